This is an optimization exercise on Yosys and OpenROAD, whose aim is small area, not a production implementation.
Where RTL was checked, it was by simulation tests only, not by an equivalence proof against the original.
The runs stand in the order in which they began. Some may have run side by side, so a run need not build on the results above it, and the first need not be the original design.
Not every run is shown, and edits may drop behaviour that the tests do not exercise.
No functional check of the RTL was part of runs 3 to 5.

**config.mk**
```make
export PLATFORM = sky130hd
export DESIGN_NAME = mastermind_top
export DESIGN_NICKNAME = mastermind_top
export VERILOG_FILES = /design/flow/design.v
export SDC_FILE = /design/flow/constraint.sdc
export NUM_CORES = 4
export LEC_CHECK = 0
export CAP_MARGIN = 20
export CORE_MARGIN = 2
export CORE_UTILIZATION = 40
export SLEW_MARGIN = 20
```
**constraint.sdc**
```tcl
create_clock -name core_clock -period 10.0 [get_ports {clk}]
set_input_delay 2.0000 -clock core_clock [delete_from_list [all_inputs] [get_ports {clk}]]
set_output_delay 2.0000 -clock core_clock [all_outputs]
set_load 0.01 [all_outputs]
```
**design.v**
```verilog
module debouncer(
	input 		clk,
	input 		rst,
	input 		noisy_in,  
	output reg 	clean_out  
    );
reg noisy_in_reg;
reg clean_out_tmp1;  
reg clean_out_tmp2;  
reg clean_out_tmp3;  
reg clean_out_tmp4;  
always@(posedge clk)
begin
	if (rst) begin
		noisy_in_reg <= 0;
		clean_out_tmp1 <= 0;
		clean_out_tmp2 <= 0;
		clean_out_tmp3 <= 0;
		clean_out_tmp4 <= 0;
		clean_out <= 0;
	end
	else begin
		noisy_in_reg <= noisy_in; 
		clean_out_tmp1 <= noisy_in_reg;
		clean_out_tmp2 <= clean_out_tmp1;
        clean_out_tmp3 <= clean_out_tmp2;
        clean_out_tmp4 <= clean_out_tmp3;
		clean_out <= ~clean_out_tmp4 & clean_out_tmp3;  
	end
end
endmodule
module mastermind (
    input clk,
    input rst,
    input enterA,
    input enterB,
    input [2:0] letterIn,
    output reg [7:0] LEDX,
    output reg [7:0] disp3,
    output reg [7:0] disp2,
    output reg [7:0] disp1,
    output reg [7:0] disp0
  );
  reg [3:0] following_st;
  parameter ST_WAIT           = 4'd0;
  parameter ST_DISPLAY_SCORE  = 4'd1;
  parameter ST_DISPLAY_MAKER  = 4'd2;
  parameter ST_INPUT_CODE     = 4'd3;
  parameter ST_DISPLAY_BREAK  = 4'd4;
  parameter ST_DISPLAY_TRIES  = 4'd5;
  parameter ST_INPUT_GUESS    = 4'd6;
  parameter ST_CHECK_RESULT   = 4'd7;
  parameter ST_REVEAL_CODE    = 4'd8;
  parameter ST_ADD_POINTS     = 4'd9;
  parameter ST_FINISH         = 4'd10;
  parameter [7:0] DISP_OFF   = 8'b1_1111111;
  parameter [7:0] DISP_LINE  = 8'b1_0111111;
  parameter [7:0] DISP_ZERO  = 8'b1_1000000;
  parameter [7:0] DISP_ONE   = 8'b1_1111001;
  parameter [7:0] DISP_TWO   = 8'b1_0100100;
  parameter [7:0] DISP_THREE = 8'b1_0110000;
  parameter [7:0] DISP_A = 8'b1_0001000;
  parameter [7:0] DISP_B = 8'b1_0000011;
  parameter [7:0] DISP_C = 8'b1_1000110;
  parameter [7:0] DISP_E = 8'b1_0000110;
  parameter [7:0] DISP_F = 8'b1_0001110;
  parameter [7:0] DISP_H = 8'b1_0001001;
  parameter [7:0] DISP_L = 8'b1_1000111;
  parameter [7:0] DISP_U = 8'b1_1000001;
  parameter [7:0] DISP_P = 8'b1_0001100;
  parameter [7:0] TIME_SHOW  = 8'd100;
  parameter [7:0] TIME_BLINK = 8'd25;
  reg maker_is_A;
  reg [1:0] points_A;
  reg [1:0] points_B;
  reg [2:0] tries_remaining;
  reg [2:0] input_position;
  reg [7:0] wait_counter;
  reg [2:0] hidden_char_3;
  reg [2:0] hidden_char_2;
  reg [2:0] hidden_char_1;
  reg [2:0] hidden_char_0;
  reg [2:0] guess_char_3;
  reg [2:0] guess_char_2;
  reg [2:0] guess_char_1;
  reg [2:0] guess_char_0;
  reg hidden_input_complete;
  reg guess_input_complete;
  wire maker_btn_signal;
  wire breaker_btn_signal;
  wire timer_expired;
  wire game_finished;
  wire match_all;
  wire no_tries_left;
  wire en_hidden_input;
  wire en_guess_input;
  wire en_score_update_breaker;
  wire en_score_update_maker;
  wire timer_enable;
  wire timer_load;
  wire input_pos_reset;
  reg [1:0] hint_3, hint_2, hint_1, hint_0;
  reg used_h3_temp, used_h2_temp, used_h1_temp, used_h0_temp;
  reg [7:0] hidden_disp_3, hidden_disp_2, hidden_disp_1, hidden_disp_0;
  reg [7:0] guess_disp_3, guess_disp_2, guess_disp_1, guess_disp_0;
  reg [7:0] points_A_disp, points_B_disp, tries_disp;
  assign en_hidden_input = (present_st == ST_INPUT_CODE);
  assign en_guess_input  = (present_st == ST_INPUT_GUESS);
  assign en_score_update_breaker = (present_st == ST_CHECK_RESULT) && (following_st == ST_ADD_POINTS);
  assign en_score_update_maker   = (present_st == ST_REVEAL_CODE) && (following_st == ST_ADD_POINTS);
  assign timer_enable = (present_st == ST_DISPLAY_SCORE) ||
         (present_st == ST_DISPLAY_MAKER) ||
         (present_st == ST_DISPLAY_BREAK) ||
         (present_st == ST_DISPLAY_TRIES) ||
         (present_st == ST_REVEAL_CODE) ||
         (present_st == ST_ADD_POINTS) ||
         (present_st == ST_FINISH) ||
         ((present_st == ST_INPUT_CODE) && (input_position == 3'd4)) ||
         ((present_st == ST_INPUT_GUESS) && (input_position == 3'd4));
  assign timer_load = (present_st != following_st);
  assign input_pos_reset = ((present_st == ST_DISPLAY_MAKER) && (following_st == ST_INPUT_CODE)) ||
         ((present_st == ST_DISPLAY_TRIES) && (following_st == ST_INPUT_GUESS));
  assign maker_btn_signal   = en_hidden_input ? ((maker_is_A == 1'b1) ? enterA : enterB) : 1'b0;
  assign breaker_btn_signal = (en_guess_input || (present_st == ST_CHECK_RESULT)) ? ((maker_is_A == 1'b1) ? enterB : enterA) : 1'b0;
  assign timer_expired = (wait_counter >= TIME_SHOW - 1);
  assign game_finished = ((points_A == 2'd2) || (points_B == 2'd2));
  assign match_all = (hint_3 == 2'b11) && (hint_2 == 2'b11) && (hint_1 == 2'b11) && (hint_0 == 2'b11);
  assign no_tries_left = (tries_remaining == 3'd1) && (!match_all);
  reg [3:0] present_st;
  always @(posedge clk) begin
    if (rst) begin
        present_st <= ST_WAIT;
    end else begin
        present_st <= following_st;
    end
  end
  always @(*)
  begin
    following_st = present_st;
    case (present_st)
      ST_WAIT:
      begin
        if ((enterA == 1'b1) || (enterB == 1'b1))
        begin
          following_st = ST_DISPLAY_SCORE;
        end
      end
      ST_DISPLAY_SCORE:
      begin
        if (timer_expired == 1'b1)
        begin
          following_st = ST_DISPLAY_MAKER;
        end
      end
      ST_DISPLAY_MAKER:
      begin
        if (timer_expired == 1'b1)
        begin
          following_st = ST_INPUT_CODE;
        end
      end
      ST_INPUT_CODE:
      begin
        if ((hidden_input_complete == 1'b1) && ((input_position != 3'd4) || (timer_expired == 1'b1)))
        begin
          following_st = ST_DISPLAY_BREAK;
        end
      end
      ST_DISPLAY_BREAK:
      begin
        if (timer_expired == 1'b1)
        begin
          following_st = ST_DISPLAY_TRIES;
        end
      end
      ST_DISPLAY_TRIES:
      begin
        if (timer_expired == 1'b1)
        begin
          following_st = ST_INPUT_GUESS;
        end
      end
      ST_INPUT_GUESS:
      begin
        if ((guess_input_complete == 1'b1) && ((input_position != 3'd4) || (timer_expired == 1'b1)))
        begin
          following_st = ST_CHECK_RESULT;
        end
      end
      ST_CHECK_RESULT:
      begin
        if (breaker_btn_signal == 1'b1)
        begin
          if (match_all == 1'b1)
          begin
            following_st = ST_ADD_POINTS;
          end
          else if (no_tries_left == 1'b1)
          begin
            following_st = ST_REVEAL_CODE;
          end
          else
          begin
            following_st = ST_DISPLAY_TRIES;
          end
        end
      end
      ST_REVEAL_CODE:
      begin
        if (timer_expired == 1'b1)
        begin
          following_st = ST_ADD_POINTS;
        end
      end
      ST_ADD_POINTS:
      begin
        if (timer_expired == 1'b1)
        begin
          if (game_finished == 1'b1)
          begin
            following_st = ST_FINISH;
          end
          else
          begin
            following_st = ST_DISPLAY_SCORE;
          end
        end
      end
      ST_FINISH:
      begin
        if ((enterA == 1'b1) || (enterB == 1'b1))
        begin
          following_st = ST_WAIT;
        end
      end
      default:
      begin
        following_st = ST_WAIT;
      end
    endcase
  end
  always @(posedge clk)
  begin
    if (rst) begin
        wait_counter <= 8'd0;
    end
    else if (timer_load) begin
        wait_counter <= 8'd0;
    end
    else if (timer_enable) begin
        if (wait_counter >= TIME_SHOW - 1)
            wait_counter <= 8'd0;
        else
            wait_counter <= wait_counter + 1;
    end
    else begin
        wait_counter <= 8'd0;
    end
  end
  always @(posedge clk)
  begin
    if (rst)
    begin
      maker_is_A <= 1'b1;
      points_A <= 2'd0;
      points_B <= 2'd0;
      tries_remaining <= 3'd3;
      input_position <= 3'd0;
      hidden_char_3 <= 3'd0;
      hidden_char_2 <= 3'd0;
      hidden_char_1 <= 3'd0;
      hidden_char_0 <= 3'd0;
      guess_char_3 <= 3'd0;
      guess_char_2 <= 3'd0;
      guess_char_1 <= 3'd0;
      guess_char_0 <= 3'd0;
      hidden_input_complete <= 1'b0;
      guess_input_complete <= 1'b0;
    end
    else
    begin
      if (present_st == ST_WAIT)
      begin
        if ((enterA == 1'b1) && (enterB == 1'b0))
        begin
          maker_is_A <= 1'b1;
          points_A <= 2'd0;
          points_B <= 2'd0;
          tries_remaining <= 3'd3;
        end
        else if ((enterB == 1'b1) && (enterA == 1'b0))
        begin
          maker_is_A <= 1'b0;
          points_A <= 2'd0;
          points_B <= 2'd0;
          tries_remaining <= 3'd3;
        end
        else if ((enterA == 1'b1) && (enterB == 1'b1))
        begin
          maker_is_A <= 1'b1;
          points_A <= 2'd0;
          points_B <= 2'd0;
          tries_remaining <= 3'd3;
        end
      end
      if (present_st != following_st)
      begin
        if (following_st == ST_INPUT_CODE || following_st == ST_INPUT_GUESS)
          input_position <= 3'd0;
      end
      if (present_st != ST_INPUT_CODE)
      begin
        hidden_input_complete <= 1'b0;
      end
      if (present_st != ST_INPUT_GUESS)
      begin
        guess_input_complete <= 1'b0;
      end
      if (input_pos_reset)
        input_position <= 3'd0;
      if ((present_st == ST_DISPLAY_MAKER) && (following_st == ST_INPUT_CODE))
      begin
        hidden_char_3 <= 3'd0;
        hidden_char_2 <= 3'd0;
        hidden_char_1 <= 3'd0;
        hidden_char_0 <= 3'd0;
      end
      if (en_hidden_input)
      begin
        if ((maker_btn_signal == 1'b1) && (letterIn != 3'd0))
        begin
          case (input_position)
            3'd0:
            begin
              hidden_char_3 <= letterIn;
              input_position <= 3'd1;
            end
            3'd1:
            begin
              hidden_char_2 <= letterIn;
              input_position <= 3'd2;
            end
            3'd2:
            begin
              hidden_char_1 <= letterIn;
              input_position <= 3'd3;
            end
            3'd3:
            begin
              hidden_char_0 <= letterIn;
              input_position <= 3'd4;
              hidden_input_complete <= 1'b1;
            end
            default:
            begin
              input_position <= 3'd0;
            end
          endcase
        end
      end
      if ((present_st == ST_DISPLAY_TRIES) && (following_st == ST_INPUT_GUESS))
      begin
        guess_char_3 <= 3'd0;
        guess_char_2 <= 3'd0;
        guess_char_1 <= 3'd0;
        guess_char_0 <= 3'd0;
      end
      if (en_guess_input)
      begin
        if ((breaker_btn_signal == 1'b1) && (letterIn != 3'd0))
        begin
          case (input_position)
            3'd0:
            begin
              guess_char_3 <= letterIn;
              input_position <= 3'd1;
            end
            3'd1:
            begin
              guess_char_2 <= letterIn;
              input_position <= 3'd2;
            end
            3'd2:
            begin
              guess_char_1 <= letterIn;
              input_position <= 3'd3;
            end
            3'd3:
            begin
              guess_char_0 <= letterIn;
              input_position <= 3'd4;
              guess_input_complete <= 1'b1;
            end
            default:
            begin
              input_position <= 3'd0;
            end
          endcase
        end
      end
      if (en_score_update_breaker)
      begin
        if (maker_is_A)
          points_B <= points_B + 2'd1;
        else
          points_A <= points_A + 2'd1;
      end
      if ((present_st == ST_CHECK_RESULT) && (following_st == ST_DISPLAY_TRIES))
        tries_remaining <= tries_remaining - 3'd1;
      if (en_score_update_maker)
      begin
        if (maker_is_A)
          points_A <= points_A + 2'd1;
        else
          points_B <= points_B + 2'd1;
      end
      if ((present_st == ST_ADD_POINTS) && (following_st == ST_DISPLAY_SCORE))
      begin
        maker_is_A <= ~maker_is_A;
        tries_remaining <= 3'd3;
        input_position <= 3'd0;
        hidden_char_3 <= 3'd0;
        hidden_char_2 <= 3'd0;
        hidden_char_1 <= 3'd0;
        hidden_char_0 <= 3'd0;
        guess_char_3 <= 3'd0;
        guess_char_2 <= 3'd0;
        guess_char_1 <= 3'd0;
        guess_char_0 <= 3'd0;
      end
      if ((present_st == ST_FINISH) && (following_st == ST_WAIT))
      begin
        points_A <= 2'd0;
        points_B <= 2'd0;
        tries_remaining <= 3'd3;
        input_position <= 3'd0;
      end
    end
  end
  always @(*)
  begin
    used_h3_temp = 1'b0;
    used_h2_temp = 1'b0;
    used_h1_temp = 1'b0;
    used_h0_temp = 1'b0;
    hint_3 = 2'b00;
    hint_2 = 2'b00;
    hint_1 = 2'b00;
    hint_0 = 2'b00;
    if ((guess_char_3 == hidden_char_3) && (guess_char_3 != 3'd0))
    begin
      hint_3 = 2'b11;
      used_h3_temp = 1'b1;
    end
    if ((guess_char_2 == hidden_char_2) && (guess_char_2 != 3'd0))
    begin
      hint_2 = 2'b11;
      used_h2_temp = 1'b1;
    end
    if ((guess_char_1 == hidden_char_1) && (guess_char_1 != 3'd0))
    begin
      hint_1 = 2'b11;
      used_h1_temp = 1'b1;
    end
    if ((guess_char_0 == hidden_char_0) && (guess_char_0 != 3'd0))
    begin
      hint_0 = 2'b11;
      used_h0_temp = 1'b1;
    end
    if ((hint_3 != 2'b11) && (guess_char_3 != 3'd0))
    begin
      if ((guess_char_3 == hidden_char_2) && (used_h2_temp == 1'b0))
      begin
        hint_3 = 2'b01;
        used_h2_temp = 1'b1;
      end
      else if ((guess_char_3 == hidden_char_1) && (used_h1_temp == 1'b0))
      begin
        hint_3 = 2'b01;
        used_h1_temp = 1'b1;
      end
      else if ((guess_char_3 == hidden_char_0) && (used_h0_temp == 1'b0))
      begin
        hint_3 = 2'b01;
        used_h0_temp = 1'b1;
      end
    end
    if ((hint_2 != 2'b11) && (guess_char_2 != 3'd0))
    begin
      if ((guess_char_2 == hidden_char_3) && (used_h3_temp == 1'b0))
      begin
        hint_2 = 2'b01;
        used_h3_temp = 1'b1;
      end
      else if ((guess_char_2 == hidden_char_1) && (used_h1_temp == 1'b0))
      begin
        hint_2 = 2'b01;
        used_h1_temp = 1'b1;
      end
      else if ((guess_char_2 == hidden_char_0) && (used_h0_temp == 1'b0))
      begin
        hint_2 = 2'b01;
        used_h0_temp = 1'b1;
      end
    end
    if ((hint_1 != 2'b11) && (guess_char_1 != 3'd0))
    begin
      if ((guess_char_1 == hidden_char_3) && (used_h3_temp == 1'b0))
      begin
        hint_1 = 2'b01;
        used_h3_temp = 1'b1;
      end
      else if ((guess_char_1 == hidden_char_2) && (used_h2_temp == 1'b0))
      begin
        hint_1 = 2'b01;
        used_h2_temp = 1'b1;
      end
      else if ((guess_char_1 == hidden_char_0) && (used_h0_temp == 1'b0))
      begin
        hint_1 = 2'b01;
        used_h0_temp = 1'b1;
      end
    end
    if ((hint_0 != 2'b11) && (guess_char_0 != 3'd0))
    begin
      if ((guess_char_0 == hidden_char_3) && (used_h3_temp == 1'b0))
      begin
        hint_0 = 2'b01;
        used_h3_temp = 1'b1;
      end
      else if ((guess_char_0 == hidden_char_2) && (used_h2_temp == 1'b0))
      begin
        hint_0 = 2'b01;
        used_h2_temp = 1'b1;
      end
      else if ((guess_char_0 == hidden_char_1) && (used_h1_temp == 1'b0))
      begin
        hint_0 = 2'b01;
        used_h1_temp = 1'b1;
      end
    end
  end
  always @(*)
  begin
    case (hidden_char_3)
      3'b001:
        hidden_disp_3 = DISP_A;
      3'b010:
        hidden_disp_3 = DISP_C;
      3'b011:
        hidden_disp_3 = DISP_E;
      3'b100:
        hidden_disp_3 = DISP_F;
      3'b101:
        hidden_disp_3 = DISP_H;
      3'b110:
        hidden_disp_3 = DISP_L;
      3'b111:
        hidden_disp_3 = DISP_U;
      default:
        hidden_disp_3 = DISP_OFF;
    endcase
    case (hidden_char_2)
      3'b001:
        hidden_disp_2 = DISP_A;
      3'b010:
        hidden_disp_2 = DISP_C;
      3'b011:
        hidden_disp_2 = DISP_E;
      3'b100:
        hidden_disp_2 = DISP_F;
      3'b101:
        hidden_disp_2 = DISP_H;
      3'b110:
        hidden_disp_2 = DISP_L;
      3'b111:
        hidden_disp_2 = DISP_U;
      default:
        hidden_disp_2 = DISP_OFF;
    endcase
    case (hidden_char_1)
      3'b001:
        hidden_disp_1 = DISP_A;
      3'b010:
        hidden_disp_1 = DISP_C;
      3'b011:
        hidden_disp_1 = DISP_E;
      3'b100:
        hidden_disp_1 = DISP_F;
      3'b101:
        hidden_disp_1 = DISP_H;
      3'b110:
        hidden_disp_1 = DISP_L;
      3'b111:
        hidden_disp_1 = DISP_U;
      default:
        hidden_disp_1 = DISP_OFF;
    endcase
    case (hidden_char_0)
      3'b001:
        hidden_disp_0 = DISP_A;
      3'b010:
        hidden_disp_0 = DISP_C;
      3'b011:
        hidden_disp_0 = DISP_E;
      3'b100:
        hidden_disp_0 = DISP_F;
      3'b101:
        hidden_disp_0 = DISP_H;
      3'b110:
        hidden_disp_0 = DISP_L;
      3'b111:
        hidden_disp_0 = DISP_U;
      default:
        hidden_disp_0 = DISP_OFF;
    endcase
  end
  always @(*)
  begin
    case (guess_char_3)
      3'b001:
        guess_disp_3 = DISP_A;
      3'b010:
        guess_disp_3 = DISP_C;
      3'b011:
        guess_disp_3 = DISP_E;
      3'b100:
        guess_disp_3 = DISP_F;
      3'b101:
        guess_disp_3 = DISP_H;
      3'b110:
        guess_disp_3 = DISP_L;
      3'b111:
        guess_disp_3 = DISP_U;
      default:
        guess_disp_3 = DISP_OFF;
    endcase
    case (guess_char_2)
      3'b001:
        guess_disp_2 = DISP_A;
      3'b010:
        guess_disp_2 = DISP_C;
      3'b011:
        guess_disp_2 = DISP_E;
      3'b100:
        guess_disp_2 = DISP_F;
      3'b101:
        guess_disp_2 = DISP_H;
      3'b110:
        guess_disp_2 = DISP_L;
      3'b111:
        guess_disp_2 = DISP_U;
      default:
        guess_disp_2 = DISP_OFF;
    endcase
    case (guess_char_1)
      3'b001:
        guess_disp_1 = DISP_A;
      3'b010:
        guess_disp_1 = DISP_C;
      3'b011:
        guess_disp_1 = DISP_E;
      3'b100:
        guess_disp_1 = DISP_F;
      3'b101:
        guess_disp_1 = DISP_H;
      3'b110:
        guess_disp_1 = DISP_L;
      3'b111:
        guess_disp_1 = DISP_U;
      default:
        guess_disp_1 = DISP_OFF;
    endcase
    case (guess_char_0)
      3'b001:
        guess_disp_0 = DISP_A;
      3'b010:
        guess_disp_0 = DISP_C;
      3'b011:
        guess_disp_0 = DISP_E;
      3'b100:
        guess_disp_0 = DISP_F;
      3'b101:
        guess_disp_0 = DISP_H;
      3'b110:
        guess_disp_0 = DISP_L;
      3'b111:
        guess_disp_0 = DISP_U;
      default:
        guess_disp_0 = DISP_OFF;
    endcase
  end
  always @(*)
  begin
    case (points_A)
      2'd0:
        points_A_disp = DISP_ZERO;
      2'd1:
        points_A_disp = DISP_ONE;
      2'd2:
        points_A_disp = DISP_TWO;
      default:
        points_A_disp = DISP_ZERO;
    endcase
    case (points_B)
      2'd0:
        points_B_disp = DISP_ZERO;
      2'd1:
        points_B_disp = DISP_ONE;
      2'd2:
        points_B_disp = DISP_TWO;
      default:
        points_B_disp = DISP_ZERO;
    endcase
    case (tries_remaining)
      3'd3:
        tries_disp = DISP_THREE;
      3'd2:
        tries_disp = DISP_TWO;
      3'd1:
        tries_disp = DISP_ONE;
      default:
        tries_disp = DISP_ZERO;
    endcase
  end
  always @(*)
  begin
    LEDX = 8'b00000000;
    disp3 = DISP_OFF;
    disp2 = DISP_OFF;
    disp1 = DISP_LINE;
    disp0 = DISP_OFF;
    case (present_st)
      ST_WAIT:
      begin
        disp3 = DISP_OFF;
        disp2 = DISP_A;
        disp1 = DISP_LINE;
        disp0 = DISP_B;
        LEDX = 8'b00000000;
      end
      ST_DISPLAY_SCORE:
      begin
        disp3 = DISP_OFF;
        disp2 = points_A_disp;
        disp1 = DISP_LINE;
        disp0 = points_B_disp;
        LEDX = 8'b00000000;
      end
      ST_DISPLAY_MAKER:
      begin
        disp3 = DISP_OFF;
        disp2 = DISP_P;
        disp1 = DISP_LINE;
        if (maker_is_A == 1'b1)
        begin
          disp0 = DISP_A;
        end
        else
        begin
          disp0 = DISP_B;
        end
        LEDX = 8'b00000000;
      end
      ST_DISPLAY_BREAK:
      begin
        disp3 = DISP_OFF;
        disp2 = DISP_P;
        disp1 = DISP_LINE;
        if (maker_is_A == 1'b1)
        begin
          disp0 = DISP_B;
        end
        else
        begin
          disp0 = DISP_A;
        end
        LEDX = 8'b00000000;
      end
      ST_DISPLAY_TRIES:
      begin
        disp3 = DISP_OFF;
        disp2 = DISP_L;
        disp1 = DISP_LINE;
        disp0 = tries_disp;
        LEDX = 8'b00000000;
      end
      ST_INPUT_CODE:
      begin
        case (input_position)
          3'd0:
          begin
            disp3 = DISP_OFF;
            disp2 = DISP_OFF;
            disp1 = DISP_OFF;
            disp0 = DISP_OFF;
          end
          3'd1:
          begin
            disp3 = hidden_disp_3;
            disp2 = DISP_OFF;
            disp1 = DISP_OFF;
            disp0 = DISP_OFF;
          end
          3'd2:
          begin
            disp3 = DISP_LINE;
            disp2 = hidden_disp_2;
            disp1 = DISP_OFF;
            disp0 = DISP_OFF;
          end
          3'd3:
          begin
            disp3 = DISP_LINE;
            disp2 = DISP_LINE;
            disp1 = hidden_disp_1;
            disp0 = DISP_OFF;
          end
          3'd4:
          begin
            disp3 = DISP_LINE;
            disp2 = DISP_LINE;
            disp1 = DISP_LINE;
            disp0 = hidden_disp_0;
          end
          default:
          begin
            disp3 = DISP_OFF;
            disp2 = DISP_OFF;
            disp1 = DISP_OFF;
            disp0 = DISP_OFF;
          end
        endcase
        LEDX = 8'b00000000;
      end
      ST_INPUT_GUESS:
      begin
        if (guess_char_3 != 3'd0)
        begin
          disp3 = guess_disp_3;
        end
        else
        begin
          disp3 = DISP_OFF;
        end
        if (guess_char_2 != 3'd0)
        begin
          disp2 = guess_disp_2;
        end
        else
        begin
          disp2 = DISP_OFF;
        end
        if (guess_char_1 != 3'd0)
        begin
          disp1 = guess_disp_1;
        end
        else
        begin
          disp1 = DISP_OFF;
        end
        if (guess_char_0 != 3'd0)
        begin
          disp0 = guess_disp_0;
        end
        else
        begin
          disp0 = DISP_OFF;
        end
        LEDX = 8'b00000000;
      end
      ST_CHECK_RESULT:
      begin
        disp3 = guess_disp_3;
        disp2 = guess_disp_2;
        disp1 = guess_disp_1;
        disp0 = guess_disp_0;
        LEDX = {hint_3, hint_2, hint_1, hint_0};
      end
      ST_REVEAL_CODE:
      begin
        disp3 = hidden_disp_3;
        disp2 = hidden_disp_2;
        disp1 = hidden_disp_1;
        disp0 = hidden_disp_0;
        LEDX = 8'b00000000;
      end
      ST_ADD_POINTS:
      begin
        disp3 = DISP_OFF;
        disp2 = points_A_disp;
        disp1 = DISP_LINE;
        disp0 = points_B_disp;
        LEDX = 8'b00000000;
      end
      ST_FINISH:
      begin
        disp3 = DISP_OFF;
        disp2 = points_A_disp;
        disp1 = DISP_LINE;
        disp0 = points_B_disp;
        if (wait_counter < TIME_BLINK)
        begin
          LEDX = 8'b11111111;
        end
        else
        begin
          LEDX = 8'b00000000;
        end
      end
      default:
      begin
        disp3 = DISP_OFF;
        disp2 = DISP_OFF;
        disp1 = DISP_LINE;
        disp0 = DISP_OFF;
        LEDX = 8'b00000000;
      end
    endcase
  end
endmodule
module mastermind_top (
    input        clk,
    input        rst,         
    input        enterA,      
    input        enterB,      
    input  [2:0] letterIn,
    output [7:0] led,
    output [7:0] disp3,
    output [7:0] disp2,
    output [7:0] disp1,
    output [7:0] disp0
);
    wire enterA_clean;
    wire enterB_clean;
    debouncer dbA (
        .clk(clk),
        .rst(~rst),
        .noisy_in(~enterA),
        .clean_out(enterA_clean)
    );
    debouncer dbB (
        .clk(clk),
        .rst(~rst),
        .noisy_in(~enterB),
        .clean_out(enterB_clean)
    );
    mastermind game (
        .clk(clk),
        .rst(~rst),
        .enterA(enterA_clean),
        .enterB(enterB_clean),
        .letterIn(letterIn),
        .LEDX(led),
        .disp3(disp3),
        .disp2(disp2),
        .disp1(disp1),
        .disp0(disp0)
    );
endmodule
```
**run.sh**
```bash
#!/bin/bash
# synth_recipe.tcl (not shown) runs the flow's synth.tcl, then flattens the netlist and writes it again
# the make line also repeats each setting of config.mk as NAME=value (left out here)
make -C /OpenROAD-flow-scripts/flow DESIGN_CONFIG=/design/flow/config.mk WORK_HOME=/design/flow/orfs CLKGATE_MAP_FILE= SYNTH_SCRIPT=/design/flow/synth_recipe.tcl finish
```
==> impl_metrics.toml, run 1 <==
[outcome]
outcome = "timing/DRC/antenna clean"

[clocking]
clkTransAtPathRegs_ns = 0.05
cts_buffers = 9
cts_resized = 0
cts_setup_buffers = 0
clock_tree.buffer_depth = 2
cts_root_buffer = "clkbuf_16"
postCtsHoldBufs = 0
cts_num_sinks = 61
cts_tree = "done"
cts_htree_levels = 3
insertion_delay_ns = 0.34

[routing]
vias = 5066
postRouteAntennaNets = 0
drtPass1Iterations = 5
wl_per_cell_um = 17.44
drtIter0Drc = 566
routed_via_density = 5.803
drc_errors = 0
wl_um = 15230

[finish]
diodes = 0
syn2layout_area_growth_pct = 12.35
layout.nets = 719
reg.largest.list = "game.wait_counter: 8 flops, game.present_st: 4 flops"
drive_above_1_share_pct = 5.706
largest_reg_flops = 8
top_register = "game.wait_counter"

[placed_design]
post-dp-hpwl_um = 11090
numPortBuffers = 42
routabilityCongestion = 0.9117

[sta]
rsz0062_at_grt = "false"
period_share_pct = 53.27
finalHoldViolations = 0
fmax_mhz = 187.7
period_needed_ns = 5.327
setup_viol = 0
tightest_slew_ns = 0.9909
fin_tns_setup_ns = 0
slew_headroom_pct = 33.94
slew_violations = 0
skew_ns = 0.007555

[logic_synthesis]
syn_avg_cell_area_um2 = 7.367
yosys-top-cells-area = "dfxtp_1, xnor2_1, nor2_1"
synth_top_area_share_pct = 23.78
yosysUniqueCellTypes = 80
dominantRegCellSynth = "dfxtp_1"
synth_edf_count = 0
seq_area_frac_synth_pct = 23.78
yosysTopAreaCell = "dfxtp_1"
yosysWarningCount = 2
syn-instance-count = 697
async_flop_share_pct = 0
syn_area_mm2 = 0.005135
ys_seq_elements = 61

[worst_hold_path]
hold_path.class = "register to register"
holdPathStages = 1
hp-start = "dbA.clean_out_tmp4$_SDFF_PN0_"
whs_endpoint = "dbA.clean_out$_SDFF_PN0_"

[global_routing]
grt_remaining_overflow = 0
grt_pass1_wl_um = 24560
antenna_found_initial = 0
grt_pass1_vias = 4783
grt_max_degree = 32
grt_usage_pct = 21.88

[critical_path]
end_kind = "output port"
worstPathRequired_ns = 8.00
r2r_slack_ns = 6.74
rr_worst_depth = 7
critPathMaxFanout = 24
crit_type = "register to output port"
timing.rr.end = "game.tries_remaining[0]$_SDFFE_PP1P_"
cp.arrival_ns = 3.33
r2r_start = "game.present_st[2]$_SDFF_PN0_"
start_kind = "register"

[floorplan]
chipHeight_um = 117.3
coreArea_mm2 = 0.01257
ioPinCount = 47
start_util_pct = 40.86
die_w_um = 117.3
rows = 41
dieArea_mm2 = 0.01376

[flow_run]
drv_cap = 0
-- per-layer routing --
| metal | GRT usage (%) | up-vias | part of all wire (%) |
|---|---|---|---|
| li1 | - | 2465 | - |
| met3 | 2.870 | 33 | 5.7 |
| met2 | 37.54 | 202 | 48 |
| met1 | 28.17 | 2366 | 44 |
| met5 | 0 | - | 0 |
| met4 | 7.756 | 0 | 2.3 |
-- metrics by stage --
stage / utilization [%] / instances / instance area, µm² / setup WS (ns) / hold slack, ns
final: 45.90 / 873 / 5769 / 4.673 / 0.3802
after global routing: 45.90 / 873 / 5769 / 4.480 / 0.3981
after CTS: 45.90 / 873 / 5769 / 4.743 / 0.3845
after detailed placement: 43.50 / 857 / 5468 / 5.108 / 0.3767
after global placement: 43.50 / 857 / 5468 / 5.163 / 0.3710
after floorplan: - / 700 / 5146 / 6.000 / 0.3674
-- how the worst max path moves through the flow --
| stage | from | depth (start not counted) | endpoint | slack, ns |
|---|---|---|---|---|
| after floorplan | game.hidden_char_3[1]$_SDFF_PP0_ | 8 | led[4] | 6.00 |
| after global placement | game.present_st[3]$_SDFF_PN0_ | 8 | disp3[0] | 5.16 |
| after detailed placement | game.present_st[3]$_SDFF_PN0_ | 8 | disp3[0] | 5.11 |
| after CTS | game.present_st[3]$_SDFF_PN0_ | 8 | disp3[0] | 4.74 |
| after global routing | game.present_st[3]$_SDFF_PN0_ | 8 | disp3[0] | 4.48 |
| final | game.present_st[3]$_SDFF_PN0_ | 8 | disp3[0] | 4.67 |
-- placed cells by master (no fill, tap or decap), types with 9 or more instances in the layout --
master,n
clkbuf_16,9
a31oi_1,12
o21ai_0,45
a22oi_1,10
nor3_1,28
xnor2_1,33
nand2_1,50
dfxtp_1,61
xor2_1,19
nor2_1,75
and2_1,23
a21oi_1,52
clkdlybuf4s50_1,42
inv_1,27
nand3_1,35
nand2b_1,9
ha_1,16
-- worst max-delay path, stage by stage, from the launching register on --
cell             delay, ns
dfxtp_1               0.83
inv_2                 0.21
or3_1                 0.38
a21oi_1               0.15
buf_4                 0.22
o22ai_1               0.15
a221o_1               0.33
or2_1                 0.24
clkdlybuf4s50_1       0.48
-- cell families after synthesis --
kind of cell,synth area share [%]
AO/OA/AOI/OAI,23.68
XOR/XNOR,9.722
adder cells (fa/ha/maj),3.899
buffers and inverters,8.601
flip-flops,23.78
multiplexers,1.901
other,0.1463
AND/OR/NAND/NOR,28.27
-- cells in the mapped netlist (4+ instances only) --
library cell and number:
nor3b_1 4, nand2b_1 9, nor4_1 5, nand3_1 35, buf_1 13, or3_1 8, o211ai_1 7, and2_1 23
a21oi_1 52, buf_2 7, nand2_1 50, clkbuf_1 22, a221o_1 7, nor2_1 75, o21a_1 8, a32oi_1 4
buf_4 13, o21ai_0 45, xor2_1 19, mux2i_1 6, a22oi_1 10, o22ai_1 8, xnor2_1 33, a31oi_1 12
dfxtp_1 61, inv_1 27, nand4_1 4, ha_1 16, nor3_1 28, nor2b_1 7, and3_1 4
-- cell type report --
class / instances / area (µm²)
fill: 1275 / 6799
clock buffer: 11 / 242.7
tap: 172 / 215.2
inverter: 28 / 105.1
clock inverter: 5 / 58.81
sequential: 61 / 1221
multi-input combinational: 551 / 3483
timing repair buffer: 45 / 442.9
Power of run 1 is not shown: the default activity estimate is doubtful for this run.
==> run 2, diff against run 1 <==
==> design.v (replaced) <==
module debouncer (
    input      clk,
    input      rst_n,
    input      btn_n,
    output reg pulse
);
reg [4:0] sh;   
always @(posedge clk) begin
    if (!rst_n) begin
        sh    <= 5'd0;
        pulse <= 1'b0;
    end else begin
        sh    <= {sh[3:0], ~btn_n};
        pulse <= sh[3] & ~sh[4];
    end
end
endmodule
module mastermind (
    input            clk,
    input            rst_n,
    input            enterA,
    input            enterB,
    input      [2:0] letterIn,
    output reg [7:0] LEDX,
    output     [7:0] disp3,
    output     [7:0] disp2,
    output     [7:0] disp1,
    output     [7:0] disp0
);
  localparam [3:0] WAIT   = 4'd0,
                   SCORE  = 4'd1,
                   MAKER  = 4'd2,
                   CODE   = 4'd3,    
                   CODE4  = 4'd4,    
                   BREAK  = 4'd5,
                   TRIES  = 4'd6,
                   GUESS  = 4'd7,    
                   GUESS4 = 4'd8,
                   CHECK  = 4'd9,
                   REVEAL = 4'd10,
                   ADD    = 4'd11,
                   FINISH = 4'd12;
  localparam [6:0] S_OFF  = 7'b1111111, S_LINE = 7'b0111111,
                   S_ZERO = 7'b1000000, S_ONE  = 7'b1111001,
                   S_TWO  = 7'b0100100, S_THREE= 7'b0110000,
                   S_A    = 7'b0001000, S_B    = 7'b0000011,
                   S_L    = 7'b1000111, S_P    = 7'b0001100;
  reg  [3:0] st;
  reg  [6:0] c;           
  reg        maker;       
  reg  [1:0] ptA, ptB;
  reg  [1:0] tries;
  reg  [2:0] h3, h2, h1, h0;
  reg  [2:0] g3, g2, g1, g0;
  wire te      = (c >= 7'd99);
  wire mk_btn  = maker ? enterA : enterB;
  wire br_btn  = maker ? enterB : enterA;
  wire letter  = |letterIn;
  wire entry   = (st == CODE) | (st == GUESS);
  wire shown4  = (st == CODE4) | (st == GUESS4);
  wire btn     = (st == CODE || st == CODE4) ? mk_btn : br_btn;
  wire press   = btn & letter;
  reg [3:0] ex, mi;
  reg [3:0] used;
  always @(*) begin
    ex[3] = (g3 == h3);
    ex[2] = (g2 == h2);
    ex[1] = (g1 == h1);
    ex[0] = (g0 == h0);
    used = ex;
    mi = 4'b0;
    if (!ex[3]) begin
      if      (g3 == h2 && !used[2]) begin mi[3] = 1'b1; used[2] = 1'b1; end
      else if (g3 == h1 && !used[1]) begin mi[3] = 1'b1; used[1] = 1'b1; end
      else if (g3 == h0 && !used[0]) begin mi[3] = 1'b1; used[0] = 1'b1; end
    end
    if (!ex[2]) begin
      if      (g2 == h3 && !used[3]) begin mi[2] = 1'b1; used[3] = 1'b1; end
      else if (g2 == h1 && !used[1]) begin mi[2] = 1'b1; used[1] = 1'b1; end
      else if (g2 == h0 && !used[0]) begin mi[2] = 1'b1; used[0] = 1'b1; end
    end
    if (!ex[1]) begin
      if      (g1 == h3 && !used[3]) begin mi[1] = 1'b1; used[3] = 1'b1; end
      else if (g1 == h2 && !used[2]) begin mi[1] = 1'b1; used[2] = 1'b1; end
      else if (g1 == h0 && !used[0]) begin mi[1] = 1'b1; used[0] = 1'b1; end
    end
    if (!ex[0]) begin
      if      (g0 == h3 && !used[3]) begin mi[0] = 1'b1; used[3] = 1'b1; end
      else if (g0 == h2 && !used[2]) begin mi[0] = 1'b1; used[2] = 1'b1; end
      else if (g0 == h1 && !used[1]) begin mi[0] = 1'b1; used[1] = 1'b1; end
    end
  end
  wire match_all = &ex;
  wire won       = (ptA == 2'd2) | (ptB == 2'd2);
  reg [3:0] nst;
  always @(*) begin
    nst = st;
    case (st)
      WAIT:   if (enterA | enterB) nst = SCORE;
      SCORE:  if (te) nst = MAKER;
      MAKER:  if (te) nst = CODE;
      CODE:   if (c[2]) nst = BREAK;
              else if (press && c[1:0] == 2'd3) nst = CODE4;
      CODE4:  if (te) nst = BREAK;
              else if (press) nst = CODE;
      BREAK:  if (te) nst = TRIES;
      TRIES:  if (te) nst = GUESS;
      GUESS:  if (c[2]) nst = CHECK;
              else if (press && c[1:0] == 2'd3) nst = GUESS4;
      GUESS4: if (te) nst = CHECK;
              else if (press) nst = GUESS;
      CHECK:  if (br_btn) nst = match_all ? ADD : (tries == 2'd1) ? REVEAL : TRIES;
      REVEAL: if (te) nst = ADD;
      ADD:    if (te) nst = won ? FINISH : SCORE;
      FINISH: if (enterA | enterB) nst = WAIT;
      default: nst = WAIT;
    endcase
  end
  always @(posedge clk) begin
    if (!rst_n) st <= WAIT;
    else        st <= nst;
  end
  always @(posedge clk) begin
    if (nst != st)
      c <= (shown4 && !te) ? 7'd4 : 7'd0;
    else if (te)
      c <= 7'd0;
    else if (!entry || press)
      c <= c + 7'd1;
  end
  always @(posedge clk) begin
    if (st == WAIT) maker <= enterA;
    else if (st == ADD && te) maker <= ~maker;
  end
  always @(posedge clk) begin
    if (st == WAIT) begin
      ptA <= 2'd0;
      ptB <= 2'd0;
    end else if ((st == CHECK && br_btn && match_all && !maker) ||
                 (st == REVEAL && te && maker))
      ptA <= ptA + 2'd1;
    else if ((st == CHECK && br_btn && match_all && maker) ||
             (st == REVEAL && te && !maker))
      ptB <= ptB + 2'd1;
  end
  always @(posedge clk) begin
    if (st == WAIT || st == ADD) tries <= 2'd3;
    else if (st == CHECK && br_btn && !match_all && tries != 2'd1)
      tries <= tries - 2'd1;
  end
  always @(posedge clk) begin
    if (st == CODE && press) begin
      case (c[1:0])
        2'd0: h3 <= letterIn;
        2'd1: h2 <= letterIn;
        2'd2: h1 <= letterIn;
        2'd3: h0 <= letterIn;
      endcase
    end
    if (st == GUESS && press) begin
      case (c[1:0])
        2'd0: g3 <= letterIn;
        2'd1: g2 <= letterIn;
        2'd2: g1 <= letterIn;
        2'd3: g0 <= letterIn;
      endcase
    end
  end
  function [6:0] seg;
    input [2:0] l;
    case (l)
      3'd1: seg = 7'b0001000;
      3'd2: seg = 7'b1000110;
      3'd3: seg = 7'b0000110;
      3'd4: seg = 7'b0001110;
      3'd5: seg = 7'b0001001;
      3'd6: seg = 7'b1000111;
      3'd7: seg = 7'b1000001;
      default: seg = 7'b1111111;
    endcase
  endfunction
  function [6:0] num;
    input [1:0] n;
    case (n)
      2'd1: num = S_ONE;
      2'd2: num = S_TWO;
      2'd3: num = S_THREE;
      default: num = S_ZERO;
    endcase
  endfunction
  reg [6:0] d3, d2, d1, d0;
  always @(*) begin
    d3 = S_OFF; d2 = S_OFF; d1 = S_LINE; d0 = S_OFF;
    LEDX = 8'h00;
    case (st)
      WAIT:   begin d2 = S_A; d0 = S_B; end
      SCORE, ADD:
              begin d2 = num(ptA == 2'd3 ? 2'd0 : ptA); d0 = num(ptB == 2'd3 ? 2'd0 : ptB); end
      FINISH: begin d2 = num(ptA == 2'd3 ? 2'd0 : ptA); d0 = num(ptB == 2'd3 ? 2'd0 : ptB);
                    if (c < 7'd25) LEDX = 8'hff; end
      MAKER:  begin d2 = S_P; d0 = maker ? S_A : S_B; end
      BREAK:  begin d2 = S_P; d0 = maker ? S_B : S_A; end
      TRIES:  begin d2 = S_L; d0 = num(tries); end
      CODE:   begin
                d1 = S_OFF;
                case (c[2:0])
                  3'd1: d3 = seg(h3);
                  3'd2: begin d3 = S_LINE; d2 = seg(h2); end
                  3'd3: begin d3 = S_LINE; d2 = S_LINE; d1 = seg(h1); end
                  default: ;
                endcase
              end
      CODE4:  begin d3 = S_LINE; d2 = S_LINE; d1 = S_LINE; d0 = seg(h0); end
      GUESS:  begin
                d3 = (c[2:0] >= 3'd1) ? seg(g3) : S_OFF;
                d2 = (c[2:0] >= 3'd2) ? seg(g2) : S_OFF;
                d1 = (c[2:0] >= 3'd3) ? seg(g1) : S_OFF;
                d0 = (c[2:0] >= 3'd4) ? seg(g0) : S_OFF;
              end
      GUESS4, CHECK:
              begin d3 = seg(g3); d2 = seg(g2); d1 = seg(g1); d0 = seg(g0);
                    if (st == CHECK) LEDX = {ex[3], ex[3] | mi[3], ex[2], ex[2] | mi[2],
                                             ex[1], ex[1] | mi[1], ex[0], ex[0] | mi[0]}; end
      REVEAL: begin d3 = seg(h3); d2 = seg(h2); d1 = seg(h1); d0 = seg(h0); end
      default: ;
    endcase
  end
  assign disp3 = {1'b1, d3};
  assign disp2 = {1'b1, d2};
  assign disp1 = {1'b1, d1};
  assign disp0 = {1'b1, d0};
endmodule
module mastermind_top (
    input        clk,
    input        rst,         
    input        enterA,      
    input        enterB,      
    input  [2:0] letterIn,
    output [7:0] led,
    output [7:0] disp3,
    output [7:0] disp2,
    output [7:0] disp1,
    output [7:0] disp0
);
    wire pa, pb;
    debouncer dbA (.clk(clk), .rst_n(rst), .btn_n(enterA), .pulse(pa));
    debouncer dbB (.clk(clk), .rst_n(rst), .btn_n(enterB), .pulse(pb));
    mastermind game (
        .clk(clk), .rst_n(rst), .enterA(pa), .enterB(pb), .letterIn(letterIn),
        .LEDX(led), .disp3(disp3), .disp2(disp2), .disp1(disp1), .disp0(disp0)
    );
endmodule
--- a/config.mk
+++ b/config.mk
@@ -6,4 +6,5 @@
 export NUM_CORES = 4
 export LEC_CHECK = 0
+export ABC_AREA = 1
 export CAP_MARGIN = 20
 export CORE_MARGIN = 2
==> run 2 against run 1 <==
Still clean on timing, DRC and antenna. Setup slack gained 0.25 ns. Synthesized area shrank 12%. Via count shrank 10%. Largest cell class unchanged.
==> impl_metrics.toml, run 2 <==
[logic_synthesis]
syn_area_mm2 = 0.004534
yosysWarningCount = 2
ys_top_cells_by_count = "nand2_1, inv_1, nor2_1"
synth_edf_count = 32
yosysUniqueCellTypes = 42
syn_avg_cell_area_um2 = 6.768
yosysTopAreaCell = "edfxtp_1"
yosys-top-cells-area = "edfxtp_1, nand2_1, dfxtp_1"
ys_seq_elements = 54
dominantRegCellSynth = "edfxtp_1"
async_flop_share_pct = 0
seq_area_frac_synth_pct = 30.91
syn-instance-count = 670
synth_most_common_cell = "nand2_1"
synth_top_area_share_pct = 21.19

[finish]
layout_commonest_cell = "nand2_1"
syn2layout_area_growth_pct = 12.39
largest_reg_flops = 7
final_cell_mix = "nand2_1, inv_1, nor2_1"
reg.largest.list = "game.c: 7 flops, dbA.sh: 5 flops, dbB.sh: 5 flops"
layout.nets = 709
diodes = 0
drive_above_1_share_pct = 4.215
top_register = "game.c"
fin_area_mm2 = 0.005096

[placed_design]
pre_cts_ws_ns = 5.300
numPortBuffers = 42
routabilityCongestion = 1.008
placed_area_mm2 = 0.004945
post-dp-hpwl_um = 11150

[critical_path]
critPathMaxFanout = 10
crit_type = "register to output port"
worstPathRequired_ns = 8.00
end_kind = "output port"
cp.arrival_ns = 3.08
start_kind = "register"

[routing]
routed_via_density = 5.477
vias = 4535
drc_errors = 0
wl_um = 14130
postRouteAntennaNets = 0
drtIter0Drc = 375
drtPass1Iterations = 6
wl_per_cell_um = 17.06

[clocking]
cts_tree = "done"
cts_buffers = 5
postCtsHoldBufs = 0
cts_resized = 0
insertion_delay_ns = 0.30
cts_num_sinks = 54
cts_root_buffer = "clkbuf_16"
clock_tree.buffer_depth = 2
cts_setup_buffers = 0
cts_htree_levels = 2
clkTransAtPathRegs_ns = 0.07

[global_routing]
grt_pass1_vias = 4280
antenna_found_initial = 0
grt_pass1_wl_um = 22460
grt_remaining_overflow = 0
grt_max_degree = 17
grt_usage_pct = 22.81

[sta]
period_needed_ns = 5.081
finalHoldViolations = 0
tightest_slew_ns = 0.5325
fin_tns_setup_ns = 0
setup_ws_ns = 4.919
slew_headroom_pct = 64.13
period_share_pct = 50.81
rsz0062_at_grt = "false"
setup_viol = 0
fmax_mhz = 196.8
skew_ns = 0.007839
slew_violations = 0

[floorplan]
dieArea_mm2 = 0.01220
rows = 38
coreArea_mm2 = 0.01094
die_w_um = 110.5
start_util_pct = 41.46
ioPinCount = 47
chipHeight_um = 110.5

[outcome]
outcome = "timing/DRC/antenna clean"

[worst_hold_path]
hold_path.class = "register to register"

[flow_run]
drv_cap = 0
-- run 2: path summary, 6_finish.rpt --
kind         cells after the start  slack [ns]                       to                    start
max                              9        4.92                 disp1[0]    game.st[3]$_SDFF_PN0_
max reg2reg                     13        7.08  game.c[1]$_SDFFCE_PP0P_  game.c[0]$_SDFFCE_PP0P_
min                              1        0.38     dbA.pulse$_SDFF_PN0_     dbA.sh[4]$_SDFF_PN0_
min reg2reg                      1        0.38     dbA.pulse$_SDFF_PN0_     dbA.sh[4]$_SDFF_PN0_
-- run 2: layout make-up --
type | count | area, µm²
Multi-Input combinational cell | 485 | 2576
Fill cell | 1147 | 5839
Inverter | 99 | 371.6
Tap cell | 140 | 175.2
Clock inverter | 2 | 12.51
Clock buffer | 6 | 138.9
Timing Repair Buffer | 42 | 420.4
Sequential cell | 54 | 1401
-- run 2: layer usage --
metal	track usage (%)	vias up	routed length, µm	share of wire [%]
met1	32.02	2091	6436	46
met4	8.417	0	383	2.7
li1	-	2202	-	-
met2	36.24	211	6374	45
met3	2.470	31	934	6.6
met5	0	-	0	0
-- run 2: cell families after synthesis --
family	after synthesis	synth area share [%]
adder cells (fa/ha/maj)	15	4.139
AO/OA/AOI/OAI	108	14.46
buffers and inverters	134	12.53
flip-flops	54	30.90
XOR/XNOR	39	7.533
other	1	0.08270
AND/OR/NAND/NOR	319	30.35
-- run 2: stage by stage --
stage / util, % / std cells / hold slack [ns]
3_5_place_dp: 45.22 / 820 / 0.3786
3_3_place_gp: 45.22 / 820 / 0.3734
6_report: 46.60 / 828 / 0.3815
5_1_grt: 46.60 / 828 / 0.4139
4_1_cts: 46.60 / 828 / 0.3901
2_1_floorplan: - / 673 / 0.3680
-- run 2: critical path, cell delays in order (launching register included) --
cell and delay, ns:
dfxtp_1 0.54, nand2_1 0.20, nor2_1 0.46, nor2_2 0.22, inv_1 0.24, nand2_1 0.09
or2_2 0.29, o221a_2 0.13, nand3_1 0.07, clkdlybuf4s50_1 0.54
Power of run 2 is not shown: the default activity estimate is doubtful for this run.
==> run 3, diff against run 2 <==
--- a/design.v
+++ b/design.v
@@ -41,24 +41,40 @@
                    ADD    = 4'd11,
                    FINISH = 4'd12;
+  localparam [4:0] LO_CLR  = 5'b01111;
+  localparam [4:0] LO_LAST = 5'b10100;   
+  localparam [2:0] C_A = 3'b000, C_C = 3'b110, C_E = 3'b010, C_F = 3'b011,
+                   C_H = 3'b001, C_L = 3'b111, C_U = 3'b101;
   localparam [6:0] S_OFF  = 7'b1111111, S_LINE = 7'b0111111,
                    S_ZERO = 7'b1000000, S_ONE  = 7'b1111001,
                    S_TWO  = 7'b0100100, S_THREE= 7'b0110000,
-                   S_A    = 7'b0001000, S_B    = 7'b0000011,
-                   S_L    = 7'b1000111, S_P    = 7'b0001100;
+                   S_B    = 7'b0000011, S_P    = 7'b0001100;
   reg  [3:0] st;
-  reg  [6:0] c;           
+  reg  [4:0] lo;          
+  reg  [1:0] hi;          
   reg        maker;       
   reg  [1:0] ptA, ptB;
-  reg  [1:0] tries;
+  reg  [1:0] used_tries;  
   reg  [2:0] h3, h2, h1, h0;
   reg  [2:0] g3, g2, g1, g0;
-  wire te      = (c >= 7'd99);
+  wire lo_last = (lo[4] & ~lo[3] & ~lo[1] & ~lo[0]);
+  wire te      = (hi == 2'd3) & lo_last;
   wire mk_btn  = maker ? enterA : enterB;
   wire br_btn  = maker ? enterB : enterA;
-  wire letter  = |letterIn;
   wire entry   = (st == CODE) | (st == GUESS);
   wire shown4  = (st == CODE4) | (st == GUESS4);
   wire btn     = (st == CODE || st == CODE4) ? mk_btn : br_btn;
-  wire press   = btn & letter;
+  wire press   = btn & (|letterIn);
+  reg [2:0] lcode;
+  always @(*) begin
+    case (letterIn)
+      3'd1: lcode = C_A;
+      3'd2: lcode = C_C;
+      3'd3: lcode = C_E;
+      3'd4: lcode = C_F;
+      3'd5: lcode = C_H;
+      3'd6: lcode = C_L;
+      default: lcode = C_U;
+    endcase
+  end
   reg [3:0] ex, mi;
   reg [3:0] used;
@@ -100,15 +116,15 @@
       SCORE:  if (te) nst = MAKER;
       MAKER:  if (te) nst = CODE;
-      CODE:   if (c[2]) nst = BREAK;
-              else if (press && c[1:0] == 2'd3) nst = CODE4;
+      CODE:   if (lo[3]) nst = BREAK;
+              else if (press && lo[2]) nst = CODE4;
       CODE4:  if (te) nst = BREAK;
               else if (press) nst = CODE;
       BREAK:  if (te) nst = TRIES;
       TRIES:  if (te) nst = GUESS;
-      GUESS:  if (c[2]) nst = CHECK;
-              else if (press && c[1:0] == 2'd3) nst = GUESS4;
+      GUESS:  if (lo[3]) nst = CHECK;
+              else if (press && lo[2]) nst = GUESS4;
       GUESS4: if (te) nst = CHECK;
               else if (press) nst = GUESS;
-      CHECK:  if (br_btn) nst = match_all ? ADD : (tries == 2'd1) ? REVEAL : TRIES;
+      CHECK:  if (br_btn) nst = match_all ? ADD : (used_tries == 2'd2) ? REVEAL : TRIES;
       REVEAL: if (te) nst = ADD;
       ADD:    if (te) nst = won ? FINISH : SCORE;
@@ -122,10 +138,14 @@
   end
   always @(posedge clk) begin
-    if (nst != st)
-      c <= (shown4 && !te) ? 7'd4 : 7'd0;
-    else if (te)
-      c <= 7'd0;
-    else if (!entry || press)
-      c <= c + 7'd1;
+    if (nst != st) begin
+      lo <= (shown4 && !te) ? LO_CLR : 5'd0;
+      hi <= 2'd0;
+    end else if (!entry || press) begin
+      if (lo_last) begin
+        lo <= 5'd0;
+        hi <= hi + 2'd1;
+      end else
+        lo <= {lo[3:0], ~(lo[4] ^ lo[2])};
+    end
   end
   always @(posedge clk) begin
@@ -145,38 +165,25 @@
   end
   always @(posedge clk) begin
-    if (st == WAIT || st == ADD) tries <= 2'd3;
-    else if (st == CHECK && br_btn && !match_all && tries != 2'd1)
-      tries <= tries - 2'd1;
+    if (st == WAIT || st == ADD) used_tries <= 2'd0;
+    else if (st == CHECK && br_btn && !match_all && used_tries != 2'd2)
+      used_tries <= used_tries + 2'd1;
   end
   always @(posedge clk) begin
     if (st == CODE && press) begin
-      case (c[1:0])
-        2'd0: h3 <= letterIn;
-        2'd1: h2 <= letterIn;
-        2'd2: h1 <= letterIn;
-        2'd3: h0 <= letterIn;
-      endcase
+      if (!lo[0]) h3 <= lcode;
+      else if (!lo[1]) h2 <= lcode;
+      else if (!lo[2]) h1 <= lcode;
+      else h0 <= lcode;
     end
     if (st == GUESS && press) begin
-      case (c[1:0])
-        2'd0: g3 <= letterIn;
-        2'd1: g2 <= letterIn;
-        2'd2: g1 <= letterIn;
-        2'd3: g0 <= letterIn;
-      endcase
+      if (!lo[0]) g3 <= lcode;
+      else if (!lo[1]) g2 <= lcode;
+      else if (!lo[2]) g1 <= lcode;
+      else g0 <= lcode;
     end
   end
   function [6:0] seg;
-    input [2:0] l;
-    case (l)
-      3'd1: seg = 7'b0001000;
-      3'd2: seg = 7'b1000110;
-      3'd3: seg = 7'b0000110;
-      3'd4: seg = 7'b0001110;
-      3'd5: seg = 7'b0001001;
-      3'd6: seg = 7'b1000111;
-      3'd7: seg = 7'b1000001;
-      default: seg = 7'b1111111;
-    endcase
+    input [2:0] q;
+    seg = {q[2], 2'b00, ~q[2] & (~q[1] | q[0]), q[1], q[1], q[0] & (q[2] | ~q[1])};
   endfunction
   function [6:0] num;
@@ -189,45 +196,47 @@
     endcase
   endfunction
-  reg [6:0] d3, d2, d1, d0;
-  always @(*) begin
-    d3 = S_OFF; d2 = S_OFF; d1 = S_LINE; d0 = S_OFF;
+  reg       l3, l2, l1, l0;
+  reg [2:0] q3, q2, q1, q0;
+  reg [6:0] s3, s2, s1, s0;
+  always @(*) begin
+    l3 = 1'b0; l2 = 1'b0; l1 = 1'b0; l0 = 1'b0;
+    q3 = g3; q2 = g2; q1 = g1; q0 = g0;
+    s3 = S_OFF; s2 = S_OFF; s1 = S_LINE; s0 = S_OFF;
     LEDX = 8'h00;
     case (st)
-      WAIT:   begin d2 = S_A; d0 = S_B; end
+      WAIT:   begin l2 = 1'b1; q2 = C_A; s0 = S_B; end
       SCORE, ADD:
-              begin d2 = num(ptA == 2'd3 ? 2'd0 : ptA); d0 = num(ptB == 2'd3 ? 2'd0 : ptB); end
-      FINISH: begin d2 = num(ptA == 2'd3 ? 2'd0 : ptA); d0 = num(ptB == 2'd3 ? 2'd0 : ptB);
-                    if (c < 7'd25) LEDX = 8'hff; end
-      MAKER:  begin d2 = S_P; d0 = maker ? S_A : S_B; end
-      BREAK:  begin d2 = S_P; d0 = maker ? S_B : S_A; end
-      TRIES:  begin d2 = S_L; d0 = num(tries); end
+              begin s2 = num(ptA); s0 = num(ptB); end
+      FINISH: begin s2 = num(ptA); s0 = num(ptB);
+                    if (hi == 2'd0) LEDX = 8'hff; end
+      MAKER:  begin s2 = S_P; if (maker) begin l0 = 1'b1; q0 = C_A; end else s0 = S_B; end
+      BREAK:  begin s2 = S_P; if (!maker) begin l0 = 1'b1; q0 = C_A; end else s0 = S_B; end
+      TRIES:  begin l2 = 1'b1; q2 = C_L; s0 = num(2'd3 - used_tries); end
       CODE:   begin
-                d1 = S_OFF;
-                case (c[2:0])
-                  3'd1: d3 = seg(h3);
-                  3'd2: begin d3 = S_LINE; d2 = seg(h2); end
-                  3'd3: begin d3 = S_LINE; d2 = S_LINE; d1 = seg(h1); end
-                  default: ;
-                endcase
+                s1 = S_OFF;
+                q3 = h3; q2 = h2; q1 = h1;
+                if (lo[3]) ;
+                else if (lo[2]) begin s3 = S_LINE; s2 = S_LINE; l1 = 1'b1; end
+                else if (lo[1]) begin s3 = S_LINE; l2 = 1'b1; end
+                else if (lo[0]) l3 = 1'b1;
               end
-      CODE4:  begin d3 = S_LINE; d2 = S_LINE; d1 = S_LINE; d0 = seg(h0); end
+      CODE4:  begin s3 = S_LINE; s2 = S_LINE; l0 = 1'b1; q0 = h0; end
       GUESS:  begin
-                d3 = (c[2:0] >= 3'd1) ? seg(g3) : S_OFF;
-                d2 = (c[2:0] >= 3'd2) ? seg(g2) : S_OFF;
-                d1 = (c[2:0] >= 3'd3) ? seg(g1) : S_OFF;
-                d0 = (c[2:0] >= 3'd4) ? seg(g0) : S_OFF;
+                s1 = S_OFF;
+                l3 = lo[0]; l2 = lo[1]; l1 = lo[2]; l0 = lo[3];
               end
-      GUESS4, CHECK:
-              begin d3 = seg(g3); d2 = seg(g2); d1 = seg(g1); d0 = seg(g0);
-                    if (st == CHECK) LEDX = {ex[3], ex[3] | mi[3], ex[2], ex[2] | mi[2],
-                                             ex[1], ex[1] | mi[1], ex[0], ex[0] | mi[0]}; end
-      REVEAL: begin d3 = seg(h3); d2 = seg(h2); d1 = seg(h1); d0 = seg(h0); end
+      GUESS4: begin l3 = 1'b1; l2 = 1'b1; l1 = 1'b1; l0 = 1'b1; end
+      CHECK:  begin l3 = 1'b1; l2 = 1'b1; l1 = 1'b1; l0 = 1'b1;
+                    LEDX = {ex[3], ex[3] | mi[3], ex[2], ex[2] | mi[2],
+                            ex[1], ex[1] | mi[1], ex[0], ex[0] | mi[0]}; end
+      REVEAL: begin l3 = 1'b1; l2 = 1'b1; l1 = 1'b1; l0 = 1'b1;
+                    q3 = h3; q2 = h2; q1 = h1; q0 = h0; end
       default: ;
     endcase
   end
-  assign disp3 = {1'b1, d3};
-  assign disp2 = {1'b1, d2};
-  assign disp1 = {1'b1, d1};
-  assign disp0 = {1'b1, d0};
+  assign disp3 = {1'b1, l3 ? seg(q3) : s3};
+  assign disp2 = {1'b1, l2 ? seg(q2) : s2};
+  assign disp1 = {1'b1, l1 ? seg(q1) : s1};
+  assign disp0 = {1'b1, l0 ? seg(q0) : s0};
 endmodule
 module mastermind_top (
--- a/config.mk
+++ b/config.mk
@@ -10,3 +10,4 @@
 export CORE_MARGIN = 2
 export CORE_UTILIZATION = 40
+export CTS_BUF_LIST = sky130_fd_sc_hd__clkbuf_8
 export SLEW_MARGIN = 20
==> run 3 against run 2 <==
Clock skew is 0.014 ns higher. Flip-flop and latch count stayed put. Sequential share of layout area is 0.93 points higher. Global-route usage is 2.2 points lower. Non-clock buffer count stayed put. First-iteration DRC count is 45% lower. Die area is 5.2% lower. Critical path type unchanged. Largest cell class unchanged.
==> impl_metrics.toml, run 3 <==
[critical_path]
start_kind = "register"
cp.arrival_ns = 3.12
worstPathRequired_ns = 8.00
critical_path.cell_chain = "inv_2 > nand2_2 > inv_1 > nand2_1 > nand2_1 > nor2_1 > inv_1 > o21ai_0 > o21ai_0 > o211ai_1 > clkdlybuf4s50_1"
worst_path_largest_cell_delay_ns = 0.57
cpMaxStageDelayCell = "clkdlybuf4s50_1"
r2r_slack_ns = 7.17
crit_type = "register to output port"
critPathMaxFanout = 15
end_kind = "output port"

[routing]
routed-wl-met3_um = 500
routed_via_density = 5.076
drtIter0Drc = 205
drtPass1Iterations = 5
highest_layer = "met4"
drc_errors = 0
wl_per_cell_um = 14.92
postRouteAntennaNets = 0
met1_length_um = 5443
met2_length_um = 5428
wl_um = 11600
vias = 3949

[clocking]
postCtsHoldBufs = 0
cts_root_buffer = "clkbuf_8"
cts_buffers = 5
clkTransAtPathRegs_ns = 0.12
cts_resized = 0
insertion_delay_ns = 0.33
cts_num_sinks = 54
clock_tree.buffer_depth = 2
cts_setup_buffers = 0
cts_htree_levels = 2
cts_tree = "done"

[finish]
syn2layout_area_growth_pct = 13.21
reg.largest.list = "dbA.sh: 5 flops, dbB.sh: 5 flops, game.lo: 5 flops"
diodes = 0
drive_above_1_share_pct = 7.477
layoutNonFillerInstCount = 778
layout.nets = 666
layout_commonest_cell = "nand2_1"
final_cell_mix = "nand2_1, inv_1, nor2_1"

[flow_run]
drv_cap = 0

[global_routing]
grt_max_degree = 19
grt_remaining_overflow = 0
grt_pass1_wl_um = 18640
grt_usage_pct = 20.58
grt_pass1_vias = 3774
antenna_found_initial = 0

[placed_design]
placedCellCount = 770
routabilityCongestion = 0.9472
numPortBuffers = 42
post-dp-hpwl_um = 9184
pre_cts_ws_ns = 5.250

[sta]
fmax_mhz = 195.2
tightest_slew_ns = 0.9624
slew_violations = 0
finalHoldViolations = 0
fin_tns_setup_ns = 0
period_share_pct = 51.22
setup_viol = 0
slew_headroom_pct = 35.16
setup_ws_ns = 4.878
rsz0062_at_grt = "false"
period_needed_ns = 5.122
skew_ns = 0.02183

[logic_synthesis]
synth_most_common_cell = "nand2_1"
syn_avg_cell_area_um2 = 6.956
dominantRegCellSynth = "edfxtp_1"
yosys-top-cells-area = "edfxtp_1, nand2_1, dfxtp_1"
ys_seq_elements = 54
syn-instance-count = 617
async_flop_share_pct = 0
syn_area_mm2 = 0.004292
ys_top_cells_by_count = "nand2_1, inv_1, nor2_1"
seq_area_frac_synth_pct = 32.19
synth_top_area_share_pct = 20.99
yosysWarningCount = 2
synth_edf_count = 30
yosysUniqueCellTypes = 49
yosysTopAreaCell = "edfxtp_1"

[floorplan]
start_util_pct = 41.39
dieArea_mm2 = 0.01157
die_w_um = 107.6
coreArea_mm2 = 0.01037
rows = 37
chipHeight_um = 107.6
ioPinCount = 47

[outcome]
outcome = "timing/DRC/antenna clean"

[worst_hold_path]
hold_path.class = "register to register"
## run 3: per-stage QoR
stage / cell area [µm²] / hold slack (ns) / util [%]
floorplan: 4303 / 0.3680 / -
global placement: 4742 / 0.3721 / 45.73
detailed placement: 4742 / 0.3754 / 45.73
CTS: 4858 / 0.3848 / 46.85
global route: 4858 / 0.4115 / 46.85
finish: 4858 / 0.3714 / 46.85
## run 3: logic make-up (layout without fill, tap and decap cells)
group	Yosys count	in the layout	synth area share [%]
mux	2	2	0.4956
flops	54	54	32.19
other cells	1	4	0.08738
simple gates	292	292	30.61
xor+xnor	35	35	7.143
compound gates	93	93	12.48
buf+inv	122	144	11.75
fa+ha+maj	18	18	5.248
## run 3: layer usage
metal	vias up	track usage (%)
li1	2018	-
met1	1808	27.83
met2	105	34.28
met3	18	2.542
met4	0	6.319
met5	-	0
## run 3: layout make-up
type / count / area (µm²)
well taps: 136 / 170.2
repair buffers: 42 / 420.4
flip-flops and latches: 54 / 1381
inverters: 94 / 352.8
fillers: 1052 / 5512
multi-input cells: 444 / 2417
clock buffers: 5 / 68.82
clock inverters: 3 / 47.55
## run 3: critical path, delay by kind of cell, from the launching register on
kind | cells | cell delay, ns
buffers and inverters | 4 | 0.84
AOI/OAI and AO/OA | 3 | 0.70
and+or+nand+nor | 4 | 0.82
DFF | 1 | 0.45
## run 3: final timing paths
path,start,to,cells past startpoint
worst max-delay path,game.st[2]$_SDFF_PN0_,disp2[3],11
worst min-delay path,dbB.sh[4]$_SDFF_PN0_,dbB.pulse$_SDFF_PN0_,1
worst min register to register,dbB.sh[4]$_SDFF_PN0_,dbB.pulse$_SDFF_PN0_,1
worst max register to register,game.st[3]$_SDFF_PN0_,game.lo[2]$_DFFE_PP_,11
Power of run 3 is not shown: the default activity estimate is doubtful for this run.
==> run 4, diff against run 3 <==
--- a/design.v
+++ b/design.v
@@ -1,31 +1,31 @@
-module debouncer (
-    input      clk,
-    input      rst_n,
-    input      btn_n,
-    output reg pulse
+module mastermind_top (
+    input        clk,
+    input        rst,         
+    input        enterA,      
+    input        enterB,      
+    input  [2:0] letterIn,
+    output [7:0] led,
+    output [7:0] disp3,
+    output [7:0] disp2,
+    output [7:0] disp1,
+    output [7:0] disp0
 );
-reg [4:0] sh;   
-always @(posedge clk) begin
-    if (!rst_n) begin
-        sh    <= 5'd0;
-        pulse <= 1'b0;
+  reg [4:0] shA, shB;    
+  reg       pa, pb;      
+  always @(posedge clk) begin
+    if (!rst) begin
+      shA <= 5'd0;
+      shB <= 5'd0;
+      pa  <= 1'b0;
+      pb  <= 1'b0;
     end else begin
-        sh    <= {sh[3:0], ~btn_n};
-        pulse <= sh[3] & ~sh[4];
-    end
-end
-endmodule
-module mastermind (
-    input            clk,
-    input            rst_n,
-    input            enterA,
-    input            enterB,
-    input      [2:0] letterIn,
-    output reg [7:0] LEDX,
-    output     [7:0] disp3,
-    output     [7:0] disp2,
-    output     [7:0] disp1,
-    output     [7:0] disp0
-);
+      shA <= {shA[3:0], ~enterA};
+      shB <= {shB[3:0], ~enterB};
+      pa  <= shA[3] & ~shA[4];
+      pb  <= shB[3] & ~shB[4];
+    end
+  end
+  reg [7:0] LEDX;
+  assign led = LEDX;
   localparam [3:0] WAIT   = 4'd0,
                    SCORE  = 4'd1,
@@ -59,6 +59,6 @@
   wire lo_last = (lo[4] & ~lo[3] & ~lo[1] & ~lo[0]);
   wire te      = (hi == 2'd3) & lo_last;
-  wire mk_btn  = maker ? enterA : enterB;
-  wire br_btn  = maker ? enterB : enterA;
+  wire mk_btn  = maker ? pa : pb;
+  wire br_btn  = maker ? pb : pa;
   wire entry   = (st == CODE) | (st == GUESS);
   wire shown4  = (st == CODE4) | (st == GUESS4);
@@ -113,5 +113,5 @@
     nst = st;
     case (st)
-      WAIT:   if (enterA | enterB) nst = SCORE;
+      WAIT:   if (pa | pb) nst = SCORE;
       SCORE:  if (te) nst = MAKER;
       MAKER:  if (te) nst = CODE;
@@ -129,10 +129,10 @@
       REVEAL: if (te) nst = ADD;
       ADD:    if (te) nst = won ? FINISH : SCORE;
-      FINISH: if (enterA | enterB) nst = WAIT;
+      FINISH: if (pa | pb) nst = WAIT;
       default: nst = WAIT;
     endcase
   end
   always @(posedge clk) begin
-    if (!rst_n) st <= WAIT;
+    if (!rst) st <= WAIT;
     else        st <= nst;
   end
@@ -150,5 +150,5 @@
   end
   always @(posedge clk) begin
-    if (st == WAIT) maker <= enterA;
+    if (st == WAIT) maker <= pa;
     else if (st == ADD && te) maker <= ~maker;
   end
@@ -240,22 +240,2 @@
   assign disp0 = {1'b1, l0 ? seg(q0) : s0};
 endmodule
-module mastermind_top (
-    input        clk,
-    input        rst,         
-    input        enterA,      
-    input        enterB,      
-    input  [2:0] letterIn,
-    output [7:0] led,
-    output [7:0] disp3,
-    output [7:0] disp2,
-    output [7:0] disp1,
-    output [7:0] disp0
-);
-    wire pa, pb;
-    debouncer dbA (.clk(clk), .rst_n(rst), .btn_n(enterA), .pulse(pa));
-    debouncer dbB (.clk(clk), .rst_n(rst), .btn_n(enterB), .pulse(pb));
-    mastermind game (
-        .clk(clk), .rst_n(rst), .enterA(pa), .enterB(pb), .letterIn(letterIn),
-        .LEDX(led), .disp3(disp3), .disp2(disp2), .disp1(disp1), .disp0(disp0)
-    );
-endmodule
--- a/config.mk
+++ b/config.mk
@@ -9,5 +9,5 @@
 export CAP_MARGIN = 20
 export CORE_MARGIN = 2
-export CORE_UTILIZATION = 40
+export CORE_UTILIZATION = 65
 export CTS_BUF_LIST = sky130_fd_sc_hd__clkbuf_8
 export SLEW_MARGIN = 20
==> run 4 against run 3 <==
Wire length fell by 6.6%. Clock skew shrank 0.011 ns. Setup slack better by 0.085 ns. Hold slack improved by 0.022 ns. Clock-buffer cell count stayed put. Fmax up 1.7%. Largest cell class unchanged. Non-clock buffer count unchanged. Flip-flop and latch count is the same. Critical path depth decreased by 2. Highest routed layer unchanged. Global-route usage grew 9.2 points. Sequential share of layout area is 0.16 points higher. First-iteration DRC count rose by 98%.
==> impl_metrics.toml, run 4 <==
[global_routing]
grt_remaining_overflow = 0
grt_max_degree = 19
antenna_found_initial = 0
grt_pass1_vias = 3818
grt_pass1_wl_um = 17640
grt_usage_pct = 29.82

[sta]
period_needed_ns = 5.037
setup_viol = 0
slew_headroom_pct = 37.84
slew_violations = 0
period_share_pct = 50.37
setup_ws_ns = 4.963
fmax_mhz = 198.5
tightest_slew_ns = 0.9227
finalHoldViolations = 0
fin_tns_setup_ns = 0
rsz0062_at_grt = "false"
skew_ns = 0.01048

[clocking]
cts_root_buffer = "clkbuf_8"
cts_tree = "done"
cts_htree_levels = 2
cts_buffers = 5
postCtsHoldBufs = 0
cts_setup_buffers = 0
insertion_delay_ns = 0.31
clkTransAtPathRegs_ns = 0.10
cts_num_sinks = 54
cts_resized = 0
clock_tree.buffer_depth = 2

[critical_path]
crit_family = "simple AND/OR/NAND/NOR gates"
cpMaxStageDelayCell = "dfxtp_1"
critical_path.cell_chain = "nand2_4 > inv_2 > nand2_1 > nand2_1 > nor2_1 > a221oi_2 > o21ai_0 > o211ai_1 > clkdlybuf4s50_1"
critPathMaxFanout = 14
rr_worst_depth = 11
cp.arrival_ns = 3.04
crit_type = "register to output port"
r2r_slack_ns = 7.17
end_kind = "output port"
worst_path_largest_cell_delay_ns = 0.65
path_common_cell = "nand2_1"
worstPathRequired_ns = 8.00
start_kind = "register"
path_buf_inv = 2
timing.rr.end = "lo[4]$_SDFFCE_PP0P_"
r2r_start = "lo[1]$_DFFE_PP_"

[routing]
routed_via_density = 5.718
postRouteAntennaNets = 0
drtIter0Drc = 405
drc_errors = 0
drtPass1Iterations = 5
vias = 4140
wl_per_cell_um = 14.98
wl_um = 10840

[floorplan]
ioPinCount = 47
start_util_pct = 68.09
rows = 29
chipHeight_um = 86.02
die_w_um = 86.02
coreArea_mm2 = 0.006422
dieArea_mm2 = 0.007399

[logic_synthesis]
yosys-top-cells-area = "edfxtp_1, nand2_1, dfxtp_1"
synth_top_area_share_pct = 20.60
async_flop_share_pct = 0
synth_edf_count = 30
dominantRegCellSynth = "edfxtp_1"
yosysWarningCount = 1
ys_top_cells_by_count = "nand2_1, inv_1, nor2_1"
yosysUniqueCellTypes = 48
syn_area_mm2 = 0.004373
syn_avg_cell_area_um2 = 7.019
synth_most_common_cell = "nand2_1"
yosysTopAreaCell = "edfxtp_1"
syn-instance-count = 623
seq_area_frac_synth_pct = 31.59
ys_seq_elements = 54

[placed_design]
pre_cts_ws_ns = 5.394
placedCellCount = 716
routabilityCongestion = 0.9578
post-dp-hpwl_um = 8688
numPortBuffers = 42

[finish]
diodes = 0
reg.largest.list = "lo: 5 flops, shA: 5 flops, shB: 5 flops"
syn2layout_area_growth_pct = 10.47
layout_commonest_cell = "nand2_1"
drive_above_1_share_pct = 9.583
final_cell_mix = "nand2_1, inv_1, nor2_1"
layoutNonFillerInstCount = 724
layout.nets = 670

[worst_hold_path]
hp-start = "shA[4]$_SDFF_PN0_"
whs_endpoint = "pa$_SDFF_PN0_"
hold_path.class = "register to register"
holdPathStages = 1

[outcome]
outcome = "timing/DRC/antenna clean"

[flow_run]
drv_cap = 0
==> run 4: changes by cell type in the layout (fill, tap and decap cells not counted), moves of 5 or more <==
cell and delta:
inv_1 +12, nand2_1 -17, nor2_1 +6, nor3_1 -5, o21ai_0 -5, o21ai_1 +5
==> run 4: worst max-delay path by stage <==
stage,to,start,cells past startpoint
floorplan,disp2[3],st[3]$_SDFF_PN0_,10
global placement,disp2[3],st[3]$_SDFF_PN0_,9
detailed placement,disp2[3],st[3]$_SDFF_PN0_,9
CTS,disp2[3],st[3]$_SDFF_PN0_,9
global route,disp2[0],st[2]$_SDFF_PN0_,13
finish,disp2[3],st[3]$_SDFF_PN0_,9
==> run 4: worst reg2reg max path: cells and delay by family, from the launching register on <==
family | cells | cell delay [ns]
flip-flops | 1 | 0.53
AO/OA/AOI/OAI | 1 | 0.10
AND/OR/NAND/NOR | 10 | 1.89
==> run 4: layer usage <==
| layer | vias up | routed length (µm) | global-route usage (%) |
|---|---|---|---|
| li1 | 2019 | - | - |
| met1 | 1898 | 4750 | 39.81 |
| met2 | 203 | 5079 | 50.11 |
| met3 | 20 | 803 | 4.235 |
| met4 | 0 | 209 | 9.091 |
| met5 | - | 0 | 0 |
==> run 4: stage by stage <==
step | hold slack (ns) | cell area (µm²) | util [%]
floorplan | 0.3680 | 4384 | -
global placement | 0.3716 | 4740 | 73.80
detailed placement | 0.3738 | 4740 | 73.80
CTS | 0.3961 | 4831 | 75.22
global route | 0.4101 | 4831 | 75.22
finish | 0.3936 | 4831 | 75.22
==> run 4: cell type report <==
cell class / count / area (µm²)
timing repair buffer: 42 / 420.4
clock buffer: 5 / 68.82
fill: 515 / 1592
inverter: 102 / 385.4
clock inverter: 3 / 22.52
tap: 77 / 96.34
multi-input combinational: 441 / 2456
sequential: 54 / 1381
==> run 4: cell families (layout without fill, tap and decap cells) <==
family / after synthesis / after routing / share of synthesized area [%]
XOR/XNOR: 34 / 34 / 6.810
multiplexers: 1 / 1 / 0.2575
adder cells (fa/ha/maj): 17 / 17 / 4.864
AO/OA/AOI/OAI: 97 / 97 / 12.79
flip-flops: 54 / 54 / 31.59
buffers and inverters: 131 / 152 / 12.50
other: 1 / 4 / 0.08575
AND/OR/NAND/NOR: 288 / 288 / 31.10
Power of run 4 is not shown: the default activity estimate is doubtful for this run.
==> run 5, diff against run 4 <==
==> flow/run.sh (new file) <==
#!/bin/bash
# Own layout flow: the standard flow (standard.sh) with two changes:
#  - synthesis maps logic with flow/abc.script (area-oriented ABC script),
#  - the port buffers are the smallest buffer, sky130_fd_sc_hd__buf_1.
# All output of the flow goes to flow.log in the work folder; ORFS keeps each
# step's log under orfs/logs.
set -euo pipefail
WORK=$(pwd)
export OWN_ABC_SCRIPT="$WORK/flow/abc.script"
export BUFFER_PORTS_ARGS="-buffer_cell sky130_fd_sc_hd__buf_1"
bash standard.sh SYNTH_SCRIPT="$WORK/flow/synth.tcl" \
  "BUFFER_PORTS_ARGS=$BUFFER_PORTS_ARGS" finish > "$WORK/flow.log" 2>&1
==> flow/abc.script (new file) <==
&get -n
&st
&syn2
&dch
&nf
&st
&syn2
&dch
&nf
&st
&syn3
&dch
&nf
&st
&deepsyn -T 20
&dch -f
&nf -R 1000
&put
==> flow/synth.tcl (new file) <==
# The standard synthesis (synth_recipe.tcl), with ABC's technology mapping
# run on an area-oriented script (abc.script beside this file) in place of
# ORFS's own abc script. Flip-flop mapping (dfflibmap) is untouched.
proc synth {args} { yosys synth -nofsm -noshare {*}$args }
proc abc {args} {
  set i [lsearch -exact $args -script]
  if { $i >= 0 } {
    set args [lreplace $args $i [expr {$i + 1}] -script $::env(OWN_ABC_SCRIPT)]
  }
  yosys abc {*}$args
}
source $::env(SCRIPTS_DIR)/synth.tcl
# left out here: clear keep_hierarchy, flatten, clean up, hide names made inside functions, write 1_2_yosys.v
==> standard.sh (new file) <==
#!/bin/bash
# synth_recipe.tcl (not shown) runs the flow's synth.tcl, then flattens the netlist and writes it again
# the make line also repeats each setting of config.mk as NAME=value (left out here)
make -C /OpenROAD-flow-scripts/flow DESIGN_CONFIG=/design/flow/config.mk WORK_HOME=/design/flow/orfs CLKGATE_MAP_FILE= SYNTH_SCRIPT=/design/flow/synth_recipe.tcl "${@:-finish}"
removed: run.sh
==> run 5 against run 4 <==
Hold slack got worse by 0.0026 ns. Sequential share of layout area increased by 6.4 points. Register-to-register slack got worse by 0.75 ns. Critical endpoint is now disp0[4]. Via count shrank 19%. Critical path depth stayed put. First-iteration DRC count decreased by 41%.
==> impl_metrics.toml, run 5 <==
[critical_path]
critical_path.cell_chain = "xor2_1 > nor3b_1 > or2_0 > o21ai_0 > nand2b_1 > nor2_1 > o21ai_0 > a21oi_1 > buf_1"
r2r_slack_ns = 6.42
timing.rr.end = "lo[3]$_DFFE_PP_"
path_buf_inv = 1
rr_worst_depth = 12
end_kind = "output port"
start_kind = "register"
worstPathRequired_ns = 8.00
crit_family = "simple AND/OR/NAND/NOR gates"
path_common_cell = "o21ai_0"
cp.arrival_ns = 3.06
cpMaxStageDelayCell = "dfxtp_1"
critPathMaxFanout = 15
crit_type = "register to output port"
r2r_start = "st[2]$_SDFF_PN0_"
worst_path_largest_cell_delay_ns = 0.68

[worst_hold_path]
whs_endpoint = "pb$_SDFF_PN0_"
hold_path.class = "register to register"
holdPathStages = 1
hp-start = "shB[4]$_SDFF_PN0_"

[clocking]
cts_root_buffer = "clkbuf_8"
postCtsHoldBufs = 0
cts_tree = "done"
clkTransAtPathRegs_ns = 0.09
cts_num_sinks = 54
clock_tree.buffer_depth = 2
cts_buffers = 5
cts_resized = 0
insertion_delay_ns = 0.30
cts_setup_buffers = 0
cts_htree_levels = 2

[logic_synthesis]
syn_area_mm2 = 0.003642
yosysWarningCount = 1
ys_seq_elements = 54
seq_area_frac_synth_pct = 37.93
yosysTopAreaCell = "edfxtp_1"
async_flop_share_pct = 0
dominantRegCellSynth = "edfxtp_1"
yosys-top-cells-area = "edfxtp_1, dfxtp_1, ha_1"
syn_avg_cell_area_um2 = 8.693
synth_most_common_cell = "nor2_1"
yosysUniqueCellTypes = 45
syn-instance-count = 419
synth_edf_count = 30
ys_top_cells_by_count = "nor2_1, o21ai_0, nand2_1"
synth_top_area_share_pct = 24.73

[finish]
syn2layout_area_growth_pct = 8.485
layout.nets = 487
reg.largest.list = "lo: 5 flops, shA: 5 flops, shB: 5 flops"
drive_above_1_share_pct = 1.509
final_cell_mix = "nor2_1, buf_1, o21ai_0"
layout_commonest_cell = "nor2_1"
fillers = 449
diodes = 0

[placed_design]
post-dp-hpwl_um = 6787
numPortBuffers = 42
routabilityCongestion = 0.9090

[sta]
slew_headroom_pct = 49.88
period_needed_ns = 5.063
finalHoldViolations = 0
fin_tns_setup_ns = 0
setup_viol = 0
skew_ns = 0.01386
fmax_mhz = 197.5
rsz0062_at_grt = "false"
tightest_slew_ns = 0.7450
slew_violations = 0
period_share_pct = 50.63

[flow_run]
drv_cap = 0

[floorplan]
rows = 27
die_w_um = 78.86
dieArea_mm2 = 0.006218
ioPinCount = 47
chipHeight_um = 78.86
coreArea_mm2 = 0.005473
start_util_pct = 66.55

[routing]
routed_via_density = 6.222
vias = 3335
postRouteAntennaNets = 0
drc_errors = 0
wl_per_cell_um = 16.41
drtIter0Drc = 238
drtPass1Iterations = 4
wl_um = 8798

[global_routing]
grt_usage_pct = 29.25
grt_pass1_wl_um = 14210
grt_max_degree = 23
grt_pass1_vias = 2937
grt_remaining_overflow = 0
antenna_found_initial = 0

[outcome]
outcome = "timing/DRC/antenna clean"
==> run 5: changes by cell type after synthesis, sizes merged, moves of 12 or more <==
cell | previous run | this run
clkinv | 0 | 31
clkbuf | 14 | 0
nand2 | 160 | 35
o221ai | 0 | 12
nor2 | 74 | 48
nand3 | 30 | 13
inv | 102 | 0
==> run 5: final cells by class <==
| cell class | instances | area (µm²) | share of cell area (%) |
|---|---|---|---|
| inverter | 31 | 116.4 | 2.945 |
| multi-input combinational | 329 | 2096 | 53.04 |
| timing repair buffer | 42 | 157.7 | 3.990 |
| clock buffer | 5 | 68.82 | 1.742 |
| tap | 72 | 90.09 | 2.280 |
| clock inverter | 3 | 41.29 | 1.045 |
| sequential | 54 | 1381 | 34.96 |
==> run 5: worst max-delay path by stage <==
stage	slack, ns	to	start	depth (start not counted)
2_1_floorplan	5.65	disp2[0]	st[1]$_SDFF_PN0_	8
3_3_place_gp	5.41	disp2[0]	st[1]$_SDFF_PN0_	9
3_5_place_dp	5.38	disp0[0]	st[2]$_SDFF_PN0_	9
4_1_cts	5.01	disp0[0]	st[2]$_SDFF_PN0_	9
5_1_grt	4.68	disp0[4]	st[2]$_SDFF_PN0_	9
6_report	4.94	disp0[4]	st[2]$_SDFF_PN0_	9
==> run 5: layer usage <==
layer	share of wire (%)	GRT usage (%)	vias to the layer above	wire [µm]
met4	0.94	6.552	0	83
met1	47	42.11	1581	4122
met2	45	47.78	143	3998
li1	-	-	1603	-
met3	6.7	3.523	8	593
met5	0	0	-	0
==> run 5: cell families after synthesis <==
kind of cell,share of synthesized area [%]
AND/OR/NAND/NOR,19.34
AO/OA/AOI/OAI,20.65
flip-flops,37.92
buffers and inverters,4.844
XOR/XNOR,7.935
adder cells (fa/ha/maj),5.840
multiplexers,3.367
other,0.1030
==> run 5: worst reg2reg max path: cells and delay by family (launching register included) <==
family	cells	cell delay (ns)
AOI/OAI and AO/OA	3	0.76
xor gates and xnor gates	3	0.67
buffers and inverters	1	0.22
DFF	1	0.68
muxes	1	0.45
and+or+nand+nor	4	0.70
==> run 5: metrics by stage <==
step	setup slack (ns)	utilization, %	area (µm²)	hold slack (ns)	instances
finish	4.937	72.20	3951	0.3909	536
global route	4.685	72.20	3951	0.4043	536
CTS	5.005	72.20	3951	0.3971	536
detailed placement	5.384	70.19	3841	0.3808	528
global placement	5.413	70.19	3841	0.3705	528
floorplan	5.655	-	3654	0.3674	422
Power of run 5 is not shown: the default activity estimate is doubtful for this run.
==> run 6, diff against run 5 <==
--- a/design.v
+++ b/design.v
@@ -15,13 +15,13 @@
   always @(posedge clk) begin
     if (!rst) begin
-      shA <= 5'd0;
-      shB <= 5'd0;
+      shA <= 5'b01010;
+      shB <= 5'b01010;
       pa  <= 1'b0;
       pb  <= 1'b0;
     end else begin
-      shA <= {shA[3:0], ~enterA};
-      shB <= {shB[3:0], ~enterB};
-      pa  <= shA[3] & ~shA[4];
-      pb  <= shB[3] & ~shB[4];
+      shA <= {~shA[3], ~shA[2], ~shA[1], ~shA[0], ~enterA};
+      shB <= {~shB[3], ~shB[2], ~shB[1], ~shB[0], ~enterB};
+      pa  <= ~shA[3] & ~shA[4];
+      pb  <= ~shB[3] & ~shB[4];
     end
   end
==> run.sh (new file) <==
#!/bin/bash
# synth_recipe.tcl (not shown) runs the flow's synth.tcl, then flattens the netlist and writes it again
# the make line also repeats each setting of config.mk as NAME=value (left out here)
make -C /OpenROAD-flow-scripts/flow DESIGN_CONFIG=/design/flow/config.mk WORK_HOME=/design/flow/orfs CLKGATE_MAP_FILE= SYNTH_SCRIPT=/design/flow/synth_recipe.tcl finish
removed: flow/run.sh
removed: flow/abc.script
removed: flow/synth.tcl
removed: standard.sh
==> run 6 against run 5 <==
Still clean on timing, DRC and antenna. Synthesized cell count grew 47%. Cell area rose by 20%. Global-route usage increased by 2.3 points. Via count up 24%. Utilization rose by 2.5 points.
==> impl_metrics.toml, run 6 <==
[finish]
drive_above_1_share_pct = 6.687
layout_commonest_cell = "nand2_1"
syn2layout_area_growth_pct = 11.69
diodes = 0
final_cell_mix = "nand2_1, inv_1, nor2_1"
fin_area_mm2 = 0.004746
layout.nets = 666
reg.largest.list = "lo: 5 flops, shA: 5 flops, shB: 5 flops"

[routing]
drtPass1Iterations = 5
vias = 4127
wl_um = 11120
drtIter0Drc = 289
routed_via_density = 5.732
postRouteAntennaNets = 0
drc_errors = 0
wl_per_cell_um = 15.45

[critical_path]
timing.rr.end = "lo[4]$_SDFFCE_PP0P_"
worstPathRequired_ns = 8.00
end_kind = "output port"
critical_path.cell_chain = "nand2_2 > inv_1 > nand2_1 > nand2_1 > nor2_1 > a221oi_1 > o21ai_0 > o21ai_0 > clkdlybuf4s50_1"
crit_type = "register to output port"
critPathMaxFanout = 14
worst_path_largest_cell_delay_ns = 0.56
cpMaxStageDelayCell = "dfxtp_1"
r2r_slack_ns = 7.08
cp.arrival_ns = 3.09
start_kind = "register"
r2r_start = "g1[2]$_DFFE_PP_"
rr_worst_depth = 14

[clocking]
cts_num_sinks = 54
insertion_delay_ns = 0.32
cts_setup_buffers = 0
cts_tree = "done"
cts_buffers = 5
cts_root_buffer = "clkbuf_8"
clkTransAtPathRegs_ns = 0.10
clock_tree.buffer_depth = 2
cts_resized = 0
cts_htree_levels = 2
postCtsHoldBufs = 0

[sta]
period_needed_ns = 5.088
slew_violations = 0
setup_viol = 0
finalHoldViolations = 0
fin_tns_setup_ns = 0
hold_ws_ns = 0.3731
setup_ws_ns = 4.912
rsz0062_at_grt = "false"
fmax_mhz = 196.5
tightest_slew_ns = 1.097
slew_headroom_pct = 26.12
skew_ns = 0.01239
period_share_pct = 50.88

[logic_synthesis]
ys_seq_elements = 54
syn-instance-count = 617
yosysTopAreaCell = "edfxtp_1"
synth_edf_count = 30
synth-xor-area-share_pct = 7.008
synth_compound_area_share_pct = 13.10
yosysWarningCount = 1
async_flop_share_pct = 0
synth_simple_gate_area_share_pct = 30.39
dominantRegCellSynth = "edfxtp_1"
syn_area_mm2 = 0.004249
synth.area.mux_share_pct = 0.2650
ys_top_cells_by_count = "nand2_1, inv_1, nor2_1"
synth_most_common_cell = "nand2_1"
synth_top_area_share_pct = 21.20
synthAdderAreaFrac_pct = 5.006
yosysUniqueCellTypes = 48
synth_top_family_by_area = "simple AND/OR/NAND/NOR gates"
yosys-top-cells-area = "edfxtp_1, nand2_1, dfxtp_1"
syn_avg_cell_area_um2 = 6.887
seq_area_frac_synth_pct = 32.51

[global_routing]
grt_max_degree = 19
antenna_found_initial = 0
grt_usage_pct = 31.59
grt_remaining_overflow = 0
grt_pass1_vias = 3985
grt_pass1_wl_um = 18200

[floorplan]
chipHeight_um = 84.85
die_w_um = 84.85
dieArea_mm2 = 0.007200
coreArea_mm2 = 0.006350
ioPinCount = 47
start_util_pct = 66.92
rows = 29

[worst_hold_path]
hp-start = "shB[2]$_SDFF_PN0_"
whs_endpoint = "shB[3]$_SDFF_PN1_"
hold_path.class = "register to register"
holdPathStages = 1

[placed_design]
routabilityCongestion = 0.9712
post-dp-hpwl_um = 8774
pre_cts_ws_ns = 5.324
numPortBuffers = 42
placed_area_mm2 = 0.004628

[flow_run]
drv_cap = 0

[outcome]
outcome = "timing/DRC/antenna clean"
## run 6: cell count changes in the layout (fill, tap and decap cells not counted), sizes merged, moves of 11 or more
| cell | delta |
|---|---|
| a221oi | -12 |
| and2 | -11 |
| buf | -42 |
| clkdlybuf4s50 | +42 |
| clkinv | -31 |
| inv | +92 |
| nand2 | +122 |
| nand3 | +19 |
| nor2 | +31 |
| nor2b | -11 |
| o221ai | -12 |
## run 6: worst max-delay path by stage
stage | startpoint | endpoint | slack (ns) | cells past startpoint
6_report | st[3]$_SDFF_PN0_ | disp2[0] | 4.91 | 9
4_1_cts | st[3]$_SDFF_PN0_ | disp2[0] | 4.96 | 9
2_1_floorplan | st[3]$_SDFF_PN0_ | disp0[3] | 6.16 | 13
5_1_grt | st[2]$_SDFF_PN0_ | disp0[5] | 4.71 | 13
3_3_place_gp | st[3]$_SDFF_PN0_ | disp2[0] | 5.41 | 9
3_5_place_dp | st[3]$_SDFF_PN0_ | disp2[0] | 5.32 | 9
## run 6: stage by stage
stage / instances / util, %
3_5_place_dp: 712 / 72.89
2_1_floorplan: 620 / -
6_report: 720 / 74.74
3_3_place_gp: 712 / 72.89
5_1_grt: 720 / 74.74
4_1_cts: 720 / 74.74
## run 6: area by class of cell
type / instances / area (µm²)
timing repair buffer: 42 / 420.4
fill: 504 / 1604
multi-input combinational: 447 / 2385
inverter: 92 / 345.3
sequential: 54 / 1381
clock inverter: 3 / 48.80
tap: 77 / 96.34
clock buffer: 5 / 68.82
## run 6: worst max-delay path, delay by kind of cell (launching register included)
kind,cells,cell delay (ns)
flops,1,0.56
simple gates,4,0.70
compound gates,3,0.87
buf+inv,2,0.64
## run 6: logic make-up (layout without fill, tap and decap cells)
group | after synthesis | count (layout)
xor+xnor | 34 | 34
buf+inv | 119 | 142
flops | 54 | 54
fa+ha+maj | 17 | 17
simple gates | 293 | 293
other cells | 1 | 4
mux | 1 | 1
compound gates | 98 | 98
## run 6: layer usage
metal,part of all wire (%),vias to the layer above,GRT usage [%]
met5,0,-,0
met4,2.5,0,11.40
met3,7.8,26,5.545
met2,49,185,55.55
met1,41,1897,38.93
li1,-,2019,-
Power of run 6 is not shown: the default activity estimate is doubtful for this run.
==> run 7, diff against run 6 <==
==> flow/run.sh (new file) <==
#!/bin/bash
# Own layout flow: the standard flow (standard.sh) with two changes:
#  - synthesis maps logic with flow/abc.script (area-oriented ABC script),
#  - the port buffers are the smallest buffer, sky130_fd_sc_hd__buf_1.
# All output of the flow goes to flow.log in the work folder; ORFS keeps each
# step's log under orfs/logs.
set -euo pipefail
WORK=$(pwd)
export OWN_ABC_SCRIPT="$WORK/flow/abc.script"
export BUFFER_PORTS_ARGS="-buffer_cell sky130_fd_sc_hd__buf_1"
bash standard.sh SYNTH_SCRIPT="$WORK/flow/synth.tcl" \
  "BUFFER_PORTS_ARGS=$BUFFER_PORTS_ARGS" finish > "$WORK/flow.log" 2>&1
==> flow/abc.script (new file) <==
&get -n
&st
&syn2
&dch
&nf
&st
&syn2
&dch
&nf
&st
&syn3
&dch
&nf
&st
&deepsyn -T 20
&dch -f
&nf -R 1000
&put
==> flow/synth.tcl (new file) <==
# The standard synthesis (synth_recipe.tcl), with ABC's technology mapping
# run on an area-oriented script (abc.script beside this file) in place of
# ORFS's own abc script. Flip-flop mapping (dfflibmap) is untouched.
proc synth {args} { yosys synth -nofsm -noshare {*}$args }
proc abc {args} {
  set i [lsearch -exact $args -script]
  if { $i >= 0 } {
    set args [lreplace $args $i [expr {$i + 1}] -script $::env(OWN_ABC_SCRIPT)]
  }
  yosys abc {*}$args
}
source $::env(SCRIPTS_DIR)/synth.tcl
# left out here: clear keep_hierarchy, flatten, clean up, hide names made inside functions, write 1_2_yosys.v
==> standard.sh (new file) <==
#!/bin/bash
# synth_recipe.tcl (not shown) runs the flow's synth.tcl, then flattens the netlist and writes it again
# the make line also repeats each setting of config.mk as NAME=value (left out here)
make -C /OpenROAD-flow-scripts/flow DESIGN_CONFIG=/design/flow/config.mk WORK_HOME=/design/flow/orfs CLKGATE_MAP_FILE= SYNTH_SCRIPT=/design/flow/synth_recipe.tcl "${@:-finish}"
removed: run.sh
==> run 7 against run 6 <==
Clock skew decreased by 0.0060 ns. Fmax down 22%. Wire length decreased by 19%. Final cell count fell by 24%. Flip-flop and latch count did not move. Critical endpoint is now disp0[0]. Global-route usage is 2.3 points lower. Utilization decreased by 2.3 points. Non-clock buffer count increased by 1.
==> impl_metrics.toml, run 7 <==
[critical_path]
critPathMaxFanout = 19
path_common_cell = "nand2_1"
r2r_start = "st[2]$_SDFF_PN0_"
cp-startpoint = "st[2]$_SDFF_PN0_"
setup.worst_path.end = "disp0[0]"
rr_worst_depth = 11
start_kind = "register"
cp.depth = 11
worst_path_largest_cell_delay_ns = 0.77
worstPathRequired_ns = 8.00
end_kind = "output port"
cp.arrival_ns = 4.52
crit_family = "simple AND/OR/NAND/NOR gates"
crit_type = "register to output port"
critical_path.cell_chain = "clkinv_1 > nand2_1 > nand2_1 > a21oi_1 > nand2_1 > nor2_1 > nor4b_1 > nor3_1 > clkinv_1 > a221oi_1 > buf_1"
r2r_slack_ns = 5.41
cpMaxStageDelayCell = "dfxtp_1"
path_buf_inv = 3
timing.rr.end = "lo[3]$_DFFE_PP_"

[finish]
multi_input_area_mm2 = 0.002153
reg.largest.list = "lo: 5 flops, shA: 5 flops, shB: 5 flops"
layout_commonest_cell = "nand2_1"
drive_above_1_share_pct = 1.477
diodes = 0
layout.nets = 497
regArea_mm2 = 0.001381
final_cell_mix = "nand2_1, nor2_1, buf_1"
fillers = 440
syn2layout_area_growth_pct = 7.846

[global_routing]
grt_usage_pct = 29.27
busiest_layer = "met2"
grt_remaining_overflow = 0
met1_usage_pct = 42.68
grtUsageMet2_pct = 46.72
grtUsageMet3_pct = 3.167
antenna_found_initial = 0
grt_pass1_wl_um = 14360
grt_max_degree = 21
grt_pass1_vias = 2860

[sta]
slew_headroom_pct = 35.88
fmax_mhz = 153.3
slew_violations = 0
finalHoldViolations = 0
rsz0062_at_grt = "false"
setup_ws_ns = 3.477
fin_tns_setup_ns = 0
period_needed_ns = 6.523
setup_viol = 0
tightest_slew_ns = 0.9560
period_share_pct = 65.23
skew_ns = 0.006438

[floorplan]
ioPinCount = 47
chipHeight_um = 79.45
die_w_um = 79.45
start_util_pct = 67.19
rows = 27
coreArea_mm2 = 0.005507
dieArea_mm2 = 0.006312

[clocking]
cts_htree_levels = 2
cts_resized = 0
postCtsHoldBufs = 0
clock_tree.buffer_depth = 2
cts_tree = "done"
clkTransAtPathRegs_ns = 0.09
cts_root_buffer = "clkbuf_8"
cts_buffers = 5
insertion_delay_ns = 0.31
cts_setup_buffers = 0
cts_num_sinks = 54

[logic_synthesis]
yosysTopAreaCell = "edfxtp_1"
ys_seq_elements = 54
synth_simple_gate_area_share_pct = 18.87
syn-instance-count = 428
synth.area.mux_share_pct = 3.010
ys_top_cells_by_count = "nand2_1, nor2_1, clkinv_1"
synth_top_area_share_pct = 24.35
synthAdderAreaFrac_pct = 5.749
yosys-top-cells-area = "edfxtp_1, dfxtp_1, xnor2_1"
async_flop_share_pct = 0
syn_avg_cell_area_um2 = 8.644
syn_area_mm2 = 0.003700
yosysUniqueCellTypes = 50
synth_top_family_by_area = "compound AO/OA/AOI/OAI gates"
yosysWarningCount = 1
seq_area_frac_synth_pct = 37.34
synth-xor-area-share_pct = 9.232
synth_edf_count = 30
dominantRegCellSynth = "edfxtp_1"
synth_compound_area_share_pct = 20.93
synth_most_common_cell = "nand2_1"

[routing]
routed_via_density = 6.211
vias = 3391
wl_per_cell_um = 16.41
wl_um = 8961
drtIter0Drc = 309
drtPass1Iterations = 6
drc_errors = 0
postRouteAntennaNets = 0

[outcome]
outcome = "timing/DRC/antenna clean"

[placed_design]
post-dp-hpwl_um = 6752
numPortBuffers = 42
pre_cts_ws_ns = 4.036
routabilityCongestion = 0.9391

[flow_run]
drv_cap = 0

[worst_hold_path]
hold_path.class = "register to register"
## run 7: cell types whose count changed in the layout (fill, tap and decap cells not counted), sizes merged, moves of 31 or more
cell | before | now
clkdlybuf4s50 | 42 | 0
nor2 | 79 | 42
clkinv | 0 | 31
inv | 93 | 2
nand2 | 157 | 43
buf | 0 | 43
## run 7: routing by layer
metal  vias to the layer above  wire length, µm
met5                         -                0
met3                        19              739
met1                      1551             3914
met4                         0              125
met2                       186             4182
li1                       1635                -
## run 7: how the worst min path moves through the flow
stage	from	to	slack [ns]	cells past startpoint
after floorplan	shA[0]$_SDFF_PN0_	shA[1]$_SDFF_PN1_	0.34	1
after global routing	shB[0]$_SDFF_PN0_	shB[1]$_SDFF_PN1_	0.38	1
after detailed placement	shA[2]$_SDFF_PN0_	shA[3]$_SDFF_PN1_	0.35	1
after CTS	shB[0]$_SDFF_PN0_	shB[1]$_SDFF_PN1_	0.37	1
final	shB[0]$_SDFF_PN0_	shB[1]$_SDFF_PN1_	0.36	1
after global placement	shA[2]$_SDFF_PN0_	shA[3]$_SDFF_PN1_	0.34	1
## run 7: through the flow
| step | cell area, µm² | cells | hold slack, ns | utilization (%) |
|---|---|---|---|---|
| 5_1_grt | 3990 | 546 | 0.3835 | 72.46 |
| 3_5_place_dp | 3906 | 538 | 0.3493 | 70.94 |
| 2_1_floorplan | 3711 | 431 | 0.3434 | - |
| 6_report | 3990 | 546 | 0.3628 | 72.46 |
| 4_1_cts | 3990 | 546 | 0.3696 | 72.46 |
| 3_3_place_gp | 3906 | 538 | 0.3443 | 70.94 |
## run 7: cell families after synthesis
logic type | Yosys count
compound gates | 119
flops | 54
other cells | 1
fa+ha+maj | 17
simple gates | 148
buf+inv | 39
mux | 11
xor+xnor | 39
## run 7: cell type report
| type | count | share of cell area [%] |
|---|---|---|
| Clock buffer | 5 | 1.725 |
| Clock inverter | 3 | 0.3763 |
| Inverter | 31 | 2.916 |
| Multi-Input combinational cell | 338 | 53.97 |
| Sequential cell | 54 | 34.62 |
| Tap cell | 72 | 2.258 |
| Timing Repair Buffer | 43 | 4.139 |
Power of run 7 is not shown: the default activity estimate is doubtful for this run.
==> run 8, diff against run 7 <==
--- a/design.v
+++ b/design.v
@@ -53,10 +53,10 @@
   reg  [1:0] hi;          
   reg        maker;       
-  reg  [1:0] ptA, ptB;
+  reg  [1:0] ptA, ptB;    
   reg  [1:0] used_tries;  
   reg  [2:0] h3, h2, h1, h0;
   reg  [2:0] g3, g2, g1, g0;
   wire lo_last = (lo[4] & ~lo[3] & ~lo[1] & ~lo[0]);
-  wire te      = (hi == 2'd3) & lo_last;
+  wire te      = hi[1] & ~hi[0] & lo_last;
   wire mk_btn  = maker ? pa : pb;
   wire br_btn  = maker ? pb : pa;
@@ -108,5 +108,5 @@
   end
   wire match_all = &ex;
-  wire won       = (ptA == 2'd2) | (ptB == 2'd2);
+  wire won       = ptA[1] | ptB[1];
   reg [3:0] nst;
   always @(*) begin
@@ -126,5 +126,5 @@
       GUESS4: if (te) nst = CHECK;
               else if (press) nst = GUESS;
-      CHECK:  if (br_btn) nst = match_all ? ADD : (used_tries == 2'd2) ? REVEAL : TRIES;
+      CHECK:  if (br_btn) nst = match_all ? ADD : used_tries[1] ? REVEAL : TRIES;
       REVEAL: if (te) nst = ADD;
       ADD:    if (te) nst = won ? FINISH : SCORE;
@@ -138,11 +138,14 @@
   end
   always @(posedge clk) begin
-    if (nst != st) begin
-      lo <= (shown4 && !te) ? LO_CLR : 5'd0;
-      hi <= 2'd0;
+    if (st == WAIT || st == CHECK || (entry && (lo[3] || (press && lo[2])))) begin
+      lo <= 5'd0;
+      hi <= 2'b00;
+    end else if (shown4 && press && !te) begin
+      lo <= LO_CLR;
+      hi <= 2'b00;
     end else if (!entry || press) begin
       if (lo_last) begin
         lo <= 5'd0;
-        hi <= hi + 2'd1;
+        hi <= {hi[0], ~hi[1]};
       end else
         lo <= {lo[3:0], ~(lo[4] ^ lo[2])};
@@ -159,13 +162,13 @@
     end else if ((st == CHECK && br_btn && match_all && !maker) ||
                  (st == REVEAL && te && maker))
-      ptA <= ptA + 2'd1;
+      ptA <= {ptA[0], 1'b1};
     else if ((st == CHECK && br_btn && match_all && maker) ||
              (st == REVEAL && te && !maker))
-      ptB <= ptB + 2'd1;
+      ptB <= {ptB[0], 1'b1};
   end
   always @(posedge clk) begin
     if (st == WAIT || st == ADD) used_tries <= 2'd0;
-    else if (st == CHECK && br_btn && !match_all && used_tries != 2'd2)
-      used_tries <= used_tries + 2'd1;
+    else if (st == CHECK && br_btn && !match_all && !used_tries[1])
+      used_tries <= {used_tries[0], 1'b1};
   end
   always @(posedge clk) begin
@@ -187,11 +190,10 @@
     seg = {q[2], 2'b00, ~q[2] & (~q[1] | q[0]), q[1], q[1], q[0] & (q[2] | ~q[1])};
   endfunction
-  function [6:0] num;
+  function [6:0] pts;
     input [1:0] n;
     case (n)
-      2'd1: num = S_ONE;
-      2'd2: num = S_TWO;
-      2'd3: num = S_THREE;
-      default: num = S_ZERO;
+      2'b01: pts = S_ONE;
+      2'b11: pts = S_TWO;
+      default: pts = S_ZERO;
     endcase
   endfunction
@@ -207,10 +209,10 @@
       WAIT:   begin l2 = 1'b1; q2 = C_A; s0 = S_B; end
       SCORE, ADD:
-              begin s2 = num(ptA); s0 = num(ptB); end
-      FINISH: begin s2 = num(ptA); s0 = num(ptB);
-                    if (hi == 2'd0) LEDX = 8'hff; end
+              begin s2 = pts(ptA); s0 = pts(ptB); end
+      FINISH: begin s2 = pts(ptA); s0 = pts(ptB);
+                    if (hi == 2'b00) LEDX = 8'hff; end
       MAKER:  begin s2 = S_P; if (maker) begin l0 = 1'b1; q0 = C_A; end else s0 = S_B; end
       BREAK:  begin s2 = S_P; if (!maker) begin l0 = 1'b1; q0 = C_A; end else s0 = S_B; end
-      TRIES:  begin l2 = 1'b1; q2 = C_L; s0 = num(2'd3 - used_tries); end
+      TRIES:  begin l2 = 1'b1; q2 = C_L; s0 = used_tries[1] ? S_ONE : used_tries[0] ? S_TWO : S_THREE; end
       CODE:   begin
                 s1 = S_OFF;
==> flow/abc.script (replaced) <==
&get -n
&st
&deepsyn -T 20
&dch -f
&nf -R 1000 -p -F 8 -A 4 -C 32
&put
==> run 8 against run 7 <==
Clock-buffer cell count grew 1. Synthesized area down 10%. Still clean on timing, DRC and antenna. Hold slack improved by 0.0065 ns. Register-to-register slack improved by 0.77 ns. Die area down 9.6%. Cell area down 7.7%.
==> impl_metrics.toml, run 8 <==
[clocking]
cts_num_sinks = 54
clkTransAtPathRegs_ns = 0.09
cts_buffers = 5
cts_tree = "done"
postCtsHoldBufs = 0
cts_setup_buffers = 0
cts_htree_levels = 2
clock_tree.buffer_depth = 2
cts_resized = 0
cts_root_buffer = "clkbuf_8"
insertion_delay_ns = 0.31

[logic_synthesis]
dominantRegCellSynth = "dfxtp_1"
ys_seq_elements = 54
synth_top_area_share_pct = 22.56
seq_area_frac_synth_pct = 40.00
ys_top_cells_by_count = "xnor2_1, nor2_1, nand2_1"
syn_area_mm2 = 0.003328
synth_most_common_cell = "xnor2_1"
syn_avg_cell_area_um2 = 8.667
synth_edf_count = 25
syn-instance-count = 384
yosysUniqueCellTypes = 45
async_flop_share_pct = 0
yosysWarningCount = 1
yosys-top-cells-area = "edfxtp_1, dfxtp_1, xnor2_1"
yosysTopAreaCell = "edfxtp_1"

[critical_path]
worstPathRequired_ns = 8.00
timing.rr.end = "st[2]$_SDFFE_PN0P_"
r2r_slack_ns = 6.18
crit_type = "register to output port"
r2r_start = "st[1]$_SDFFE_PN0P_"
cp-startpoint = "st[0]$_SDFFE_PN0P_"
rr_worst_depth = 9
start_kind = "register"
cp.arrival_ns = 3.57
end_kind = "output port"
critPathMaxFanout = 19

[finish]
layout.nets = 437
drive_above_1_share_pct = 2.552
fin_area_mm2 = 0.003685
reg.largest.list = "lo: 5 flops, shA: 5 flops, shB: 5 flops"
final_cell_mix = "buf_1, xnor2_1, nor2_1"
layout_commonest_cell = "buf_1"
syn2layout_area_growth_pct = 10.71
fillers = 413
diodes = 0

[global_routing]
antenna_found_initial = 0
grt_pass1_vias = 2671
busiest_layer = "met2"
met1_usage_pct = 43.05
grt_max_degree = 22
grt_pass1_wl_um = 12980
grt_remaining_overflow = 0
grt_usage_pct = 30.26
grtUsageMet2_pct = 48.31
grtUsageMet3_pct = 4.630

[sta]
rsz0062_at_grt = "false"
slew_headroom_pct = 27.77
skew_ns = 0.01104
tightest_slew_ns = 1.070
fmax_mhz = 179.6
slew_violations = 0
period_share_pct = 55.67
finalHoldViolations = 0
fin_tns_setup_ns = 0
period_needed_ns = 5.567
setup_viol = 0

[floorplan]
coreArea_mm2 = 0.005010
dieArea_mm2 = 0.005709
start_util_pct = 66.43
die_w_um = 75.56
ioPinCount = 47
rows = 26
chipHeight_um = 75.56

[placed_design]
post-dp-hpwl_um = 6250
placed_area_mm2 = 0.003540
numPortBuffers = 42
routabilityCongestion = 0.9295

[worst_hold_path]
holdPathStages = 1
hold_path.class = "register to register"
whs_endpoint = "shB[1]$_SDFF_PN1_"
hp-start = "shB[0]$_SDFF_PN0_"

[routing]
postRouteAntennaNets = 0
drc_errors = 0
drtIter0Drc = 332
drtPass1Iterations = 5
wl_per_cell_um = 16.50
routed_via_density = 6.128
vias = 3070
wl_um = 8266

[outcome]
outcome = "timing/DRC/antenna clean"

[flow_run]
drv_cap = 0
-- run 8: cell types whose count changed after synthesis, moves of 7 or more --
cell	before	now
xnor2_1	25	38
nand2_1	43	34
nor2_1	42	35
o221ai_1	8	0
ha_1	17	0
a221oi_1	10	2
nor3_1	9	16
clkinv_1	31	11
-- run 8: per-stage QoR --
step                      instances  setup slack (ns)  util [%]  hold WS (ns)
after floorplan                 387             5.259         -        0.3434
after global placement          493             4.930     70.65        0.3448
after detailed placement        493             4.767     70.65        0.3518
after CTS                       501             4.411     73.50        0.3742
after global routing            501             4.053     73.55        0.3812
final                           501             4.433     73.55        0.3693
-- run 8: cell families after synthesis --
kind of cell	count (synthesis)	synth area share, %
xor gates and xnor gates	51	13.42
DFF	54	40.00
AOI/OAI and AO/OA	99	18.31
buffers and inverters	19	3.045
other	1	0.1127
muxes	11	3.421
and+or+nand+nor	149	21.69
-- run 8: area by class of cell --
type | instances | area [µm²] | share of cell area, %
Tap cell | 70 | 87.58 | 2.377
Clock inverter | 2 | 60.06 | 1.630
Clock buffer | 6 | 82.58 | 2.241
Timing Repair Buffer | 44 | 172.7 | 4.686
Inverter | 11 | 41.29 | 1.121
Sequential cell | 54 | 1331 | 36.13
Multi-Input combinational cell | 314 | 1909 | 51.82
-- run 8: how the worst max path moves through the flow --
stage | to | slack [ns]
finish | disp0[0] | 4.43
global route | disp0[0] | 4.05
CTS | disp3[0] | 4.41
detailed placement | disp3[0] | 4.77
global placement | disp3[0] | 4.93
floorplan | disp3[0] | 5.26
-- run 8: routing by layer --
layer	wire length, µm	share of wire (%)
met5	0	0
met4	102	1.2
met3	709	8.6
met2	3697	45
met1	3756	45
-- run 8: worst max-delay path: stages, from the launching register on --
cell and delay [ns]:
dfxtp_1 0.71, nand2_1 0.22, and3_1 0.31, or3_1 0.44, nor2_1 0.16, a21oi_1 0.10, nor2_1 0.34, nand2_1 0.11
o21ai_0 0.22, a21oi_1 0.10, nor2b_1 0.15, a311oi_1 0.23, buf_1 0.18
Power of run 8 is not shown: the default activity estimate is doubtful for this run.
==> run 9, diff against run 8 <==
==> flow/run.sh (replaced) <==
#!/bin/bash
# Own layout flow: the standard flow (standard.sh) with two changes:
#  - synthesis maps logic with flow/abc.script (area-oriented ABC script),
#  - the port buffers are the smallest buffer, sky130_fd_sc_hd__buf_1,
#  - clock tree synthesis without dummy loads (CTS_ARGS).
# All output of the flow goes to flow.log in the work folder; ORFS keeps each
# step's log under orfs/logs.
set -euo pipefail
WORK=$(pwd)
export OWN_ABC_SCRIPT="$WORK/flow/abc.script"
export CTS_ARGS="-sink_clustering_enable -repair_clock_nets -root_buf sky130_fd_sc_hd__clkbuf_8 -buf_list sky130_fd_sc_hd__clkbuf_4 -dont_use_dummy_load"
export BUFFER_PORTS_ARGS="-buffer_cell sky130_fd_sc_hd__buf_1"
bash standard.sh SYNTH_SCRIPT="$WORK/flow/synth.tcl" \
  "BUFFER_PORTS_ARGS=$BUFFER_PORTS_ARGS" "CTS_ARGS=$CTS_ARGS" finish > "$WORK/flow.log" 2>&1
==> flow/abc.script (replaced) <==
&get -n
&st
&deepsyn -J 200 -T 300
&dch -f
&nf -R 1000 -p -F 8 -A 4 -C 32
&put
==> run 9 against run 8 <==
Clock skew increased by 0.0055 ns. Fmax increased by 0.51%. Final cell count decreased by 0.60%. Die area unchanged. Utilization decreased by 1.5 points. Wire length decreased by 0.65%.
==> impl_metrics.toml, run 9 <==
[logic_synthesis]
synth-xor-area-share_pct = 13.42
yosysWarningCount = 1
yosysTopAreaCell = "edfxtp_1"
ys_seq_elements = 54
synth_compound_area_share_pct = 18.31
ys_top_cells_by_count = "xnor2_1, nor2_1, nand2_1"
synthAdderAreaFrac_pct = 0
synth_edf_count = 25
synth_top_family_by_area = "simple AND/OR/NAND/NOR gates"
dominantRegCellSynth = "dfxtp_1"
yosys-top-cells-area = "edfxtp_1, dfxtp_1, xnor2_1"
syn-instance-count = 384
synth_simple_gate_area_share_pct = 21.69
synth_top_area_share_pct = 22.56
seq_area_frac_synth_pct = 40.00
yosysUniqueCellTypes = 45
syn_area_mm2 = 0.003328
synth.area.mux_share_pct = 3.421
syn_avg_cell_area_um2 = 8.667
async_flop_share_pct = 0
synth_most_common_cell = "xnor2_1"

[global_routing]
grtUsageMet2_pct = 46.28
busiest_layer = "met2"
grt_remaining_overflow = 0
grt_usage_pct = 29.84
grt_pass1_vias = 2607
grt_pass1_wl_um = 12730
antenna_found_initial = 0
grt_max_degree = 22
met1_usage_pct = 42.80
grtUsageMet3_pct = 4.630

[floorplan]
die_w_um = 75.56
coreArea_mm2 = 0.005010
chipHeight_um = 75.56
rows = 26
start_util_pct = 66.43
ioPinCount = 47
dieArea_mm2 = 0.005709

[worst_hold_path]
hold_path.class = "register to register"

[finish]
diodes = 0
layout.nets = 437
fillers = 422
drive_above_1_share_pct = 1.869
syn2layout_area_growth_pct = 8.496
reg.largest.list = "lo: 5 flops, shA: 5 flops, shB: 5 flops"
final_cell_mix = "buf_1, xnor2_1, nor2_1"
layout_commonest_cell = "buf_1"

[critical_path]
end_kind = "output port"
cp-startpoint = "st[1]$_SDFFE_PN0P_"
worstPathRequired_ns = 8.00
setup.worst_path.end = "disp0[0]"
crit_type = "register to output port"
r2r_start = "st[1]$_SDFFE_PN0P_"
rr_worst_depth = 9
r2r_slack_ns = 6.16
critPathMaxFanout = 18
timing.rr.end = "st[2]$_SDFFE_PN0P_"
start_kind = "register"
cp.arrival_ns = 3.54

[clocking]
cts_num_sinks = 54
cts_resized = 0
cts_tree = "done"
postCtsHoldBufs = 0
clock_tree.buffer_depth = 2
cts_setup_buffers = 0
clkTransAtPathRegs_ns = 0.09
cts_root_buffer = "clkbuf_8"
insertion_delay_ns = 0.31
cts_buffers = 5
cts_htree_levels = 2

[sta]
fin_tns_setup_ns = 0
finalHoldViolations = 0
fmax_mhz = 180.6
slew_violations = 0
tightest_slew_ns = 1.047
slew_headroom_pct = 29.34
setup_viol = 0
period_share_pct = 55.38
rsz0062_at_grt = "false"
skew_ns = 0.01655
period_needed_ns = 5.538

[placed_design]
routabilityCongestion = 0.9295
post-dp-hpwl_um = 6250
numPortBuffers = 42

[outcome]
outcome = "timing/DRC/antenna clean"

[routing]
drtPass1Iterations = 5
drc_errors = 0
vias = 3065
routed_via_density = 6.155
postRouteAntennaNets = 0
wl_um = 8212
wl_per_cell_um = 16.49
drtIter0Drc = 264

[flow_run]
drv_cap = 0
## run 9: cell counts after synthesis
No cell type changed its count.
## run 9: how the worst min path moves through the flow
stage / slack, ns / cells past startpoint / endpoint / start
6_report: 0.37 / 1 / shB[1]$_SDFF_PN1_ / shB[0]$_SDFF_PN0_
3_5_place_dp: 0.35 / 1 / shA[3]$_SDFF_PN1_ / shA[2]$_SDFF_PN0_
4_1_cts: 0.37 / 1 / shB[1]$_SDFF_PN1_ / shB[0]$_SDFF_PN0_
5_1_grt: 0.38 / 1 / shA[3]$_SDFF_PN1_ / shA[2]$_SDFF_PN0_
2_1_floorplan: 0.34 / 1 / shA[1]$_SDFF_PN1_ / shA[0]$_SDFF_PN0_
3_3_place_gp: 0.34 / 1 / shA[1]$_SDFF_PN1_ / shA[0]$_SDFF_PN0_
## run 9: logic make-up after synthesis
family,Yosys count
xor+xnor,51
simple gates,149
compound gates,99
other cells,1
buf+inv,19
mux,11
flops,54
## run 9: per-stage QoR
stage	hold WS, ns	cells	instance area [µm²]	utilization [%]	setup slack (ns)
detailed placement	0.3518	493	3540	70.65	4.767
CTS	0.3742	498	3608	72.03	4.411
finish	0.3693	498	3611	72.08	4.462
floorplan	0.3434	387	3339	-	5.259
global placement	0.3448	493	3540	70.65	4.930
global route	0.3812	498	3611	72.08	4.058
## run 9: layout make-up
cell class | instances | area, µm² | share of cell area [%]
clock buffer | 5 | 68.82 | 1.906
inverter | 11 | 41.29 | 1.143
multi-input combinational | 314 | 1909 | 52.88
timing repair buffer | 44 | 172.7 | 4.782
tap | 70 | 87.58 | 2.426
sequential | 54 | 1331 | 36.87
## run 9: layer usage
| metal | part of all wire [%] | wire length (µm) | up-vias |
|---|---|---|---|
| met5 | 0 | 0 | - |
| met4 | 1.6 | 133 | 0 |
| met3 | 9.8 | 804 | 14 |
| met2 | 44 | 3617 | 185 |
| met1 | 45 | 3657 | 1402 |
| li1 | - | - | 1464 |
## run 9: worst max-delay path: stages (launching register included)
cell,delay (ns)
dfxtp_1,0.70
nand2_1,0.22
and3_1,0.31
or3_1,0.42
nor2_1,0.15
a21oi_1,0.10
nor2_1,0.34
nand2_1,0.11
o21ai_0,0.23
a21oi_1,0.11
nor2b_1,0.14
a311oi_1,0.21
buf_1,0.18
Power of run 9 is not shown: the default activity estimate is doubtful for this run.
==> run 10, diff against run 9 <==
--- a/flow/run.sh
+++ b/flow/run.sh
@@ -9,5 +9,5 @@
 WORK=$(pwd)
 export OWN_ABC_SCRIPT="$WORK/flow/abc.script"
-export CTS_ARGS="-sink_clustering_enable -repair_clock_nets -root_buf sky130_fd_sc_hd__clkbuf_8 -buf_list sky130_fd_sc_hd__clkbuf_4 -dont_use_dummy_load"
+export CTS_ARGS="-sink_clustering_enable -repair_clock_nets -buf_list sky130_fd_sc_hd__clkbuf_8 -dont_use_dummy_load"
 export BUFFER_PORTS_ARGS="-buffer_cell sky130_fd_sc_hd__buf_1"
 bash standard.sh SYNTH_SCRIPT="$WORK/flow/synth.tcl" \
==> run 10 against run 9 <==
Non-clock buffer count is the same. Die area did not move. Setup slack stayed put. Still clean. Clock-buffer cell count unchanged. First-iteration DRC count unchanged. Clock skew unchanged. Global-route usage unchanged.
==> impl_metrics.toml, run 10 <==
[finish]
drive_above_1_share_pct = 1.869
diodes = 0
final_cell_mix = "buf_1, xnor2_1, nor2_1"
layout.nets = 437
fillers = 422
syn2layout_area_growth_pct = 8.496
reg.largest.list = "lo: 5 flops, shA: 5 flops, shB: 5 flops"
fin_util_pct = 72.08
layout_commonest_cell = "buf_1"

[logic_synthesis]
synth_top_area_share_pct = 22.56
synth_edf_count = 25
yosysWarningCount = 1
syn_avg_cell_area_um2 = 8.667
async_flop_share_pct = 0
synth_most_common_cell = "xnor2_1"
yosys-top-cells-area = "edfxtp_1, dfxtp_1, xnor2_1"
seq_area_frac_synth_pct = 40.00
syn-instance-count = 384
yosysTopAreaCell = "edfxtp_1"
syn_area_mm2 = 0.003328
ys_top_cells_by_count = "xnor2_1, nor2_1, nand2_1"
ys_seq_elements = 54
dominantRegCellSynth = "dfxtp_1"
yosysUniqueCellTypes = 45

[routing]
drtPass1Iterations = 5
wl_per_cell_um = 16.49
routed_via_density = 6.155
drtIter0Drc = 264
postRouteAntennaNets = 0
vias = 3065
wl_um = 8212
drc_errors = 0

[critical_path]
worstPathRequired_ns = 8.00
crit_type = "register to output port"
cp.arrival_ns = 3.54
end_kind = "output port"
worst_path_largest_cell_delay_ns = 0.70
critical_path.cell_chain = "nand2_1 > and3_1 > or3_1 > nor2_1 > a21oi_1 > nor2_1 > nand2_1 > o21ai_0 > a21oi_1 > nor2b_1 > a311oi_1 > buf_1"
cpMaxStageDelayCell = "dfxtp_1"
start_kind = "register"
rr_worst_depth = 9
critPathMaxFanout = 18

[sta]
skew_ns = 0.01655
fmax_mhz = 180.6
period_share_pct = 55.38
fin_tns_setup_ns = 0
setup_viol = 0
slew_headroom_pct = 29.34
period_needed_ns = 5.538
rsz0062_at_grt = "false"
slew_violations = 0
setup_ws_ns = 4.462
hold_ws_ns = 0.3693
finalHoldViolations = 0
tightest_slew_ns = 1.047

[global_routing]
grt_pass1_wl_um = 12730
grt_usage_pct = 29.84
antenna_found_initial = 0
grt_max_degree = 22
grt_pass1_vias = 2607
grt_remaining_overflow = 0

[clocking]
cts_buffers = 5
cts_setup_buffers = 0
postCtsHoldBufs = 0
clock_tree.buffer_depth = 2
cts_htree_levels = 2
clkTransAtPathRegs_ns = 0.09
cts_root_buffer = "clkbuf_8"
cts_tree = "done"
cts_resized = 0
insertion_delay_ns = 0.31
cts_num_sinks = 54

[outcome]
outcome = "timing/DRC/antenna clean"

[floorplan]
rows = 26
start_util_pct = 66.43
chipHeight_um = 75.56
dieArea_mm2 = 0.005709
die_w_um = 75.56
ioPinCount = 47
coreArea_mm2 = 0.005010

[placed_design]
pre_cts_ws_ns = 4.767
numPortBuffers = 42
post-dp-hpwl_um = 6250
routabilityCongestion = 0.9295

[worst_hold_path]
holdPathStages = 1
hold_path.class = "register to register"

[flow_run]
drv_cap = 0
==> run 10: worst max-delay path: cells and delay by family (launching register included) <==
family / cells / cell delay, ns
and+or+nand+nor: 7 / 1.69
AOI/OAI and AO/OA: 4 / 0.65
DFF: 1 / 0.70
buffers and inverters: 1 / 0.18
==> run 10: logic make-up after synthesis <==
group                  count (synthesis)  synth area share (%)
flip-flops                            54                 40.00
other                                  1                0.1127
AO/OA/AOI/OAI                         99                 18.31
buffers and inverters                 19                 3.045
XOR/XNOR                              51                 13.42
AND/OR/NAND/NOR                      149                 21.69
multiplexers                          11                 3.421
==> run 10: final cells by class <==
cell class              count  area, µm²  area share (%)
inverters                  11      41.29           1.143
multi-input cells         314       1909           52.88
well taps                  70      87.58           2.426
repair buffers             44      172.7           4.782
clock buffers               5      68.82           1.906
flip-flops and latches     54       1331           36.87
==> run 10: stage by stage <==
stage	area, µm²	cells
2_1_floorplan	3339	387
4_1_cts	3608	498
3_3_place_gp	3540	493
5_1_grt	3611	498
3_5_place_dp	3540	493
6_report	3611	498
==> run 10: final timing paths <==
path / slack, ns / startpoint / end
setup / recovery: 4.46 / st[1]$_SDFFE_PN0P_ / disp0[0]
hold / removal: 0.37 / shB[0]$_SDFF_PN0_ / shB[1]$_SDFF_PN1_
setup reg to reg: 6.16 / st[1]$_SDFFE_PN0P_ / st[2]$_SDFFE_PN0P_
hold reg to reg: 0.37 / shB[0]$_SDFF_PN0_ / shB[1]$_SDFF_PN1_
==> run 10: metal layers <==
| metal | wire (µm) | GRT usage [%] |
|---|---|---|
| met5 | 0 | 0 |
| met4 | 133 | 10.33 |
| met3 | 804 | 4.630 |
| met2 | 3617 | 46.28 |
| met1 | 3657 | 42.80 |
Power of run 10 is not shown: the default activity estimate is doubtful for this run.
==> run 11, diff against run 10 <==
--- a/config.mk
+++ b/config.mk
@@ -7,7 +7,7 @@
 export LEC_CHECK = 0
 export ABC_AREA = 1
-export CAP_MARGIN = 20
+export CAP_MARGIN = 0
 export CORE_MARGIN = 2
 export CORE_UTILIZATION = 65
 export CTS_BUF_LIST = sky130_fd_sc_hd__clkbuf_8
-export SLEW_MARGIN = 20
+export SLEW_MARGIN = 0
==> run 11 against run 10 <==
Critical path depth decreased by 2. Via count fell by 0.59%. Cell area about the same. Flip-flop and latch count unchanged. Largest cell class unchanged. Clock skew up 0.00051 ns. Synthesized cell count is the same. Critical path type unchanged. Highest routed layer unchanged. Sequential share of layout area about the same.
==> impl_metrics.toml, run 11 <==
[sta]
slew_headroom_pct = 20.41
slew_violations = 0
period_share_pct = 56.75
rsz0062_at_grt = "false"
tightest_slew_ns = 1.191
setup_viol = 0
finalHoldViolations = 0
skew_ns = 0.01706
period_needed_ns = 5.675
fmax_mhz = 176.2
fin_tns_setup_ns = 0

[clocking]
clkTransAtPathRegs_ns = 0.09
insertion_delay_ns = 0.30
cts_root_buffer = "clkbuf_8"
cts_num_sinks = 54
cts_resized = 0
clock_tree.buffer_depth = 2
cts_setup_buffers = 0
cts_htree_levels = 2
cts_buffers = 5
cts_tree = "done"
postCtsHoldBufs = 0

[global_routing]
met1_usage_pct = 42.80
busiest_layer = "met2"
grtUsageMet2_pct = 46.28
grt_remaining_overflow = 0
grt_pass1_wl_um = 12730
grtUsageMet3_pct = 4.630
antenna_found_initial = 0
grt_usage_pct = 29.84
grt_pass1_vias = 2607
grt_max_degree = 22

[floorplan]
start_util_pct = 66.43
die_w_um = 75.56
coreArea_mm2 = 0.005010
rows = 26
dieArea_mm2 = 0.005709
chipHeight_um = 75.56
ioPinCount = 47

[logic_synthesis]
syn_avg_cell_area_um2 = 8.667
synth_most_common_cell = "xnor2_1"
synth_top_area_share_pct = 22.56
ys_top_cells_by_count = "xnor2_1, nor2_1, nand2_1"
yosys-top-cells-area = "edfxtp_1, dfxtp_1, xnor2_1"
syn-instance-count = 384
ys_seq_elements = 54
yosysUniqueCellTypes = 45
async_flop_share_pct = 0
synth_edf_count = 25
seq_area_frac_synth_pct = 40.00
syn_area_mm2 = 0.003328
yosysTopAreaCell = "edfxtp_1"
dominantRegCellSynth = "dfxtp_1"
yosysWarningCount = 1

[outcome]
outcome = "timing/DRC/antenna clean"

[placed_design]
routabilityCongestion = 0.9295
numPortBuffers = 42
post-dp-hpwl_um = 6250

[routing]
postRouteAntennaNets = 0
vias = 3047
drc_errors = 0
drtPass1Iterations = 6
wl_per_cell_um = 16.42
routed_via_density = 6.118
drtIter0Drc = 302
wl_um = 8175

[critical_path]
end_kind = "output port"
start_kind = "register"
cp.arrival_ns = 3.68
worstPathRequired_ns = 8.00
critPathMaxFanout = 18
crit_type = "register to output port"

[worst_hold_path]
hold_path.class = "register to register"

[finish]
layout.nets = 437
reg.largest.list = "lo: 5 flops, shA: 5 flops, shB: 5 flops"
fin_util_pct = 72.03
diodes = 0
final_cell_mix = "buf_1, xnor2_1, nor2_1"
layout_commonest_cell = "buf_1"
syn2layout_area_growth_pct = 8.421
drive_above_1_share_pct = 1.636

[flow_run]
drv_cap = 0
-- run 11: per-stage QoR --
stage / hold slack [ns] / setup slack [ns] / instance area, µm² / instances
2_1_floorplan: 0.3434 / 5.259 / 3339 / 387
3_3_place_gp: 0.3448 / 4.930 / 3540 / 493
3_5_place_dp: 0.3518 / 4.767 / 3540 / 493
4_1_cts: 0.3742 / 4.411 / 3608 / 498
5_1_grt: 0.3812 / 3.912 / 3608 / 498
6_report: 0.3693 / 4.325 / 3608 / 498
-- run 11: area by class of cell --
type,instances,area [µm²]
Sequential cell,54,1331
Tap cell,70,87.58
Timing Repair Buffer,44,172.7
Inverter,11,41.29
Fill cell,422,1401
Multi-Input combinational cell,314,1907
Clock buffer,5,68.82
-- run 11: worst paths after layout --
| check | start | to | slack [ns] | cells after the start |
|---|---|---|---|---|
| worst min register to register | shB[0]$_SDFF_PN0_ | shB[1]$_SDFF_PN1_ | 0.37 | 1 |
| worst max register to register | st[1]$_SDFFE_PN0P_ | st[2]$_SDFFE_PN0P_ | 6.18 | 10 |
| worst max-delay path | st[1]$_SDFFE_PN0P_ | disp3[0] | 4.32 | 10 |
| worst min-delay path | shB[0]$_SDFF_PN0_ | shB[1]$_SDFF_PN1_ | 0.37 | 1 |
-- run 11: critical path, stage by stage, from the launching register on --
cell	delay (ns)
dfxtp_1	0.70
nor2b_1	1.01
nand3_1	0.15
and2_0	0.29
nor2b_1	0.20
a21oi_1	0.12
nor2_1	0.07
o21bai_1	0.32
clkinv_1	0.17
o22a_1	0.23
buf_1	0.12
-- run 11: cell families (layout without fill, tap and decap cells) --
kind of cell / count (synthesis) / count (layout) / synth area share [%]
compound gates: 99 / 99 / 18.31
xor+xnor: 51 / 51 / 13.42
buf+inv: 19 / 60 / 3.045
flops: 54 / 54 / 40.00
mux: 11 / 11 / 3.421
other cells: 1 / 4 / 0.1127
simple gates: 149 / 149 / 21.69
-- run 11: per-layer routing --
| metal | wire, µm | share of wire, % | vias to the layer above |
|---|---|---|---|
| met4 | 148 | 1.8 | 0 |
| met3 | 749 | 9.2 | 17 |
| met2 | 3546 | 43 | 168 |
| met5 | 0 | 0 | - |
| met1 | 3731 | 46 | 1393 |
| li1 | - | - | 1469 |
Power of run 11 is not shown: the default activity estimate is doubtful for this run.
==> run 12, diff against run 11 <==
--- a/flow/run.sh
+++ b/flow/run.sh
@@ -9,5 +9,5 @@
 WORK=$(pwd)
 export OWN_ABC_SCRIPT="$WORK/flow/abc.script"
-export CTS_ARGS="-sink_clustering_enable -repair_clock_nets -buf_list sky130_fd_sc_hd__clkbuf_8 -dont_use_dummy_load"
+export CTS_ARGS="-sink_clustering_enable -repair_clock_nets -buf_list sky130_fd_sc_hd__clkbuf_4 -dont_use_dummy_load"
 export BUFFER_PORTS_ARGS="-buffer_cell sky130_fd_sc_hd__buf_1"
 bash standard.sh SYNTH_SCRIPT="$WORK/flow/synth.tcl" \
--- a/config.mk
+++ b/config.mk
@@ -7,7 +7,7 @@
 export LEC_CHECK = 0
 export ABC_AREA = 1
-export CAP_MARGIN = 0
+export CAP_MARGIN = 20
 export CORE_MARGIN = 2
-export CORE_UTILIZATION = 65
-export CTS_BUF_LIST = sky130_fd_sc_hd__clkbuf_8
-export SLEW_MARGIN = 0
+export CORE_UTILIZATION = 85
+export CTS_BUF_LIST = sky130_fd_sc_hd__clkbuf_4
+export SLEW_MARGIN = 20
==> run 12 against run 11 <==
Synthesized area is the same. Synthesized cell count stayed put. The flow now stops in global placement without I/O (3_1_place_gp_skip_io).
==> impl_metrics.toml, run 12 <==
[logic_synthesis]
seq_area_frac_synth_pct = 40.00
async_flop_share_pct = 0
ys_seq_elements = 54
ys_top_cells_by_count = "xnor2_1, nor2_1, nand2_1"
synth_most_common_cell = "xnor2_1"
synth_edf_count = 25
yosysWarningCount = 1
yosysTopAreaCell = "edfxtp_1"
synth_top_area_share_pct = 22.56
dominantRegCellSynth = "dfxtp_1"
yosysUniqueCellTypes = 45
syn_avg_cell_area_um2 = 8.667
yosys-top-cells-area = "edfxtp_1, dfxtp_1, xnor2_1"
syn_area_mm2 = 0.003328
syn-instance-count = 384

[outcome]
haltStage = "global placement without I/O (3_1_place_gp_skip_io)"
outcome = "aborted with a tool error"
stop_error = "[ERROR GPL-0301] Utilization 100.536 % exceeds 100%."

[floorplan]
die_w_um = 66.58
rows = 22
chipHeight_um = 66.58
start_util_pct = 89.56
## run 12: cell counts after synthesis
Identical to the previous run, type by type.
## run 12: kinds of logic after synthesis
kind of cell    share of synthesized area (%)
other cells                            0.1127
simple gates                            21.69
compound gates                          18.31
buf+inv                                 3.045
mux                                     3.421
flops                                   40.00
xor+xnor                                13.42

[what the ideal ports hide]
No port has a modelled driver above. Below, the same layouts with a new extraction and two added sets of constraints.
Step 1 assumes that a clkbuf_16 drives the clock port and a buf_2 every other input.
Step 2 adds t to the input delays and takes it off the output delays; t is the mean of the earliest and latest rising clock arrival at the registers after step 1. Input paths then give back, and output paths get back, about the clock's delay inside the block.
Three values: no drivers, after step 1, after step 2; two values: the first two.
run	shift t [ns]	setup WS [ns]	hold WS [ns]	pins driven straight from the clock port
run 1	0.371	4.673 / 4.635 / 5.006	0.380 / 0.380 / 0.380	1
run 2	0.331	4.919 / 4.881 / 5.212	0.382 / 0.382 / 0.382	1
run 3	0.349	4.878 / 4.846 / 5.195	0.371 / 0.371 / 0.371	1
run 4	0.335	4.963 / 4.932 / 5.266	0.394 / 0.394 / 0.394	1
run 5	0.325	4.937 / 4.907 / 5.232	0.391 / 0.391 / 0.391	1
run 6	0.344	4.912 / 4.881 / 5.225	0.373 / 0.373 / 0.373	1
run 7	0.333	3.477 / 3.447 / 3.779	0.363 / 0.363 / 0.363	1
run 8	0.329	4.433 / 4.406 / 4.734	0.369 / 0.369 / 0.369	1
run 9	0.327	4.462 / 4.433 / 4.760	0.369 / 0.369 / 0.369	1
run 10	0.327	4.462 / 4.433 / 4.760	0.369 / 0.369 / 0.369	1
run 11	0.324	4.325 / 4.297 / 4.621	0.369 / 0.369 / 0.369	1
After both steps every run listed still meets setup and hold.
